What follows belongs to an exercise in optimizing a design on an open flow for small area; a production flow would make more cautious choices. RTL that was checked went through simulation tests only; none was proved equivalent to the original. Order is by start time. A run may have started before the one above it ended, and the first run may already hold edits. Not every run is shown, and edits may drop behaviour that the tests do not exercise. Function not checked in runs 2 and 3: the RTL went through the layout flow alone. Power and IR drop assume default switching activity.

===== flow/rv32i.mem =====
E0D0
2E0D
EFDF
2E1D
2D70
B818
BA00
B808
EA4B
E0D0
BB48
BA10
0F44
BA00
19D1
FFD3
CFF9
B818
E043
E052
B808
EFEC
EFFF
E0D0
B368
7061
0F77
2B76
BB48
BA10
0F55
1F44
BA00
19D1
FFD3
CFF4
8370
5FEF
09F1
FDF6
CFEE
FFF7
CFEC
B818
2CA0
2CB0
C027
E0D4
C001
E0D6
2CCA
2CDB
2EAE
2EBF
C014
E040
E050
E060
E070
2FE1
95E2
7FE0
FD07
60E8
23EE
F029
EFF1
8340
8351
8362
8373
2DDA
FFD1
C009
E0D0
EFF2
E3E0
82A0
82B1
E1E0
82C0
82D1
C0CF
E0D4
0EAD
1CB0
2CCA
2CDB
2DEA
2DFB
8100
8111
8122
8133
FD02
C172
2FE2
95E2
7FE0
FD17
60E8
EFF1
80C0
80D1
80E2
80F3
FD05
C097
EF7F
EF6F
2F42
9542
704F
9532
2F53
6F50
7F30
2B43
FD53
C003
705F
E060
E070
FF04
C054
FD16
C009
FD15
C043
FD14
C01B
0D4C
1D5D
1D6E
1D7F
CFB3
FD15
C007
FD14
C026
254C
255D
256E
257F
CFAA
FD14
C005
294C
295D
296E
297F
CFA3
214C
215D
216E
217F
CF9E
2F48
714F
F031
0CCC
1CDD
1CEE
1CFF
0D41
F7D1
2D4C
2D5D
2D6E
2D7F
CF90
FD15
CFE4
FF14
CFDD
2F48
2F53
9552
714F
F391
FF52
C007
94F5
94E7
94D7
94C7
0D41
F7D1
CFE9
94F6
94E7
94D7
94C7
0D41
F7D1
CFE2
FD14
C003
E8D0
0EFD
0F7D
1AC4
0AD5
0AE6
0AF7
F008
CF68
E041
CF67
FF06
C00F
0EC4
1ED5
E0D4
0EAD
1CB0
2D4A
2D5B
EFDE
22CD
2CAC
2CBD
E0D4
1AAD
08B0
CF57
2DEC
2DFD
0FE4
1FF5
8140
FD14
C014
FD15
C00A
FD16
CF4B
FF47
CF49
EF5F
FF57
CF47
EF6F
EF7F
CF46
FDE0
CF38
FDE1
CF36
8151
8162
8173
CF3E
FDE0
CF30
8151
FF16
CFEE
CF36
FF06
C04E
FD04
C005
FD03
C04A
FF02
C048
CF60
EFF2
E1E0
E0C0
2FD1
77D0
23DD
F4A9
FF34
C003
FD35
C00E
E8C0
82A0
82B1
E0D3
FF24
60D8
23CC
F009
E0D7
E2E3
83C0
E2E0
83D0
E5E0
80A0
80B1
CF2E
2FE2
7FE0
FF37
C001
60E4
8140
8151
8162
8173
FF16
C009
2EC2
E0DF
22CD
0CCC
FD17
18C1
24DD
24EE
24FF
FF15
C010
FD14
C005
2AC4
2AD5
2AE6
2AF7
C009
EFDF
26CD
26DD
26ED
26FD
22C4
22D5
22E6
22F7
82F3
82E2
82D1
82C0
CEE8
FD06
C012
FD04
C010
2F41
0F44
714E
FD07
6041
2FD3
95D2
7ED0
2B4D
2F53
9552
7057
FD37
6F58
0EC4
1ED5
2FE2
95E6
FD30
68E0
7FE8
EFF1
8180
8191
81A2
81B3
FF06
C02A
FD15
C003
E8D0
26FD
27BD
1AC8
0AD9
0AEA
0AFB
FF16
C016
FD14
C002
F010
CEC5
F0B8
0F11
711E
9532
2FD3
7ED0
2B1D
703F
FD33
6130
7137
FD07
6038
FD34
6E30
0EA1
1EB3
CEC2
28CD
28CE
28CF
FF14
C002
F749
CEAC
F339
CEAA
FF04
C011
2F48
2F59
2F6A
2F7B
FD16
CF06
FD15
CF1D
FD14
CEF4
FF36
CED8
1AC8
0AD9
0AEA
0AFB
CEF6
2DEC
2DFD
FD14
C013
FD15
C011
8380
FFF7
C00D
FDF5
C00B
E0CA
B800
E4DD
0DD1
F7F1
B980
9587
6880
0DC1
F7C1
CE81
CE80
FDE0
CE68
FD14
C004
FDE1
CE64
83B3
83A2
8380
8391
CE75
FD04
C01D
FF05
CE71
FF03
CE88
9532
7F37
FD24
6038
9522
702E
2EC3
EFD0
22CD
2AC2
2ED1
22DD
703F
2AD3
E0D4
0EAD
1CB0
2D4A
2D5B
0CAC
1CBD
E0D8
1AAD
08B0
CE48
2F73
2F62
2F51
7F50
E040
FD05
CE43
2D4A
0D5B
CE40
CE4B
0000
0000
0000
0000

===== flow/run.sh =====
#!/bin/bash
# synth_recipe.tcl (not shown) runs the flow's synth.tcl, then flattens the netlist and writes it again
# the make line also repeats each setting of config.mk as NAME=value (left out here)
make -C /OpenROAD-flow-scripts/flow DESIGN_CONFIG=/design/flow/config.mk WORK_HOME=/design/flow/orfs CLKGATE_MAP_FILE= SYNTH_SCRIPT=/design/flow/synth_recipe.tcl finish

===== flow/config.mk =====
export PLATFORM = sky130hd
export DESIGN_NAME = engine_v
export DESIGN_NICKNAME = engine_v
export VERILOG_FILES = /design/flow/design.v
export SDC_FILE = /design/flow/constraint.sdc
export NUM_CORES = 4
export LEC_CHECK = 0
export CAP_MARGIN = 20
export CORE_MARGIN = 2
export CORE_UTILIZATION = 30
export SLEW_MARGIN = 20
export SYNTH_MEMORY_MAX_BITS = 16384

===== flow/constraint.sdc =====
create_clock -name core_clock -period 10.0 [get_ports {clk}]
set_input_delay 2.0000 -clock core_clock [delete_from_list [all_inputs] [get_ports {clk}]]
set_output_delay 2.0000 -clock core_clock [all_outputs]
set_load 0.01 [all_outputs]

===== flow/design.v =====
module addsub8 (
   a,
   b,
   q,
   sub,
   cin,
   cout
);
input   [7:0] a; 
input   [7:0] b; 
output  [7:0] q; 
input   sub; 
input   cin; 
output  cout; 
wire    [7:0] q; 
wire    cout; 
wire    [8:0] A_i; 
wire    [8:0] B_i; 
wire    [8:0] Full_Carry; 
wire    [8:0] Res_i; 
assign B_i[8] = 1'b 0; 
assign B_i[7:0] = sub === 1'b 1 ? ~b : b; 
assign A_i[8] = 1'b 0; 
assign A_i[7:0] = a; 
assign Full_Carry[8:1] = 8'b 00000000; 
assign Full_Carry[0] = cin; 
assign Res_i = A_i + B_i + Full_Carry; 
assign cout = Res_i[8]; 
assign q = Res_i[7:0]; 
endmodule  
module mf8_alu (
   Inst,
   A,
   B,
   Q,
   SREG,
   Do_SUB,
   Z_Skip,
   Status_D,
   Status_Wr
);
input   [15:0] Inst;
input   [7:0] A;
input   [7:0] B;
output  [7:0] Q;
input   [1:0] SREG;
output  Do_SUB;
output  Z_Skip;
output  [1:0] Status_D;
output  Status_Wr;
wire Do_SUB    = Inst[15:10] == 6'b000110 | Inst[15:12] == 4'b0101 | Inst[15:10] == 6'b000010;
wire Do_ADD    = Inst[15:10] == 6'b000011 | Inst[15:10] == 6'b000111;
wire Use_Carry = Inst[15:10] == 6'b000010 | Inst[15:10] == 6'b000111;
wire Do_AND    = Inst[15:10] == 6'b001000 | Inst[15:12] == 4'b0111;
wire Do_XOR    = Inst[15:10] == 6'b001001;
wire Do_OR     = Inst[15:10] == 6'b001010 | Inst[15:12] == 4'b0110;
wire One_Op    = Inst[15:9] == 7'b1001010;
wire Do_SWAP   = One_Op & Inst[3:0] == 4'b0010;
wire Do_ASR    = One_Op & Inst[3:0] == 4'b0101;
wire Do_LSR    = One_Op & Inst[3:0] == 4'b0110;
wire Do_ROR    = One_Op & Inst[3:0] == 4'b0111;
wire Do_SBRC   = Inst[15:9] == 7'b1111110;
wire Do_SBRS   = Inst[15:9] == 7'b1111111;
wire [7:0] Q_v;
wire Carry_v;
wire Carry_in = Do_SUB ^ Use_Carry & SREG[0];
addsub8 addsub_inst (
	.a	(A),
	.b	(B),
	.q	(Q_v),
	.sub	(Do_SUB),
	.cin	(Carry_in),
	.cout	(Carry_v)
);
wire [7:0] Q_L = Do_AND ? A & B : Do_OR ? A | B : A ^ B;
wire [7:0] Q_S = {A[3:0], A[7:4]};
wire [7:0] Q_R = {A[7] & Do_ASR | SREG[0] & Do_ROR, A[7:1]};
assign Q = Do_ADD | Do_SUB ? Q_v : Do_AND | Do_OR | Do_XOR ? Q_L : Do_SWAP ? Q_S : Q_R;
assign Status_D[1] = Q == 8'b0 & (~Do_SUB | ~Use_Carry) | Q == 8'b0 & Do_SUB & Use_Carry & SREG[1];
assign Status_D[0] = (Carry_v ^ Do_SUB) & (Do_ADD | Do_SUB) | A[0] & (Do_ASR | Do_LSR | Do_ROR);
assign Status_Wr = Do_ASR | Do_LSR | Do_ROR | Do_SUB | Do_ADD | Do_AND | Do_XOR | Do_OR;
wire Bit_Test = A[Inst[2:0]];
assign Z_Skip = Bit_Test & Do_SBRS | ~Bit_Test & Do_SBRC;
endmodule
module mf8_pcs(Clk, Reset, Offs_In, Pause, RJmp, PC);
	input	Clk;
	input	Reset;
	input	[8:0]	Offs_In;
	input	Pause;
	input	RJmp;
	output	[8:0]	PC;
	reg 	[8:0]	PC_i;
	wire	[8:0]	real_offset;
	assign	PC	= PC_i;
	assign	real_offset	= (RJmp == 1'b0) ? {8'b0, ~Pause} : Offs_In;
	always @(posedge Clk) begin
		if (Reset == 1'b1) begin
			PC_i	<= 9'h1ff;
		end else begin
			PC_i	<= PC_i + real_offset;
		end
	end
endmodule
module mf8_reg(Clk, Wr, Rd_Addr, Rr_Addr, Data_In, Rd_Data, Rr_Data, Z);
	input Clk;
	input Wr;
	input [4:0] Rd_Addr;
	input [4:0] Rr_Addr;
	input [7:0] Data_In;
	output [7:0] Rd_Data;
	output [7:0] Rr_Data;
	output [15:0] Z;
	reg  [255:0] RF;
	wire [7:0] W [0:31];
	genvar i;
	generate
		for (i = 0; i < 32; i = i + 1) begin : g
			if (i < 2 || i >= 10) begin : u
				always @(posedge Clk)
					if (Wr && Rd_Addr == i) RF[8*i +: 8] <= Data_In;
				assign W[i] = RF[8*i +: 8];
			end else if (i >= 8) begin : a0
				assign W[i] = RF[8*(i-8) +: 8];
			end else begin : a1
				assign W[i] = RF[8*(i+8) +: 8];
			end
		end
	endgenerate
	assign Rd_Data = W[Rd_Addr];
	assign Rr_Data = W[Rr_Addr];
	assign Z = RF[255:240];
endmodule
module mf8_core (
   Clk,
   Reset,
   ROM_Addr,
   ROM_Data,
   ZZ,
   ram_datain,
   ram_write,
   ram_read_req,
   IO_Wr,
   IO_Addr,
   IO_RData,
   IO_WData);
input   Clk;
input   Reset;
output  [8:0] ROM_Addr;
input   [15:0] ROM_Data;
output  [15:0] ZZ;
input   [7:0] ram_datain;
output  ram_write;
output  ram_read_req;
output  IO_Wr;
output  [1:0] IO_Addr;
input   [7:0] IO_RData;
output  [7:0] IO_WData;
reg     Valid;
reg     Rst_r;
reg     DidPause;
reg     Reg_Wr_ID;
reg     RAM_Rd;
reg     [1:0] SREG_i;
wire    [8:0] PC;
wire    [15:0] Z;
wire    [7:0] Rd_Data;
wire    [7:0] Rr_Data;
wire    [7:0] Q;
wire    [1:0] Status_D;
wire    Status_Wr;
wire    Z_Skip;
wire    Do_SUB;
wire    [15:0] Inst = Valid ? ROM_Data : 16'h0000;
wire    Imm_Op  = Inst[15:12] == 4'b0011 | Inst[15:14] == 2'b01 | Inst[15:12] == 4'b1110;
wire    Pause   = Inst[15:10] == 6'b100000;
wire    Is_LD   = Pause & ~Inst[9];
wire    Is_ST   = Pause &  Inst[9];
wire    Is_IN   = Inst[15:11] == 5'b10110;
wire    Is_OUT  = Inst[15:11] == 5'b10111;
wire    Do_PASSB = Inst[15:10] == 6'b001011 | Inst[15:12] == 4'b1011 | Inst[15:12] == 4'b1110 | DidPause;
wire    CBranch = Inst[15:11] == 5'b11110;
wire    [1:0] Bit_Pattern = {Inst[2:0] == 3'b001, Inst[2:0] == 3'b000};
wire    Flag    = (SREG_i & Bit_Pattern) != 2'b00;
wire    RJmp    = Inst[15:12] == 4'b1100 | CBranch & (Flag ^ Inst[10]);
wire    Inst_Skip = Z_Skip | RJmp;
wire    PCPause = Rst_r | Pause & ~DidPause;
wire    [8:0] Offset = CBranch ? {{2{Inst[9]}}, Inst[9:3]} : Inst[8:0];
wire    Reg_Wr =
	Inst[15:12] == 4'b0010 |
	Inst[15:14] == 2'b01 |
	Inst[15:11] == 5'b00001 |
	Inst[15:11] == 5'b00011 |
	Inst[15:12] == 4'b1110 |
	Inst[15:9] == 7'b1001010 & Inst[3:1] != 3'b100 |
	Inst[15:11] == 5'b10110 |
	Reg_Wr_ID;
wire    [4:0] Rd_Addr = {Inst[8] | Imm_Op, Inst[7:4]};
wire    [4:0] Rr_Addr = {Inst[9], Inst[3:0]};
wire    [7:0] Imm = {Inst[11:8], Inst[3:0]};
wire    [7:0] Pass_Mux = Imm_Op ? Imm : RAM_Rd ? ram_datain : Is_IN ? IO_RData : Rr_Data;
wire    [7:0] Op_Mux   = Imm_Op ? Imm : Rr_Data;
wire    [7:0] Wr_Data  = Do_PASSB ? Pass_Mux : Q;
assign ROM_Addr = PC;
assign ZZ = {Z[15:2], Z[1:0] ^ ROM_Data[1:0]};
assign ram_write = Is_ST & ~DidPause;
assign ram_read_req = Is_LD & ~DidPause;
assign IO_Wr = Is_OUT;
assign IO_Addr = {Inst[9], Inst[3]};
assign IO_WData = Rd_Data;
always @(posedge Clk) begin
	Reg_Wr_ID <= ram_read_req;
	RAM_Rd <= ram_read_req;
	if (Status_Wr) SREG_i <= Status_D;
	if (Reset) begin
		Rst_r <= 1'b1;
		Valid <= 1'b0;
		DidPause <= 1'b0;
	end else begin
		Rst_r <= 1'b0;
		Valid <= ~(Inst_Skip | Rst_r);
		DidPause <= Pause & ~DidPause;
	end
end
mf8_alu alu (
	.Inst		(Inst),
	.A		(Rd_Data),
	.B		(Op_Mux),
	.Q		(Q),
	.SREG		(SREG_i),
	.Do_SUB		(Do_SUB),
	.Z_Skip		(Z_Skip),
	.Status_D	(Status_D),
	.Status_Wr	(Status_Wr)
);
mf8_pcs mf8_pc (
	.Clk		(Clk),
	.Reset		(Reset),
	.Offs_In	(Offset),
	.Pause		(PCPause),
	.RJmp		(RJmp),
	.PC		(PC)
);
mf8_reg pr (
	.Clk		(Clk),
	.Wr		(Reg_Wr),
	.Rd_Addr	(Rd_Addr),
	.Rr_Addr	(Rr_Addr),
	.Data_In	(Wr_Data),
	.Rd_Data	(Rd_Data),
	.Rr_Data	(Rr_Data),
	.Z		(Z)
);
endmodule
module MF8A18 (
   CLK,
   RST,
   rom_addr,
   rom_data,
   maddr,
   mwdata,
   ramdata,
   mwrite,
   mread_req,
   SPI_MISO,
   SPI_MOSI,
   SPI_SCK,
   SPI_CS,
   UART_TXD);
input   CLK;
input   RST;
output  [8:0] rom_addr;
input   [15:0] rom_data;
output  [15:0] maddr;
output  [7:0] mwdata;
input   [7:0] ramdata;
output  mwrite;
output  mread_req;
input   SPI_MISO;
output  SPI_MOSI;
output  SPI_SCK;
output  SPI_CS;
output  UART_TXD;
reg     SPI_MOSI;
reg     SPI_SCK;
reg     SPI_CS;
reg     UART_TXD;
reg     Reset_s;
wire    IO_Wr;
wire    [1:0] IO_Addr;
wire    [7:0] IO_WData;
always @(posedge CLK)
	Reset_s <= RST;
always @(posedge CLK) begin
	if (Reset_s) begin
		UART_TXD <= 1'b1;
		SPI_CS   <= 1'b1;
		SPI_SCK  <= 1'b1;
		SPI_MOSI <= 1'b1;
	end else if (IO_Wr) begin
		if (IO_Addr == 2'b00) UART_TXD <= IO_WData[0];
		if (IO_Addr == 2'b01) SPI_CS   <= IO_WData[7];
		if (IO_Addr == 2'b10) SPI_SCK  <= IO_WData[0];
		if (IO_Addr == 2'b11) SPI_MOSI <= IO_WData[7];
	end
end
assign mwdata = IO_WData;
mf8_core core (
	.Clk		(CLK),
	.Reset		(Reset_s),
	.ROM_Addr	(rom_addr),
	.ROM_Data	(rom_data),
	.ZZ		(maddr),
	.ram_datain	(ramdata),
	.ram_write	(mwrite),
	.ram_read_req	(mread_req),
	.IO_Wr		(IO_Wr),
	.IO_Addr	(IO_Addr),
	.IO_RData	({7'b0000000, SPI_MISO}),
	.IO_WData	(IO_WData)
);
endmodule
module ROM1K16 (addr, dout);
input [8:0] addr;
output [15:0] dout;
reg [15:0] mem [0:511];
initial $readmemh("rv32i.mem", mem);
assign dout = mem[addr];
endmodule
module engine_v (
	clk,
	reset,
	ram_addr,
	ram_wdata,
	ram_we,
	ram_re,
	ram_rdata,
	spi_cs,
	spi_sck,
	spi_mosi,
	spi_miso,
	uart_txd
	);
	input         clk;
	input         reset;
	output [14:0] ram_addr;
	output  [7:0] ram_wdata;
	output        ram_we;
	output        ram_re;
	input   [7:0] ram_rdata;
	output        spi_cs;
	output        spi_sck;
	output        spi_mosi;
	input         spi_miso;
	output        uart_txd;
	wire [8:0] rom_addr;
	wire [15:0] rom_data;
	wire [15:0] maddr;
	assign ram_addr = maddr[14:0];
	MF8A18 cpu (
		.CLK		(clk),
		.RST		(reset),
		.SPI_CS		(spi_cs),
		.SPI_MISO	(spi_miso),
		.SPI_MOSI	(spi_mosi),
		.SPI_SCK	(spi_sck),
		.UART_TXD	(uart_txd),
		.maddr		(maddr),
		.mread_req	(ram_re),
		.mwdata		(ram_wdata),
		.mwrite		(ram_we),
		.ramdata	(ram_rdata),
		.rom_addr	(rom_addr),
		.rom_data	(rom_data)
	);
	ROM1K16 rom (
		.addr		(rom_addr),
		.dout		(rom_data)
	);
endmodule

==> metrics.csv, run 1 <==
metric,value,unit
status,"complete, no violations",
"count leader, synth",nand2_1,
Syn Inst Count,2666,
Fin Setup TNS,0,ps
Core Area,69910,sq um
Least-Margin Pin Slew,1298,ps
num ports,40,
register-to-register setup slack,1550,ps
Slew headroom,12.72,%
Startpoint Class,flip-flop,
DPL Wire Length,118300,um
r2r endpoint,cpu.core.ROM_Data[10],
# DRC,0,
Clock Sinks,228,
max-slew violation count,0,
crit-path max FO,23,
Hold Startpoint,cpu.UART_TXD,
worst hold path class,reg -> reg,
Hold Buf Count CTS,0,
"EDFF count, synth",194,
Syn Nets,2735,
min Tclk post-route,8447,ps
kind of critical path,reg -> reg,
Final Hold Fails,0,
"Endpoint, Worst Hold",cpu.UART_TXD,
cell row count,97,
Fill cells,7557,
"Clk Latency, worst-skew pair",600,ps
worst path cell trace,or2_2 > o21ai_0 > and3b_1 > o21a_1 > nor2_1 > nand3b_1 > o21ai_0 > ha_1 > inv_1 > fa_1 > buf_4 > nand2_1 > ha_1 > or3_1 > o211ai_1 > nor3_1 > a21oi_1 > a21oi_1 > o21ai_0 > nand3_1 > a32oi_1,
RSZ-0062 raised after global routing,no,
DR iter-0 viols,6392,
ANT nets after route,0,
WP data arrival,8830,ps
IO buf count,39,
hold depth,1,
CTS tree,done,
Post CTS Setup Buffer Count,0,
RR Startpoint,cpu.core.ROM_Data[1],
Async SR Flop Fraction,0,%
largest net degree at the start of global routing,129,
"area leader, netlist",edfxtp_1,
Die Height,269.6,um
Resize count post-CTS,0,
initial antenna violation count,15,
"flops & latches, synth",228,
post-synthesis sequential area ratio,30.75,%
Avg Vias per Cell,7.711,
synth warn,5,
Final period util,84.47,%
first-pass GRT wire length,221400,um
Die Wd,269.6,um
highest clock rate,0.1184,GHz
Most used DFF post-synth,edfxtp_1,
vias,27790,
"Avg Cell Area, Syn",7.937,sq um
Clock Path Buffers,3,
CTS clock-pin slew for the worst setup and hold paths,70,ps
multi-input logic area,13540,sq um
max cap viols,0,
Area Growth Syn to Fin,12.36,%
Register Area,6510,sq um
leakage power,7.891,nW
Yosys top cell area share,27.53,%
"most used cell, CP",o21ai_0,
crit-path max cell delay,970,ps
# setup viols final,0,
WL/cell,45.96,um
layout cells sized above 1,11.01,%
endpoint class of the critical path,flip-flop,
Crit-path slowest cell,o211ai_1,
Die Footprint,72670,sq um
drt total wl,165600,um
depth of the worst register-to-register path,21,
"top cells by count, synth","272 x nand2_1, 263 x nor2_1, 197 x a21oi_1",
CTS Buf Count,26,
drt pass-1 iters,13,
Synth cell types,111,
GRT overflow,0,
gp weighted congestion,1.172,
clock root buffer,clkbuf_16,
clk_skew,30.06,ps
Total GRT Usage,43.37,%
Post-layout nets,2700,
worst hold margin,495.4,ps
Initial Utilization,30.27,%
H-tree levels,1,
Area contributors post-synth,"edfxtp_1 28%, nand2_1 4.8%, nor2_1 4.7%",
Max IR drop VDD,0.0002835,V
number of global-route vias before repair,25400,
"Req. time, crit path",10390,ps
power per cell area,383.6,nW/um^2
Mapped Area,21160,sq um
## kinds of logic after synthesis
group | Yosys count | share of synthesized area (%)
compound gates | 1043 | 34.43
simple gates | 978 | 21.83
buf+inv | 293 | 6.351
flops | 228 | 30.75
fa+ha+maj | 58 | 3.536
mux | 40 | 2.028
xor+xnor | 26 | 1.076
## placed cells by master, fill, tap and decap left out, drive strengths merged, types with 18 or more instances in the layout
master         count
a311oi            33
a221oi            47
ha                55
a21oi            199
a211oi            61
mux2i             26
o21ai            207
o221ai            26
edfxtp           194
inv               43
o211ai            46
o311ai            34
nor3             106
and3              32
nand2b            18
nor2b             24
a22oi             96
buf              148
dfxtp             34
nand4             42
nand3            111
a22o              18
o22ai             30
a32oi             28
clkdlybuf4s50     39
nand2            275
nor2             267
and2              25
clkbuf            30
a31oi             60
## critical path: cells and delay by family (launching register included)
kind | cells | cell delay, ps
flip-flops | 1 | 930
AO/OA/AOI/OAI | 8 | 2660
AND/OR/NAND/NOR | 8 | 2710
adder cells (fa/ha/maj) | 3 | 1520
buffers and inverters | 2 | 390
## power by group
part	internal [mW]	switching [mW]
logic	1.63	5.17
registers	1.25	0.118
clock network	0.512	0.443
total	3.39	5.73
## registers in the layout, indices dropped and copies added (netlist names), 2 cells and up
name / flops
cpu.core.pr.RF: 192
cpu.core.ROM_Data: 16
cpu.core.mf8_pc.PC_i: 9
cpu.core.SREG_i: 2
## routing by layer
| layer | share of wire, % | global-route usage (%) | up-vias |
|---|---|---|---|
| met5 | 0.21 | 2.237 | - |
| met3 | 17 | 23.84 | 918 |
| met1 | 37 | 53.70 | 13400 |
| met2 | 37 | 57.86 | 3059 |
| met4 | 8.4 | 26.08 | 14 |
| li1 | - | - | 10400 |
## metrics by stage
stage	area, sq um	power, mW	cells	worst slack, ps	utilization (%)
3_3_place_gp	22900	7.651	3543	2140	32.76
3_5_place_dp	22920	7.484	3543	2142	32.79
6_report	23780	9.120	3604	1553	34.01
2_1_floorplan	21160	4.609	2666	4925	-
4_1_cts	23730	8.434	3591	2116	33.95
5_1_grt	23740	9.031	3591	1565	33.96
## worst max-delay path by stage
stage | startpoint | endpoint | slack (ps) | cells after the start
finish | cpu.core.ROM_Data[1] | cpu.core.ROM_Data[10] | 1550 | 21
global route | cpu.core.ROM_Data[1] | cpu.core.ROM_Data[10] | 1570 | 22
CTS | cpu.core.ROM_Data[1] | cpu.core.ROM_Data[10] | 2120 | 22
detailed placement | cpu.core.ROM_Data[1] | cpu.core.ROM_Data[10] | 2140 | 22
global placement | cpu.core.ROM_Data[1] | cpu.core.ROM_Data[10] | 2140 | 22
floorplan | cpu.core.ROM_Data[1] | cpu.core.ROM_Data[0] | 4930 | 23
## final cells by class
cell class / instances / area share [%]
tap: 940 / 4.947
clock inverter: 18 / 0.5684
multi-input combinational: 2145 / 56.95
antenna: 13 / 0.1368
inverter: 43 / 0.6999
clock buffer: 30 / 2.842
timing repair buffer: 187 / 6.473
sequential: 228 / 27.38
==> inputs of run 2 (changes only) <==
--- a/flow/design.v
+++ b/flow/design.v
@@ -111,23 +111,28 @@
 	output [7:0] Rr_Data;
 	output [15:0] Z;
 	reg  [255:0] RF;
-	wire [7:0] W [0:31];
+	reg  [7:0] rd, rr;
+	integer j;
 	genvar i;
 	generate
 		for (i = 0; i < 32; i = i + 1) begin : g
 			if (i < 2 || i >= 10) begin : u
 				always @(posedge Clk)
 					if (Wr && Rd_Addr == i) RF[8*i +: 8] <= Data_In;
-				assign W[i] = RF[8*i +: 8];
-			end else if (i >= 8) begin : a0
-				assign W[i] = RF[8*(i-8) +: 8];
-			end else begin : a1
-				assign W[i] = RF[8*(i+8) +: 8];
 			end
 		end
 	endgenerate
-	assign Rd_Data = W[Rd_Addr];
-	assign Rr_Data = W[Rr_Addr];
+	always @(*) begin
+		rd = 8'h00;
+		rr = 8'h00;
+		for (j = 0; j < 32; j = j + 1)
+			if (j < 2 || j >= 10) begin
+				rd = rd | (RF[8*j +: 8] & {8{Rd_Addr == j}});
+				rr = rr | (RF[8*j +: 8] & {8{Rr_Addr == j}});
+			end
+	end
+	assign Rd_Data = rd;
+	assign Rr_Data = rr;
 	assign Z = RF[255:240];
 endmodule
 module mf8_core (
==> flow/flow/run.sh (new file) <==
#!/bin/bash
# Layout flow: the standard synthesis, then the combinational logic between
# the registers is re-mapped for area with ABC (registers, their cells and
# names are kept as the standard synthesis made them), then the standard
# layout from floorplan to finish.  Each tool writes its own log here.
set -euo pipefail
W=$(pwd)
R=$W/orfs/results/sky130hd/engine_v/base
LIB=$FLOW_HOME/platforms/sky130hd/lib/sky130_fd_sc_hd__tt_025C_1v80.lib

# 1. standard synthesis
bash standard.sh synth > $W/std_synth.log 2>&1
cp $R/1_2_yosys.v $W/1_2_yosys_std.v

# 2. re-map the combinational cells for area
python3 flow/genmap.py $LIB > $W/cellmap.v 2> $W/genmap.log
DU=$(sed -n '/DONT_USE_CELLS += /,/^$/p' $FLOW_HOME/platforms/sky130hd/config.mk | grep -o 'sky130_fd_sc_hd__[a-z0-9_]*' | sed 's/^/-dont_use /' | tr '\n' ' ')
cat > $W/post_opt.ys <<EOS
read_liberty -lib $LIB
read_verilog $W/1_2_yosys_std.v
hierarchy -top engine_v
techmap -map $W/cellmap.v
techmap
opt -purge
abc -liberty $LIB $DU -script $W/flow/opt.script
opt_clean -purge
hilomap -singleton -hicell sky130_fd_sc_hd__conb_1 HI -locell sky130_fd_sc_hd__conb_1 LO
splitnets
opt_clean -purge
stat -liberty $LIB
write_verilog -noattr -nohex -nodec $W/1_2_yosys_opt.v
EOS
yosys -s $W/post_opt.ys > $W/post_opt.log 2>&1
cp $W/1_2_yosys_opt.v $R/1_2_yosys.v
rm -f $R/1_synth.odb $R/1_synth.sdc

# 3. standard layout from the re-mapped netlist
bash standard.sh finish > $W/std_layout.log 2>&1
==> flow/flow/genmap.py (new file) <==
# generate a yosys techmap file turning sky130hd combinational cells into generic logic
import re, sys
lib=open(sys.argv[1]).read()
out=[]
for m in re.finditer(r'\n\s*cell\s*\(\s*"?([\w]+)"?\s*\)\s*\{', lib):
    name=m.group(1)
    # extract cell body by brace matching
    i=m.end(); depth=1
    while depth:
        c=lib[i]
        if c=='{': depth+=1
        elif c=='}': depth-=1
        i+=1
    body=lib[m.end():i]
    if re.search(r'\b(ff|latch|statetable)\s*\(', body): continue
    if 'dont_use : true' in body: continue
    pins=[]
    for pm in re.finditer(r'\n\s*pin\s*\(\s*"?(\w+)"?\s*\)\s*\{', body):
        j=pm.end(); d=1
        while d:
            c=body[j]
            if c=='{': d+=1
            elif c=='}': d-=1
            j+=1
        pb=body[pm.end():j]
        dm=re.search(r'direction\s*:\s*"?(\w+)"?',pb)
        fm=re.search(r'\bfunction\s*:\s*"([^"]*)"',pb)
        pins.append((pm.group(1), dm.group(1) if dm else None, fm.group(1) if fm else None))
    outs=[p for p in pins if p[1]=='output']
    ins=[p for p in pins if p[1]=='input']
    if not outs or any(p[2] is None for p in outs): continue
    if any(p[1] not in ('input','output') for p in pins): continue
    def conv(f):
        f=f.replace('!','~').replace('+','|').replace('*','&')
        f=re.sub(r"(\w+)'", r"(~\1)", f)
        # implicit AND by whitespace between operands
        f=re.sub(r'([\w\)])\s+(?=[\w\(~])', r'\1 & ', f)
        return f
    ports=[p[0] for p in ins]+[p[0] for p in outs]
    s='module %s(%s);\n'%(name, ', '.join(ports))
    for p in ins: s+='  input %s;\n'%p[0]
    for p in outs: s+='  output %s;\n  assign %s = %s;\n'%(p[0],p[0],conv(p[2]))
    s+='endmodule\n'
    out.append((name,s))
print('\n'.join(s for n,s in out))
sys.stderr.write('%d cells\n'%len(out))
==> flow/flow/opt.script (new file) <==
strash
&get -n
&st
&dch
&nf -R 1000
&put
topo
==> flow/standard.sh (new file) <==
#!/bin/bash
# synth_recipe.tcl (not shown) runs the flow's synth.tcl, then flattens the netlist and writes it again
# the make line also repeats each setting of config.mk as NAME=value (left out here)
make -C /OpenROAD-flow-scripts/flow DESIGN_CONFIG=/design/flow/config.mk WORK_HOME=/design/flow/orfs CLKGATE_MAP_FILE= SYNTH_SCRIPT=/design/flow/synth_recipe.tcl "${@:-finish}"
--- a/flow/config.mk
+++ b/flow/config.mk
@@ -7,6 +7,7 @@
 export LEC_CHECK = 0
 export CAP_MARGIN = 20
 export CORE_MARGIN = 2
-export CORE_UTILIZATION = 30
+export CORE_UTILIZATION = 50
+export PLACE_DENSITY = 0.65
 export SLEW_MARGIN = 20
 export SYNTH_MEMORY_MAX_BITS = 16384
removed: flow/run.sh
==> run 2 against run 1 <==
Net effect:
- the flow now stops in 5_1_grt
- synthesized cell count decreased by 16%
- area after synthesis shrank 17%
==> metrics.csv, run 2 <==
metric,value,unit,change
Total GRT Usage,75.88,%,
DPL Wire Length,86260,um,-27%
Die Wd,191.7,um,-29%
CTS Buf Count,25,,-3.8%
Initial Utilization,50.87,%,+21 points
number of global-route vias before repair,26970,,
gp weighted congestion,1.509,,+29%
Syn Nets,2239,,-18%
GRT overflow,8,,
Fail Step,5_1_grt,,
Mapped Area,17620,sq um,-17%
Syn Inst Count,2228,,-16%
Hold Buf Count CTS,0,,unchanged
Post CTS Setup Buffer Count,0,,unchanged
largest net degree at the start of global routing,67,,
"Avg Cell Area, Syn",7.907,sq um,-0.37%
H-tree levels,1,,unchanged
first-pass GRT wire length,198000,um,
Die Height,191.7,um,-29%
synth warn,5,,unchanged
num ports,40,,unchanged
Resize count post-CTS,0,,unchanged
IO buf count,39,,unchanged
status,stopped before the end,,
clock root buffer,clkbuf_16,,
cell row count,68,,-30%
Clock Path Buffers,3,,unchanged
stop err,[ERROR GRT-0116] Global routing finished with congestion. Check the congestion regions in the DRC Viewer.,,
-- run 2: how the worst min path moves through the flow --
stage | start | to | slack, ps | depth (start not counted)
after CTS | cpu.core.Rst_r | cpu.core.Valid | 470 | 1
after global placement | cpu.core.Rst_r | cpu.core.Valid | 430 | 1
after detailed placement | cpu.core.Rst_r | cpu.core.Valid | 440 | 1
after floorplan | cpu.core.Rst_r | cpu.core.Valid | 390 | 1
-- run 2: metal layers --
layer	global-route usage, %	overflow
met4	62.43	5
met5	56.59	0
met2	85.96	1
met3	66.27	2
met1	80.48	0
-- run 2: per-stage QoR --
stage	hold slack, ps	worst slack [ps]	area [sq um]	utilization, %	instances
3_5_place_dp	441.8	2726	19640	56.70	2831
4_1_cts	471.1	2698	20520	59.27	2877
2_1_floorplan	393.4	103.3	17630	-	2228
3_3_place_gp	429.3	2551	19610	56.64	2830
==> inputs of run 3 (changes only) <==
--- a/flow/config.mk
+++ b/flow/config.mk
@@ -7,7 +7,6 @@
 export LEC_CHECK = 0
 export CAP_MARGIN = 20
 export CORE_MARGIN = 2
-export CORE_UTILIZATION = 50
-export PLACE_DENSITY = 0.65
+export CORE_UTILIZATION = 40
 export SLEW_MARGIN = 20
 export SYNTH_MEMORY_MAX_BITS = 16384
==> run 3 against run 2 <==
Net effect:
- the flow again stops in 5_1_grt
- area after synthesis stayed put
- synthesized cell count stayed put
==> metrics.csv, run 3 <==
metric,value,unit,change
gp weighted congestion,1.318,,-13%
CTS Buf Count,23,,-8.0%
DPL Wire Length,101400,um,+18%
H-tree levels,1,,unchanged
Hold Buf Count CTS,0,,unchanged
stop err,[ERROR GRT-0116] Global routing finished with congestion. Check the congestion regions in the DRC Viewer.,,
largest net degree at the start of global routing,125,,
Syn Nets,2239,,unchanged
clock root buffer,clkbuf_16,,
number of global-route vias before repair,26970,,
status,stopped before the end,,
Mapped Area,17620,sq um,unchanged
Syn Inst Count,2228,,unchanged
Die Wd,213.9,um,+12%
"Avg Cell Area, Syn",7.907,sq um,unchanged
Fail Step,5_1_grt,,
Initial Utilization,40.72,%,-10 points
Clock Path Buffers,3,,unchanged
num ports,40,,unchanged
synth warn,5,,unchanged
Resize count post-CTS,0,,unchanged
first-pass GRT wire length,225200,um,
cell row count,76,,+12%
GRT overflow,163,,
Post CTS Setup Buffer Count,0,,unchanged
Die Height,213.9,um,+12%
Total GRT Usage,70.00,%,
IO buf count,39,,unchanged
run 3: how the worst max path moves through the flow:
stage	start	to	slack, ps	cells after the start
after detailed placement	cpu.core.Valid	cpu.core.ROM_Data[2]	2350	24
after floorplan	cpu.core.Valid	cpu.core.ROM_Data[6]	100	21
after CTS	cpu.core.Valid	cpu.core.ROM_Data[2]	2310	24
after global placement	cpu.core.Valid	cpu.core.ROM_Data[2]	2190	24
run 3: metal layers:
| metal | overflow | global-route usage [%] |
|---|---|---|
| met3 | 4 | 54.91 |
| met2 | 65 | 85.86 |
| met1 | 0 | 72.58 |
| met5 | 0 | 18.43 |
| met4 | 94 | 65.49 |
run 3: per-stage QoR:
step | setup WS [ps] | cell area [sq um] | util [%] | instances | hold slack (ps)
3_5_place_dp | 2346 | 20110 | 46.47 | 2996 | 438.7
3_3_place_gp | 2190 | 20100 | 46.46 | 2996 | 452.3
4_1_cts | 2306 | 20850 | 48.20 | 3038 | 459.0
2_1_floorplan | 103.3 | 17630 | - | 2228 | 393.4
## Run 4: large edit since run 3, in outline
flow/design.v: 384 -> 2627 lines; modules unchanged: 6
  mf8_reg: edited, 34 -> 38 lines
  ROM1K16: edited, 7 -> 2246 lines, shown in part
==> module mf8_reg as of run 4 <==
module mf8_reg(Clk, Wr, Rd_Addr, Rr_Addr, Data_In, Rd_Data, Rr_Data, Z);
	input Clk;
	input Wr;
	input [4:0] Rd_Addr;
	input [4:0] Rr_Addr;
	input [7:0] Data_In;
	output [7:0] Rd_Data;
	output [7:0] Rr_Data;
	output [15:0] Z;
	function integer slot;
		input integer i;
		slot = (i == 24) ? 18 : (i == 28) ? 20 : (i >= 10) ? i : -1;
	endfunction
	reg  [255:0] RF;
	reg  [7:0] rd, rr;
	integer j;
	genvar i;
	generate
		for (i = 10; i < 32; i = i + 1) begin : g
			if (i != 24 && i != 28) begin : u
				always @(posedge Clk)
					if (Wr && (Rd_Addr == i || (i == 18 && Rd_Addr == 24) || (i == 20 && Rd_Addr == 28)))
						RF[8*i +: 8] <= Data_In;
			end
		end
	endgenerate
	always @(*) begin
		rd = {8{Rd_Addr == 5'd1}};
		rr = {8{Rr_Addr == 5'd1}};
		for (j = 10; j < 32; j = j + 1) begin
			rd = rd | (RF[8*slot(j) +: 8] & {8{Rd_Addr == j}});
			rr = rr | (RF[8*slot(j) +: 8] & {8{Rr_Addr == j}});
		end
	end
	assign Rd_Data = rd;
	assign Rr_Data = rr;
	assign Z = RF[255:240];
endmodule
==> module ROM1K16, changes in run 4, first 28 of 2250 lines <==
@@ -1,7 +1,2246 @@
 module ROM1K16 (addr, dout);
 input [8:0] addr;
 output [15:0] dout;
-reg [15:0] mem [0:511];
-initial $readmemh("rv32i.mem", mem);
-assign dout = mem[addr];
+wire new_n26, new_n27, new_n28, new_n29, new_n30, new_n31, new_n32,
+    new_n33, new_n34, new_n35, new_n36, new_n37, new_n38, new_n39, new_n40,
+    new_n41, new_n42, new_n43, new_n44, new_n45, new_n46, new_n47, new_n48,
+    new_n49, new_n50, new_n51, new_n52, new_n53, new_n54, new_n55, new_n56,
+    new_n57, new_n58, new_n59, new_n60, new_n61, new_n62, new_n63, new_n64,
+    new_n65, new_n66, new_n67, new_n68, new_n69, new_n70, new_n71, new_n72,
+    new_n73, new_n74, new_n75, new_n76, new_n77, new_n78, new_n79, new_n80,
+    new_n81, new_n82, new_n83, new_n84, new_n85, new_n86, new_n87, new_n88,
+    new_n89, new_n90, new_n91, new_n92, new_n93, new_n94, new_n95, new_n96,
+    new_n97, new_n98, new_n99, new_n100, new_n101, new_n102, new_n103,
+    new_n104, new_n105, new_n106, new_n107, new_n108, new_n109, new_n110,
+    new_n111, new_n112, new_n113, new_n114, new_n115, new_n116, new_n117,
+    new_n118, new_n119, new_n120, new_n121, new_n122, new_n123, new_n124,
+    new_n125, new_n126, new_n127, new_n128, new_n129, new_n130, new_n131,
+    new_n132, new_n133, new_n134, new_n135, new_n136, new_n137, new_n138,
+    new_n139, new_n140, new_n141, new_n142, new_n143, new_n144, new_n145,
+    new_n146, new_n147, new_n148, new_n149, new_n150, new_n151, new_n152,
+    new_n153, new_n154, new_n155, new_n156, new_n157, new_n158, new_n159,
+    new_n160, new_n161, new_n162, new_n163, new_n164, new_n165, new_n166,
+    new_n167, new_n168, new_n169, new_n170, new_n171, new_n172, new_n173,
+    new_n174, new_n175, new_n176, new_n177, new_n178, new_n179, new_n180,
removed: flow/rv32i.mem
==> flow/flow/opt.script (replaced) <==
strash
&get -n
&st
&deepsyn -T 120
&dch
&nf -R 1000
&put
topo
--- a/flow/config.mk
+++ b/flow/config.mk
@@ -6,7 +6,11 @@
 export NUM_CORES = 4
 export LEC_CHECK = 0
 export CAP_MARGIN = 20
+export CELL_PAD_IN_SITES_DETAIL_PLACEMENT = 1
+export CELL_PAD_IN_SITES_GLOBAL_PLACEMENT = 1
 export CORE_MARGIN = 2
-export CORE_UTILIZATION = 40
+export CORE_UTILIZATION = 28
+export CTS_BUF_LIST = sky130_fd_sc_hd__clkbuf_4 sky130_fd_sc_hd__clkbuf_8
+export PLACE_DENSITY = 0.5
 export SLEW_MARGIN = 20
 export SYNTH_MEMORY_MAX_BITS = 16384
==> run 4 against run 3 <==
Net effect:
- the run now finishes clean
- area after synthesis shrank 15%
- synthesized cell count shrank 14%
==> metrics.csv, run 4 <==
metric,value,unit,change
Die Wd,234.7,um,+9.7%
synth warn,4,,-1
drt total wl,141800,um,
Fill cells,6420,,
initial antenna violation count,16,,
Final period util,96.48,%,
Avg Vias per Cell,7.725,,
Syn Nets,1924,,-14%
Resize count post-CTS,0,,unchanged
Placed Cells,2932,,-2.1%
DP Area,18550,sq um,-7.8%
largest net degree at the start of global routing,48,,
r2r endpoint,cpu.core.SREG_i[0],,
global routing usage on met3,31.70,%,
Least-Margin Pin Slew,1401,ps,
fin cells,2982,,
min Tclk post-route,9648,ps,
number of global-route vias before repair,21540,,
"Req. time, crit path",8000,ps,
Register Area,5239,sq um,
cell row count,84,,+11%
H-tree levels,4,,+3
Startpoint Class,flip-flop,,
layout cells sized above 1,15.20,%,
Clock Sinks,180,,
Post-layout nets,2274,,
"leading cell type in the layout, fill and taps excluded",nand2_1,,
DR iter-0 viols,5195,,
worst path cell trace,or2_0 > nor2_1 > buf_4 > nor2_1 > nand2_1 > a21oi_1 > nand2b_1 > o21ai_0 > a21oi_1 > a2bb2oi_1 > buf_4 > or2_0 > a21oi_1 > a21oi_1 > buf_4 > a21oi_1 > o31ai_1 > a21oi_1 > and3_1 > a31oi_1 > nor2_1 > clkinv_1 > clkdlybuf4s50_1,,
num ports,40,,unchanged
Post CTS Setup Buffer Count,0,,unchanged
CTS tree,done,,
IO buf count,39,,unchanged
endpoint class of the critical path,output port,,
register-to-register setup slack,520,ps,
status,"complete, no violations",,
"Endpoint, Worst Hold",cpu.SPI_SCK,,
"Most flops, register",cpu.core.pr.RF,,
Hold Startpoint,cpu.SPI_SCK,,
Hold Buf Count CTS,0,,unchanged
WL/cell,47.55,um,
Total GRT Usage,49.33,%,
"Clk Latency, worst-skew pair",520,ps,
CTS clock-pin slew for the worst setup and hold paths,110,ps,
max FFs per register,160,,
Die Height,234.7,um,+9.7%
Final Hold Fails,0,,
first-pass GRT wire length,188200,um,
met2 usage,62.25,%,
busiest grt layer,met1,,
"most used cell, CP",a21oi_1,,
hold depth,2,,
"commonest cells after routing, fill and taps aside","291 x nand2_1, 282 x buf_4, 249 x nor2_1",,
RR Startpoint,cpu.core.mf8_pc.PC_i[3],,
fin area,19020,sq um,
"Avg Cell Area, Syn",7.787,sq um,-1.5%
DPL Wire Length,108300,um,+6.8%
CTS Buf Count,17,,-26%
Syn Inst Count,1913,,-14%
multi-input logic area,9632,sq um,
vias,23040,,
clk_skew,19.28,ps,
highest clock rate,0.1036,GHz,
clock root buffer,clkbuf_8,,
RSZ-0062 raised after global routing,no,,
worst hold path class,reg -> reg,,
grt met1 use,62.68,%,
Mapped Area,14900,sq um,-15%
crit-path max FO,26,,
kind of critical path,reg -> out,,
Core Area,52550,sq um,
depth of the worst register-to-register path,29,,
crit-path max cell delay,850,ps,
Slew headroom,5.800,%,
gp weighted congestion,1.179,,-11%
GRT overflow,0,,
Fin Setup TNS,0,ps,
worst hold margin,482.2,ps,
drt pass-1 iters,8,,
WP data arrival,7650,ps,
Die Footprint,55060,sq um,
max cap viols,0,,
Clock Path Buffers,2,,-1
# DRC,0,,
Area Growth Syn to Fin,27.69,%,
max-slew violation count,0,,
# setup viols final,0,,
ANT nets after route,0,,
Initial Utilization,28.35,%,-12 points
Crit-path slowest cell,dfxtp_2,,
## run 4: worst max-delay path by stage
stage / startpoint / end / slack (ps) / depth (start not counted)
6_report: cpu.core.mf8_pc.PC_i[0] / ram_wdata[1] / 350 / 23
2_1_floorplan: cpu.core.mf8_pc.PC_i[5] / cpu.core.pr.RF[103] / 120 / 29
5_1_grt: cpu.core.mf8_pc.PC_i[0] / ram_wdata[1] / 360 / 20
3_5_place_dp: cpu.core.mf8_pc.PC_i[3] / cpu.core.SREG_i[0] / 980 / 29
4_1_cts: cpu.core.mf8_pc.PC_i[3] / cpu.core.SREG_i[0] / 960 / 29
3_3_place_gp: cpu.core.mf8_pc.PC_i[3] / cpu.core.SREG_i[0] / 1030 / 30
## run 4: critical path, delay by kind of cell, from the launching register on
kind                   cells  cell delay [ps]
buffers and inverters      5             1430
AOI/OAI and AO/OA         10             2260
DFF                        1              850
and+or+nand+nor            8             2570
## run 4: area by class of cell
class	instances	area share [%]
clock buffer	17	1.230
inverter	30	0.5920
multi-input combinational	1703	50.63
sequential	180	27.54
tap	688	4.525
antenna	18	0.2368
clock inverter	15	1.006
timing repair buffer	331	14.23
## run 4: routing by layer
metal	vias to the layer above	wire length (um)
li1	8392	-
met1	11290	53730
met2	2654	50820
met3	687	26950
met4	14	10160
met5	-	122
## run 4: through the flow
step                setup WS [ps]  util, %
floorplan                   124.0        -
global placement             1025    35.26
detailed placement          977.0    35.29
CTS                         957.2    36.10
global route                363.1    36.12
finish                      352.1    36.20
Power of run 4 is not shown: the default activity estimate is doubtful for this run.
==> inputs of run 5 (changes only) <==
==> flow/config.mk (replaced) <==
export PLATFORM = sky130hd
export DESIGN_NAME = engine_v
export DESIGN_NICKNAME = engine_v
export VERILOG_FILES = /design/flow/design.v
export SDC_FILE = /design/flow/constraint.sdc
export NUM_CORES = 4
export LEC_CHECK = 0
export CAP_MARGIN = 20
export CELL_PAD_IN_SITES_DETAIL_PLACEMENT = 1
export CELL_PAD_IN_SITES_GLOBAL_PLACEMENT = 2
export CORE_MARGIN = 2
export CORE_UTILIZATION = 25
export GPL_TIMING_DRIVEN = 0
export PLACE_DENSITY = 0.45
export SLEW_MARGIN = 20
export SYNTH_MEMORY_MAX_BITS = 16384
==> run 5 against run 4 <==
Net effect:
- now fails the layout checks on negative setup slack
- synthesized cell count is the same
- non-clock buffer count shrank 217
- sequential share of layout area grew 0.58 points
- critical path depth shrank 5
- final area shrank 1.7%
- first-iteration DRC count shrank 25%
- area after synthesis is the same
- final cell count shrank 4.7%
- maximum frequency shrank 4.0%
- highest routed layer unchanged
- clock skew grew 1.0 ps
==> metrics.csv, run 5 <==
metric,value,unit,change
Clock Path Buffers,2,,unchanged
CTS clock-pin slew for the worst setup and hold paths,80,ps,-30 ps
ANT nets after route,0,,unchanged
fin area,18690,sq um,-1.7%
layout cells sized above 1,12.68,%,-2.5 points
Post-layout nets,2057,,-9.5%
Syn Nets,1924,,unchanged
GRT overflow,0,,unchanged
vias,20790,,-9.8%
cell row count,89,,+6.0%
crit-path max cell delay,700,ps,-150 ps
Least-Margin Pin Slew,1233,ps,-167.6 ps
Fin Setup TNS,-85.95,ps,-85.95 ps
Clock Sinks,180,,unchanged
Final period util,100.5,%,+4.0 points
"Most flops, register",cpu.core.pr.RF,,
Avg Vias per Cell,7.314,,-5.3%
Slew headroom,16.90,%,+11 points
Startpoint Class,flip-flop,,
Die Wd,248.1,um,+5.7%
Die Height,248.1,um,+5.7%
DPL Wire Length,96320,um,-11%
Fill cells,7032,,+9.5%
clock root buffer,clkbuf_16,,
CTS tree,done,,
Mapped Area,14900,sq um,unchanged
initial antenna violation count,9,,-7
H-tree levels,4,,unchanged
crit-path max FO,40,,+54%
max cap viols,0,,unchanged
Crit-path slowest cell,a21oi_2,,
Die Footprint,61560,sq um,+12%
max-slew violation count,0,,unchanged
Area Growth Syn to Fin,25.47,%,
"commonest cells after routing, fill and taps aside","277 x nand2_1, 191 x nor2_1, 175 x o21ai_0",,
"Avg Cell Area, Syn",7.787,sq um,unchanged
worst hold margin,479.2,ps,-2.994 ps
"Req. time, crit path",8000,ps,about the same
worst path cell trace,buf_16 > nor2_4 > nor2_2 > nand2_1 > nand2_1 > o311ai_2 > a21oi_1 > nor2_1 > a31oi_1 > o21ai_0 > or2_0 > a21oi_4 > a21oi_1 > buf_4 > o21ai_0 > nor2_1 > a21oi_2 > clkdlybuf4s50_1,,
Syn Inst Count,1913,,unchanged
worst hold path class,reg -> reg,,
highest clock rate,0.09954,GHz,-4.0%
drt pass-1 iters,7,,-1
endpoint class of the critical path,output port,,
# setup viols final,2,,+2
gp weighted congestion,1.105,,-6.3%
Total GRT Usage,41.39,%,-7.9 points
first-pass GRT wire length,173000,um,-8.1%
depth of the worst register-to-register path,30,,+3.4%
num ports,40,,unchanged
status,failed layout checks,,
WP data arrival,8050,ps,+400 ps
Final Hold Fails,0,,unchanged
"leading cell type in the layout, fill and taps excluded",nand2_1,,
synth warn,4,,unchanged
IO buf count,39,,unchanged
# DRC,0,,unchanged
Hold Buf Count CTS,0,,unchanged
WL/cell,45.79,um,-3.7%
number of global-route vias before repair,19470,,-9.6%
DP Area,17520,sq um,-5.6%
largest net degree at the start of global routing,67,,+40%
"Clk Latency, worst-skew pair",470,ps,-50 ps
DR iter-0 viols,3900,,-25%
max FFs per register,160,,unchanged
clk_skew,20.31,ps,+1.029 ps
CTS Buf Count,17,,unchanged
hold depth,2,,unchanged
SO Viols,negative setup slack,,
min Tclk post-route,10050,ps,+398.7 ps
Core Area,59020,sq um,+12%
final worst setup slack,-46.63,ps,-398.7 ps
kind of critical path,reg -> out,,
drt total wl,130100,um,-8.2%
Initial Utilization,25.24,%,-3.1 points
## run 5: critical path: cells and delay by family, from the launching register on
family,cells,cell delay [ps]
AOI/OAI and AO/OA,8,3240
and+or+nand+nor,7,2420
buffers and inverters,3,1270
DFF,1,520
## run 5: through the flow
step / setup slack [ps] / utilization [%] / cells
floorplan: 124.0 / - / 1913
global placement: -8629 / 27.54 / 2725
detailed placement: -1227 / 29.68 / 2786
CTS: 4.690 / 31.01 / 2820
global route: -23.96 / 31.63 / 2832
finish: -46.63 / 31.67 / 2842
## run 5: what timing repair did
| action | 4_1_cts | 5_1_grt |
|---|---|---|
| endpoints found under the hold margin | 0 | 0 |
| gates cloned | 0 | 0 |
| pin swaps | 1 | 5 |
| buffers inserted | 2 | 11 |
| setup endpoints to repair | 130 | 87 |
| gates resized for setup | 50 | 54 |
## run 5: routing by layer
| metal | wire, um | up-vias | global-route usage [%] |
|---|---|---|---|
| met5 | 130 | - | 1.351 |
| met4 | 6506 | 4 | 17.35 |
| met3 | 20860 | 393 | 20.78 |
| met2 | 48950 | 1866 | 53.77 |
| met1 | 53670 | 10570 | 56.59 |
| li1 | - | 7953 | - |
## run 5: layout make-up
type | count | area, sq um | area share [%]
inverters | 30 | 113.9 | 0.6091
well taps | 773 | 967.2 | 5.174
clock buffers | 17 | 425.4 | 2.276
flip-flops and latches | 180 | 5256 | 28.12
repair buffers | 114 | 1416 | 7.577
multi-input cells | 1703 | 10290 | 55.03
diodes | 10 | 25.02 | 0.1339
clock inverters | 15 | 201.4 | 1.078
## run 5: final timing paths
path                           start                  end  slack (ps)
max          cpu.core.mf8_pc.PC_i[2]         ram_wdata[4]         -50
min                      cpu.SPI_SCK          cpu.SPI_SCK         480
max reg2reg  cpu.core.mf8_pc.PC_i[0]  cpu.core.pr.RF[239]          90
min reg2reg              cpu.SPI_SCK          cpu.SPI_SCK         480
Power of run 5 is not shown: the default activity estimate is doubtful for this run.
==> inputs of run 6 (changes only) <==
--- a/flow/config.mk
+++ b/flow/config.mk
@@ -12,5 +12,6 @@
 export CORE_UTILIZATION = 25
 export GPL_TIMING_DRIVEN = 0
 export PLACE_DENSITY = 0.45
+export SETUP_SLACK_MARGIN = 0.3
 export SLEW_MARGIN = 20
 export SYNTH_MEMORY_MAX_BITS = 16384
==> run 6 against run 5 <==
Net effect:
- the run now finishes clean
- via count rose by 0.59%
- critical path type unchanged
- largest cell class unchanged
- synthesized cell count did not move
- routed wire length rose by 1.4%
- critical endpoint unchanged
- sequential cell count did not move
- sequential share of layout area fell by 0.75 points
==> metrics.csv, run 6 <==
metric,value,unit,change
"Most flops, register",cpu.core.pr.RF,,
Die Footprint,61560,sq um,unchanged
final core utilization,32.54,%,+0.87 points
DR iter-0 viols,3660,,-6.2%
depth of the worst register-to-register path,32,,+6.7%
crit-path max cell delay,1010,ps,+310 ps
Total GRT Usage,41.75,%,+0.37 points
clk_skew,15.81,ps,-4.501 ps
fin cells,2855,,+0.46%
worst hold path class,reg -> reg,,
CP top delay family,compound AO/OA/AOI/OAI gates,,
Least-Margin Pin Slew,1270,ps,+36.23 ps
"Req. time, crit path",8000,ps,about the same
drt total wl,132000,um,+1.4%
cell row count,89,,unchanged
Fill cells,6982,,-0.71%
first-pass GRT wire length,174700,um,+1.0%
worst hold margin,478.7,ps,-0.5240 ps
kind of critical path,reg -> out,,
Final period util,96.35,%,-4.1 points
Avg Vias per Cell,7.324,,+0.13%
Slew headroom,15.04,%,-1.9 points
WP buf/inv,5,,+2
CTS Buf Count,17,,unchanged
endpoint class of the critical path,output port,,
# setup viols final,0,,-2
initial antenna violation count,13,,+4
Post-layout nets,2076,,+0.92%
Hold Startpoint,cpu.SPI_MOSI,,
Clock Sinks,180,,unchanged
Area Growth Syn to Fin,28.93,%,
Clock Path Buffers,2,,unchanged
highest clock rate,0.1038,GHz,+4.3%
IO buf count,39,,unchanged
min Tclk post-route,9635,ps,-411.4 ps
Startpoint Class,flip-flop,,
Crit path depth,17,,-1
largest net degree at the start of global routing,65,,-3.0%
Final Hold Fails,0,,unchanged
H-tree levels,4,,unchanged
Core Area,59020,sq um,unchanged
num ports,40,,unchanged
Syn Nets,1924,,unchanged
GRT overflow,0,,unchanged
max FFs per register,160,,unchanged
multi-input logic area,10620,sq um,+3.3%
synth warn,4,,unchanged
RR Startpoint,cpu.core.mf8_pc.PC_i[3],,
max-slew violation count,0,,unchanged
Die Height,248.1,um,unchanged
Register Area,5256,sq um,unchanged
status,"complete, no violations",,
DPL Wire Length,95430,um,-0.92%
clock root buffer,clkbuf_16,,
Syn Inst Count,1913,,unchanged
"leading cell type in the layout, fill and taps excluded",nand2_1,,
WL/cell,46.23,um,+0.98%
RSZ-0062 raised after global routing,no,,
"Avg Cell Area, Syn",7.787,sq um,unchanged
worst path cell trace,buf_16 > nor2b_4 > buf_12 > nor2_1 > nand2_1 > o21ai_0 > o211ai_1 > nand4_1 > o21ai_0 > nand2_2 > clkinv_1 > nor2_1 > clkinv_1 > o21ai_0 > nor2_1 > a21oi_2 > clkdlybuf4s50_1,,
hold depth,2,,unchanged
CTS tree,done,,
gp weighted congestion,1.066,,-3.5%
Mapped Area,14900,sq um,unchanged
ANT nets after route,0,,unchanged
drt pass-1 iters,7,,unchanged
number of global-route vias before repair,19840,,+1.9%
CP Launch Point,cpu.core.mf8_pc.PC_i[3],,
vias,20910,,+0.59%
max cap viols,0,,unchanged
Die Wd,248.1,um,unchanged
"commonest cells after routing, fill and taps aside","266 x nand2_1, 179 x nor2_1, 169 x o21ai_0",,
# DRC,0,,unchanged
WP data arrival,7640,ps,-410 ps
Initial Utilization,25.24,%,unchanged
CTS clock-pin slew for the worst setup and hold paths,80,ps,about the same
crit-path max FO,52,,+30%
"Clk Latency, worst-skew pair",470,ps,about the same
layout cells sized above 1,15.59,%,+2.9 points
Crit-path slowest cell,o21ai_0,,
Placed Cells,2777,,-0.32%
## run 6: cell count changes in the layout (fill, tap and decap cells not counted), sizes merged
cell,change
clkbuf,+1
buf,+19
clkinv,-2
diode,-6
bufinv,+1
## run 6: final timing paths
check / endpoint / slack, ps
worst max-delay path: ram_wdata[4] / 360
worst min-delay path: cpu.SPI_MOSI / 480
worst max register to register: cpu.core.pr.RF[175] / 500
worst min register to register: cpu.SPI_MOSI / 480
## run 6: final cells by class
class / instances / share of cell area (%)
inverters: 30 / 0.6124
clock buffers: 18 / 2.235
well taps: 773 / 5.036
clock inverters: 14 / 1.062
diodes: 4 / 0.05212
multi-input cells: 1703 / 55.32
repair buffers: 133 / 8.319
flip-flops and latches: 180 / 27.37
## run 6: per-layer routing
metal	share of wire, %	up-vias	wire length [um]	GRT usage, %
li1	-	7980	-	-
met1	42	10650	55410	58.25
met2	37	1826	49240	54.78
met3	15	433	20160	18.12
met4	5.4	16	7082	18.21
met5	0.082	-	108	0
## run 6: through the flow
stage	instance area, sq um	TNS [ps]	setup WS (ps)
detailed placement	17430	-237130	-2441
global placement	16260	-1583140	-7727
global route	19200	0	308.5
finish	19210	0	364.8
CTS	18590	0	301.3
floorplan	14900	0	897.4
## run 6: timing repair
| action | CTS | global route |
|---|---|---|
| pin swaps | 6 | 10 |
| setup buffers | 10 | 32 |
| resized for setup | 120 | 76 |
| hold buffers | 0 | 0 |
| endpoints found under the setup margin | 171 | 88 |
| endpoints found under the hold margin | 0 | 0 |
## run 6: worst min-delay path, delay by kind of cell (launching register included)
family             cells  cell delay, ps
DFF                    1             330
AOI/OAI and AO/OA      2             120
Power of run 6 is not shown: the default activity estimate is doubtful for this run.
==> inputs of run 7 (changes only) <==
--- a/flow/design.v
+++ b/flow/design.v
@@ -82,24 +82,21 @@
 wire Bit_Test = A[Inst[2:0]];
 assign Z_Skip = Bit_Test & Do_SBRS | ~Bit_Test & Do_SBRC;
 endmodule
-module mf8_pcs(Clk, Reset, Offs_In, Pause, RJmp, PC);
+module mf8_pcs(Clk, Reset, Offs_In, Pause, RJmp, PC, NPC);
 	input	Clk;
 	input	Reset;
 	input	[8:0]	Offs_In;
 	input	Pause;
 	input	RJmp;
 	output	[8:0]	PC;
+	output	[8:0]	NPC;
 	reg 	[8:0]	PC_i;
 	wire	[8:0]	real_offset;
 	assign	PC	= PC_i;
 	assign	real_offset	= (RJmp == 1'b0) ? {8'b0, ~Pause} : Offs_In;
-	always @(posedge Clk) begin
-		if (Reset == 1'b1) begin
-			PC_i	<= 9'h1ff;
-		end else begin
-			PC_i	<= PC_i + real_offset;
-		end
-	end
+	assign	NPC	= Reset ? 9'h1ff : PC_i + real_offset;
+	always @(posedge Clk)
+		PC_i	<= NPC;
 endmodule
 module mf8_reg(Clk, Wr, Rd_Addr, Rr_Addr, Data_In, Rd_Data, Rr_Data, Z);
 	input Clk;
@@ -171,6 +168,7 @@
 reg     RAM_Rd;
 reg     [1:0] SREG_i;
 wire    [8:0] PC;
+wire    [8:0] NPC;
 wire    [15:0] Z;
 wire    [7:0] Rd_Data;
 wire    [7:0] Rr_Data;
@@ -179,7 +177,10 @@
 wire    Status_Wr;
 wire    Z_Skip;
 wire    Do_SUB;
-wire    [15:0] Inst = Valid ? ROM_Data : 16'h0000;
+reg     [15:0] IR;
+always @(posedge Clk)
+	IR <= ROM_Data;
+wire    [15:0] Inst = Valid ? IR : 16'h0000;
 wire    Imm_Op  = Inst[15:12] == 4'b0011 | Inst[15:14] == 2'b01 | Inst[15:12] == 4'b1110;
 wire    Pause   = Inst[15:10] == 6'b100000;
 wire    Is_LD   = Pause & ~Inst[9];
@@ -209,8 +210,8 @@
 wire    [7:0] Pass_Mux = Imm_Op ? Imm : RAM_Rd ? ram_datain : Is_IN ? IO_RData : Rr_Data;
 wire    [7:0] Op_Mux   = Imm_Op ? Imm : Rr_Data;
 wire    [7:0] Wr_Data  = Do_PASSB ? Pass_Mux : Q;
-assign ROM_Addr = PC;
-assign ZZ = {Z[15:2], Z[1:0] ^ ROM_Data[1:0]};
+assign ROM_Addr = NPC;
+assign ZZ = {Z[15:2], Z[1:0] ^ IR[1:0]};
 assign ram_write = Is_ST & ~DidPause;
 assign ram_read_req = Is_LD & ~DidPause;
 assign IO_Wr = Is_OUT;
@@ -247,7 +248,8 @@
 	.Offs_In	(Offset),
 	.Pause		(PCPause),
 	.RJmp		(RJmp),
-	.PC		(PC)
+	.PC		(PC),
+	.NPC		(NPC)
 );
 mf8_reg pr (
 	.Clk		(Clk),
--- a/flow/config.mk
+++ b/flow/config.mk
@@ -12,6 +12,6 @@
 export CORE_UTILIZATION = 25
 export GPL_TIMING_DRIVEN = 0
 export PLACE_DENSITY = 0.45
-export SETUP_SLACK_MARGIN = 0.3
+export SETUP_SLACK_MARGIN = 0.1
 export SLEW_MARGIN = 20
 export SYNTH_MEMORY_MAX_BITS = 16384
==> run 7 against run 6 <==
Net effect:
- highest routed layer unchanged
- worst hold slack better by 7.2 ps
- largest cell class unchanged
- via count grew 5.7%
- global-route usage rose by 6.0 points
- setup slack improved by 140 ps
- final cell count up 2.1%
- synthesized cell count grew 2.5%
- final area shrank 0.98%
- count of clock-buffer cells in the layout is 1 lower
- clock skew decreased by 3.4 ps
- critical path type is now reg -> reg
- non-clock buffer count fell by 7
- sequential cell count increased by 16
==> metrics.csv, run 7 <==
metric,value,unit,change
Mapped Area,15240,sq um,+2.3%
H-tree levels,4,,unchanged
max cap viols,0,,unchanged
synth warn,4,,unchanged
ANT nets after route,0,,unchanged
# setup viols final,0,,unchanged
"leading cell type in the layout, fill and taps excluded",nand2_1,,
CP Launch Point,cpu.core.IR[0],,
Clock Path Buffers,2,,unchanged
"most used cell, CP",a21oi_1,,
DR iter-0 viols,3843,,+5.0%
depth of the worst register-to-register path,23,,-28%
DP Area,18270,sq um,+4.8%
crit-path max FO,27,,-48%
status,"complete, no violations",,
kind of critical path,reg -> reg,,
Syn Inst Count,1961,,+2.5%
Startpoint Class,flip-flop,,
Post-layout nets,2117,,+2.0%
initial antenna violation count,15,,+2
layout cells sized above 1,10.85,%,-4.7 points
"Endpoint, Worst Hold",cpu.SPI_SCK,,
WP buf/inv,2,,-3
DPL Wire Length,114800,um,+20%
worst path cell trace,nor2_1 > a2111oi_0 > xnor2_1 > nor3_2 > or3_1 > nor2b_1 > a221oi_2 > nand2b_1 > a21oi_1 > o21ai_1 > a21oi_1 > nor2b_1 > a21oi_1 > xor2_4 > nor2_4 > buf_12 > clkinv_2 > o21ai_0 > a31oi_1 > nor3_1 > a311o_1 > a31oi_1 > nor4_2,,
num ports,40,,unchanged
max-slew violation count,0,,unchanged
RR Startpoint,cpu.core.IR[0],,
Area Growth Syn to Fin,24.80,%,
crit-path max cell delay,830,ps,-180 ps
Avg Vias per Cell,7.586,,+3.6%
endpoint class of the critical path,flip-flop,,
fin area,19020,sq um,-0.98%
largest net degree at the start of global routing,28,,-57%
first-pass GRT wire length,201900,um,+16%
Initial Utilization,25.25,%,about the same
"Avg Cell Area, Syn",7.771,sq um,-0.21%
Core Area,60360,sq um,+2.3%
Register Area,5547,sq um,+5.5%
Hold Startpoint,cpu.SPI_SCK,,
Fill cells,7201,,+3.1%
gp weighted congestion,1.119,,+5.0%
worst hold path class,reg -> reg,,
drt pass-1 iters,10,,+3
min Tclk post-route,9491,ps,-144.6 ps
GRT overflow,0,,unchanged
CTS Buf Count,17,,unchanged
clock root buffer,clkbuf_16,,
Total GRT Usage,47.74,%,+6.0 points
Least-Margin Pin Slew,1370,ps,+100.2 ps
cell row count,90,,+1.1%
"commonest cells after routing, fill and taps aside","304 x nand2_1, 240 x nor2_1, 162 x edfxtp_1",,
Syn Nets,1972,,+2.5%
drt total wl,152800,um,+16%
Final Hold Fails,0,,unchanged
CP top delay family,compound AO/OA/AOI/OAI gates,,
highest clock rate,0.1054,GHz,+1.5%
max FFs per register,160,,unchanged
Slew headroom,8.340,%,-6.7 points
Final period util,94.91,%,-1.4 points
Placement Setup Slack,11.84,ps,+2453 ps
hold depth,2,,unchanged
register-to-register setup slack,510,ps,about the same
Crit-path slowest cell,nor4_2,,
Die Height,250.9,um,+1.1%
r2r endpoint,cpu.core.IR[13],,
Die Wd,250.9,um,+1.1%
CTS tree,done,,
multi-input logic area,10130,sq um,-4.7%
"Clk Latency, worst-skew pair",470,ps,about the same
Hold Buf Count CTS,0,,unchanged
WP data arrival,9770,ps,+2130 ps
Clock Sinks,196,,+8.9%
WL/cell,52.44,um,+13%
clk_skew,12.46,ps,-3.354 ps
number of global-route vias before repair,21310,,+7.4%
Die Footprint,62940,sq um,+2.3%
RSZ-0062 raised after global routing,no,,
CTS clock-pin slew for the worst setup and hold paths,80,ps,about the same
final worst setup slack,509.4,ps,+144.6 ps
IO buf count,39,,unchanged
"Most flops, register",cpu.core.pr.RF,,
"Req. time, crit path",10280,ps,+2280 ps
# DRC,0,,unchanged
vias,22110,,+5.7%
## run 7: worst reg2reg max path, cell delays in order (launching register included)
cell       delay, ps
dfxtp_1          760
nor2_1            80
a2111oi_0        580
xnor2_1          210
nor3_2           120
or3_1            380
nor2b_1          160
a221oi_2         110
nand2b_1         330
a21oi_1          500
o21ai_1          370
a21oi_1          600
nor2b_1          110
a21oi_1          520
xor2_4           410
nor2_4           540
buf_12           260
clkinv_2         610
o21ai_0          780
a31oi_1          370
nor3_1           440
a311o_1          180
a31oi_1           50
nor4_2           830
## run 7: layer usage
| metal | wire length, um | GRT usage, % | up-vias | part of all wire, % |
|---|---|---|---|---|
| met5 | 112 | 0.3089 | - | 0.073 |
| met4 | 18210 | 45.44 | 8 | 12 |
| met3 | 18280 | 17.81 | 771 | 12 |
| met2 | 64500 | 71.30 | 2118 | 42 |
| met1 | 51690 | 52.08 | 11000 | 34 |
| li1 | - | - | 8209 | - |
## run 7: how the worst max path moves through the flow
stage | endpoint | depth (start not counted)
2_1_floorplan | cpu.core.IR[14] | 20
3_3_place_gp | cpu.core.IR[1] | 18
3_5_place_dp | cpu.core.IR[13] | 23
4_1_cts | cpu.core.IR[8] | 23
5_1_grt | cpu.core.IR[5] | 25
6_report | cpu.core.IR[13] | 23
## run 7: timing repair
action                     in CTS  in global routing
resized for setup               2                  3
setup endpoints to repair       3                 12
cloned                          0                  0
setup buffers                   0                  0
## run 7: area by class of cell
type	instances	share of cell area [%]
Timing Repair Buffer	126	8.422
Inverter	28	0.5592
Antenna cell	13	0.1711
Sequential cell	196	29.17
Tap cell	782	5.145
Clock buffer	17	2.237
Clock inverter	15	1.033
Multi-Input combinational cell	1737	53.27
## run 7: stage by stage
stage / cells / setup TNS [ps] / utilization [%] / hold WS (ps)
CTS: 2897 / 0 / 31.31 / 487.4
floorplan: 1961 / 0 / - / 478.3
finish: 2914 / 0 / 31.51 / 486.0
global route: 2901 / 0 / 31.45 / 509.5
detailed placement: 2865 / 0 / 30.27 / 465.4
global placement: 2782 / -169690 / 27.51 / 463.2
Power of run 7 is left out: the tool's default activity adds up to more than one toggle a clock period on the data nets, which glitch-free logic cannot reach.
==> inputs of run 8 (changes only) <==
--- a/flow/config.mk
+++ b/flow/config.mk
@@ -10,6 +10,7 @@
 export CELL_PAD_IN_SITES_GLOBAL_PLACEMENT = 2
 export CORE_MARGIN = 2
 export CORE_UTILIZATION = 25
+export CTS_BUF_LIST = sky130_fd_sc_hd__clkbuf_8
 export GPL_TIMING_DRIVEN = 0
 export PLACE_DENSITY = 0.45
 export SETUP_SLACK_MARGIN = 0.1
==> run 8 against run 7 <==
Net effect:
- still clean
- worst hold slack better by 4.4 ps
- maximum frequency grew 0.57%
- routed wire length shrank 0.21%
- final area shrank 0.95%
- die area stayed put
- final cell count did not move
- synthesized cell count did not move
- critical endpoint is now cpu.core.IR[8]
==> metrics.csv, run 8 <==
metric,value,unit,change
min Tclk post-route,9437,ps,-53.81 ps
r2r endpoint,cpu.core.IR[8],,
Die Wd,250.9,um,unchanged
Core Area,60360,sq um,unchanged
ANT nets after route,0,,unchanged
cell row count,90,,unchanged
DPL Wire Length,114800,um,unchanged
layout cells sized above 1,10.90,%,+0.047 points
max FFs per register,160,,unchanged
Clock Path Buffers,2,,unchanged
register-to-register setup slack,560,ps,+50 ps
largest net degree at the start of global routing,28,,unchanged
GRT overflow,0,,unchanged
vias,22060,,-0.20%
DR iter-0 viols,3615,,-5.9%
initial antenna violation count,10,,-5
synth warn,4,,unchanged
Fin Setup TNS,0,ps,unchanged
Mapped Area,15240,sq um,unchanged
clk_skew,14.37,ps,+1.910 ps
CTS Buf Count,17,,unchanged
crit-path max cell delay,880,ps,+50 ps
Syn Nets,1972,,unchanged
# DRC,0,,unchanged
Hold Buf Count CTS,0,,unchanged
"Req. time, crit path",10350,ps,+70 ps
WL/cell,52.32,um,-0.21%
"most used cell, CP",a21oi_1,,
highest clock rate,0.1060,GHz,+0.57%
"commonest cells after routing, fill and taps aside","304 x nand2_1, 240 x nor2_1, 162 x edfxtp_1",,
"Endpoint, Worst Hold",cpu.SPI_SCK,,
CP top delay family,simple AND/OR/NAND/NOR gates,,
endpoint class of the critical path,flip-flop,,
clock root buffer,clkbuf_8,,
Clock Sinks,196,,unchanged
status,"complete, no violations",,
"Most flops, register",cpu.core.pr.RF,,
WP data arrival,9790,ps,+20 ps
DP Area,18270,sq um,unchanged
number of global-route vias before repair,21250,,-0.29%
CTS clock-pin slew for the worst setup and hold paths,110,ps,+30 ps
Syn Inst Count,1961,,unchanged
gp weighted congestion,1.119,,unchanged
max cap viols,0,,unchanged
Least-Margin Pin Slew,1390,ps,+19.85 ps
Hold Startpoint,cpu.SPI_SCK,,
Total GRT Usage,47.69,%,-0.048 points
depth of the worst register-to-register path,25,,+8.7%
RR Startpoint,cpu.core.IR[0],,
IO buf count,39,,unchanged
Post-layout nets,2117,,unchanged
Post CTS Setup Buffer Count,0,,unchanged
Area Growth Syn to Fin,23.61,%,
"Avg Cell Area, Syn",7.771,sq um,unchanged
Startpoint Class,flip-flop,,
worst hold path class,reg -> reg,,
max-slew violation count,0,,unchanged
kind of critical path,reg -> reg,,
# setup viols final,0,,unchanged
Die Footprint,62940,sq um,unchanged
drt pass-1 iters,7,,-3
RSZ-0062 raised after global routing,no,,
num ports,40,,unchanged
WP buf/inv,1,,-1
H-tree levels,4,,unchanged
hold depth,2,,unchanged
Final Hold Fails,0,,unchanged
Avg Vias per Cell,7.571,,-0.20%
first-pass GRT wire length,201600,um,-0.15%
Slew headroom,7.012,%,-1.3 points
Initial Utilization,25.25,%,unchanged
Final period util,94.37,%,-0.54 points
CTS tree,done,,
"leading cell type in the layout, fill and taps excluded",nand2_1,,
fin area,18840,sq um,-0.95%
"Clk Latency, worst-skew pair",510,ps,+40 ps
Crit-path slowest cell,nand3_1,,
Die Height,250.9,um,unchanged
drt total wl,152500,um,-0.21%
crit-path max FO,11,,-59%
## run 8: how the worst max path moves through the flow
stage               depth (start not counted)         endpoint           start  slack [ps]
floorplan                                  20  cpu.core.IR[14]  cpu.core.IR[0]        1450
global placement                           18   cpu.core.IR[1]  cpu.core.IR[0]       -9310
detailed placement                         23  cpu.core.IR[13]  cpu.core.IR[0]          10
CTS                                        23   cpu.core.IR[8]  cpu.core.IR[0]         310
global route                               25   cpu.core.IR[5]  cpu.core.IR[0]         280
finish                                     25   cpu.core.IR[8]  cpu.core.IR[0]         560
## run 8: repair_timing
action	4_1_cts	5_1_grt
setup endpoints to repair	3	13
gates cloned	0	0
resized for setup	2	3
## run 8: stage by stage
stage	worst slack (ps)	hold WS [ps]	util [%]	cells
after floorplan	1453	478.3	-	1961
after global placement	-9306	463.2	27.51	2782
after detailed placement	11.84	465.4	30.27	2865
after CTS	306.4	492.4	30.99	2897
after global routing	277.5	514.7	31.16	2902
final	563.2	490.4	31.21	2914
## run 8: layer usage
metal	vias to the layer above	GRT usage, %	share of wire, %
met3	772	16.41	12
li1	8202	-	-
met4	4	44.95	12
met2	2166	71.70	42
met5	-	0.1544	0.015
met1	10920	52.69	34
## run 8: layout make-up
type / count / area [sq um]
Fill cell: 7214 / 41520
Multi-Input combinational cell: 1737 / 10140
Clock buffer: 17 / 234.0
Sequential cell: 196 / 5547
Clock inverter: 15 / 196.4
Timing Repair Buffer: 126 / 1598
Inverter: 28 / 106.4
Antenna cell: 13 / 32.53
Tap cell: 782 / 978.4
## run 8: tightest hold or removal path: cells and delay by family (launching register included)
kind               cells  cell delay [ps]
AOI/OAI and AO/OA      1               70
and+or+nand+nor        1               50
DFF                    1              330
Power of run 8 is left out for the same reason.
==> inputs of run 9 (changes only) <==
--- a/flow/config.mk
+++ b/flow/config.mk
@@ -9,10 +9,10 @@
 export CELL_PAD_IN_SITES_DETAIL_PLACEMENT = 1
 export CELL_PAD_IN_SITES_GLOBAL_PLACEMENT = 2
 export CORE_MARGIN = 2
-export CORE_UTILIZATION = 25
+export CORE_UTILIZATION = 30
 export CTS_BUF_LIST = sky130_fd_sc_hd__clkbuf_8
 export GPL_TIMING_DRIVEN = 0
-export PLACE_DENSITY = 0.45
+export PLACE_DENSITY = 0.58
 export SETUP_SLACK_MARGIN = 0.1
 export SLEW_MARGIN = 20
 export SYNTH_MEMORY_MAX_BITS = 16384
==> run 9 against run 8 <==
Net effect:
- still clean
- first-iteration DRC count rose by 46%
- routed wire length decreased by 2.6%
- global-route usage is 8.2 points higher
- clock skew rose by 7.3 ps
- count of clock-buffer cells in the layout did not move
- setup slack worse by 290 ps
- non-clock buffer count is 5 lower
- sequential share of layout area up 0.44 points
- final area is 1.5% lower
- largest cell class unchanged
- highest routed layer unchanged
==> metrics.csv, run 9 <==
metric,value,unit,change
max cap viols,0,,unchanged
clock root buffer,clkbuf_8,,
gp weighted congestion,1.233,,+10%
num ports,40,,unchanged
max-slew violation count,0,,unchanged
DP Area,18020,sq um,-1.4%
Mapped Area,15240,sq um,unchanged
Total GRT Usage,55.92,%,+8.2 points
Fill cells,6014,,-17%
"leading cell type in the layout, fill and taps excluded",nand2_1,,
"commonest cells after routing, fill and taps aside","306 x nand2_1, 247 x nor2_1, 162 x edfxtp_1",,
# DRC,0,,unchanged
CTS tree,done,,
largest net degree at the start of global routing,28,,unchanged
Clock Sinks,196,,unchanged
highest clock rate,0.1028,GHz,-3.0%
Hold Buf Count CTS,0,,unchanged
RR Startpoint,cpu.core.IR[0],,
Die Footprint,52610,sq um,-16%
Hold Startpoint,cpu.SPI_SCK,,
Post-layout nets,2112,,-0.24%
drt pass-1 iters,11,,+4
layout cells sized above 1,10.26,%,-0.64 points
register-to-register setup slack,270,ps,-290 ps
GRT overflow,0,,unchanged
synth warn,4,,unchanged
DPL Wire Length,107000,um,-6.8%
Clock Path Buffers,2,,unchanged
vias,23470,,+6.4%
cell row count,82,,-8.9%
# setup viols final,0,,unchanged
Area Growth Syn to Fin,21.79,%,
endpoint class of the critical path,flip-flop,,
Die Wd,229.4,um,-8.6%
Avg Vias per Cell,8.371,,+11%
first-pass GRT wire length,202100,um,+0.21%
final worst setup slack,269.6,ps,-293.6 ps
CTS Buf Count,17,,unchanged
WL/cell,52.96,um,+1.2%
status,"complete, no violations",,
Die Height,229.4,um,-8.6%
CTS clock-pin slew for the worst setup and hold paths,110,ps,about the same
"Most flops, register",cpu.core.pr.RF,,
Least-Margin Pin Slew,1406,ps,+15.92 ps
Syn Inst Count,1961,,unchanged
"Endpoint, Worst Hold",cpu.SPI_SCK,,
ANT nets after route,0,,unchanged
Final Hold Fails,0,,unchanged
Fin Setup TNS,0,ps,unchanged
RSZ-0062 raised after global routing,no,,
max FFs per register,160,,unchanged
H-tree levels,4,,unchanged
"Clk Latency, worst-skew pair",520,ps,about the same
Final period util,97.30,%,+2.9 points
"Req. time, crit path",10320,ps,-30 ps
worst hold margin,483.7,ps,-6.613 ps
DR iter-0 viols,5260,,+46%
Placement Setup Slack,-116.4,ps,-128.3 ps
Slew headroom,5.303,%,-1.7 points
initial antenna violation count,22,,+12
Syn Nets,1972,,unchanged
clk_skew,21.64,ps,+7.270 ps
"Avg Cell Area, Syn",7.771,sq um,unchanged
worst hold path class,reg -> reg,,
kind of critical path,reg -> reg,,
number of global-route vias before repair,22340,,+5.1%
crit-path max FO,11,,unchanged
depth of the worst register-to-register path,25,,unchanged
fin area,18560,sq um,-1.5%
Post CTS Setup Buffer Count,0,,unchanged
hold depth,2,,unchanged
Initial Utilization,30.37,%,+5.1 points
IO buf count,39,,unchanged
min Tclk post-route,9730,ps,+293.6 ps
drt total wl,148500,um,-2.6%
Core Area,50170,sq um,-17%
r2r endpoint,cpu.core.IR[5],,
Startpoint Class,flip-flop,,
WP data arrival,10050,ps,+260 ps
[run 9: changes by cell type in the layout (fill, tap and decap cells not counted), sizes merged]
cell      before  now
clkinvlp       0    1
inv           10    8
bufinv         2    0
diode         13   18
clkbuf        19   18
buf           85   81
clkinv        31   34
[run 9: cell type report]
class	instances	area [sq um]	share of cell area (%)
sequential	196	5547	29.89
antenna	18	45.04	0.2427
timing repair buffer	121	1554	8.373
tap	672	840.8	4.530
multi-input combinational	1737	10090	54.35
clock inverter	15	145.1	0.7820
clock buffer	17	234.0	1.261
inverter	28	106.4	0.5730
[run 9: routing by layer]
layer  up-vias  part of all wire [%]  global-route usage, %
li1       8203                     -                      -
met1     11230                    31                  56.86
met2      2798                    40                  78.16
met3      1228                    16                  33.02
met4        16                    13                  54.38
met5         -                  0.16                  4.963
[run 9: repair_timing]
item                                    in CTS  in global routing
pin swaps                                    0                  0
endpoints found under the setup margin       5                 14
gates resized for setup                      1                  4
gates cloned                                 0                  0
[run 9: worst max-delay path: stages, from the launching register on]
cell	delay (ps)
dfxtp_1	760
nor2_1	100
a2111oi_0	560
xnor2_1	200
nor3_2	120
or3_1	400
nor2b_1	170
a221oi_2	110
nand2b_1	350
a21oi_1	540
o21ai_1	380
a21oi_1	650
nor2b_1	110
a21oi_1	540
nor2b_1	110
a21oi_1	360
nor2_1	110
nor2_1	310
maj3_1	270
xnor2_1	220
nor2b_2	520
clkinv_1	520
nand2_1	550
a21oi_1	120
or4_1	540
nor4_1	860
[run 9: through the flow]
step | utilization (%) | cells
CTS | 36.68 | 2783
global route | 36.92 | 2790
detailed placement | 35.91 | 2751
floorplan | - | 1961
finish | 36.99 | 2804
global placement | 32.83 | 2672
[run 9: worst max-delay path by stage]
stage                              start              end  slack [ps]  cells after the start
after detailed placement  cpu.core.IR[0]   cpu.core.IR[8]        -120                     25
after global placement    cpu.core.IR[0]   cpu.core.IR[8]       -8410                     21
final                     cpu.core.IR[0]   cpu.core.IR[5]         270                     25
after CTS                 cpu.core.IR[0]   cpu.core.IR[8]         130                     25
after floorplan           cpu.core.IR[0]  cpu.core.IR[14]        1450                     20
after global routing      cpu.core.IR[0]   cpu.core.IR[8]         280                     22
Power of run 9 is left out for the same reason.

-- static timing again, ports no longer ideal --
The flow's constraints put no driver on any port. The routed layouts listed below were extracted and timed again, unchanged, in two steps.
Step 1 (the two cells are an assumption about what drives the block):
set clk [get_ports {clk}]
set_driving_cell -lib_cell sky130_fd_sc_hd__clkbuf_16 $clk
set_driving_cell -lib_cell sky130_fd_sc_hd__buf_2 [delete_from_list [all_inputs] $clk]
Step 2 moves the port delays by t, midway between the first and last clock arrival at a register: inputs arrive t later, outputs are due t later. That takes back most of the time a late clock gives input paths.
a / b / c = ideal / step 1 / step 2; a / b = the first two.
| run | shift t [ns] | setup slack, ns | hold WS [ns] | pins driven straight from the clock port |
|---|---|---|---|---|
| run 1 | 0.636 | 1.553 / 1.553 / 1.553 | 0.495 / 0.495 / 0.495 | 1 |
| run 4 | 0.554 | 0.352 / 0.308 / 0.516 | 0.482 / 0.482 / 0.482 | 1 |
| run 5 | 0.512 | -0.047 / -0.101 / 0.087 | 0.479 / 0.479 / 0.479 | 1 |
| run 6 | 0.518 | 0.365 / 0.307 / 0.500 | 0.479 / 0.479 / 0.479 | 1 |
| run 7 | 0.510 | 0.509 / 0.509 / 0.509 | 0.486 / 0.486 / 0.486 | 1 |
| run 8 | 0.552 | 0.563 / 0.563 / 0.563 | 0.490 / 0.490 / 0.490 | 1 |
| run 9 | 0.566 | 0.270 / 0.270 / 0.270 | 0.484 / 0.484 / 0.484 | 1 |
